Background: an optimization exercise with open tools, aiming at a short achievable clock period and few clock cycles. Do not read the settings as production practice. The RTL was checked by simulation tests, not by an equivalence proof against the original design. The runs stand in the order in which they began. Some may have run side by side, so a run need not build on the results above it, and the first need not be the original design. Not every run is shown, and edits may drop behaviour that the tests do not exercise. Power figures rest on the tool's default switching activity, not on a simulated workload.

File: design.v
module ALU(
    input  logic [7:0] reg_1,
    input  logic [7:0] reg_2,
    input  logic [2:0] op,
    output logic [7:0] out
);
    always_comb begin
        case (op)
            3'd0: out = reg_1 + reg_2;
            3'd1: out = reg_1 - reg_2;
            3'd2: out = reg_1 & reg_2;
            3'd3: out = reg_1 | reg_2;
            3'd4: out = {7'd0, reg_1 < reg_2};
            3'd5: out = reg_1 ^ reg_2;
            3'd6: out = reg_1 << reg_2[2:0];
            default: out = reg_1 >> reg_2[2:0];
        endcase
    end
endmodule
module reg_file (
    input  logic       clk,
    input  logic       reset,
    input  logic       we,
    input  logic [2:0] RS, RT, RD,
    input  logic [7:0] RD_data,
    output logic [7:0] RS_data, RT_data
);
    logic [7:0] file [1:7];
    always_ff @(posedge clk) begin
        for (int i = 1; i < 8; i++) begin
            if (reset) file[i] <= 8'd0;
            else if (we && RD == i[2:0]) file[i] <= RD_data;
        end
    end
    assign RS_data = (RS == 3'd0) ? 8'd0 : file[RS];
    assign RT_data = (RT == 3'd0) ? 8'd0 : file[RT];
endmodule
module core #(
    parameter logic [7:0] pc_start = 8'd0,
    parameter int WBD = 8,            
    parameter int WBW = 3,            
    parameter int NDC = 8,            
    parameter int DPW = 3             
) (
    input  logic        clk,
    input  logic        reset,
    input  logic [63:0][31:0] cw,
    input  logic [63:0][3:0]  cv,
    input  logic [63:0][3:0]  mn,
    input  logic [63:0]       comp,
    input  logic [63:0]       jmpw,
    input  logic [63:0]       comp_n, jmpw_n,
    output logic [5:0]  lwa,
    input  logic [31:0] lw,
    input  logic [3:0]  lwv,
    input  logic        port_rd,
    input  logic [8:0]  port_addr,
    input  logic [7:0]  port_data,
    input  logic        nx_rd,
    input  logic [8:0]  nx_a,
    output logic [5:0]  fa,
    output logic        wq_v,
    output logic [8:0]  wq_a,
    output logic        hd_v,
    output logic [8:0]  hd_a,
    output logic [7:0]  hd_d,
    output logic        dr_urg,       
    input  logic        pop
);
    localparam logic [5:0] O_ALU = 6'd0, O_JMP = 6'd2, O_JEQ = 6'd4, O_ALUI = 6'd8,
                           O_LOAD = 6'd32, O_STORE = 6'd40;
    logic [7:0]  fpc;          
    logic [5:0]  fa_r;         
    logic [63:0] fsel;         
    logic [1:0]  uph;          
    logic [31:0] tmp, tmp2;
    logic        fq_v;
    logic [31:0] fq;
    logic [7:0]  fq_pc;
    logic        fq_rd;        
    logic        e_v, e_alu, e_jeq, e_pt, e_ld, e_st, e_we;
    logic [2:0]  e_cur, e_wa;
    logic [7:0]  e_a, e_b, e_tgt;
    logic [8:0]  e_ad;
    logic [31:0] e_ldw;
    logic [3:0]  e_ldv;
    logic [NDC-1:0] e_dhv;     
    logic        fe_r, fd_r, tk_r;
    logic [2:0]  aop;
    function automatic logic [63:0] onehot(input logic [5:0] w);
        onehot = 64'd1 << w;
    endfunction
    logic [7:0] y;
    ALU alu(.reg_1(e_a), .reg_2(e_b), .op(e_cur), .out(y));
    logic [WBD-1:0][16:0] wb;
    logic [WBD-1:0]       wbv;
    logic [WBW-1:0]       wh, wt;
    logic [WBW:0]         wn;
    wire wb_full = (wn == WBD);
    assign hd_v = (wn != 0);
    assign hd_a = wb[wh][16:8];
    assign hd_d = wb[wh][7:0];
    logic [WBD-1:0] wbm;
    always_comb for (int i = 0; i < WBD; i++) wbm[i] = wbv[i] && (wb[i][16:8] == e_ad);
    wire wb_hit = |wbm;
    logic [NDC-1:0]       dv;
    logic [NDC-1:0][8:0]  dt;
    logic [NDC-1:0][7:0]  dd;
    logic [DPW-1:0]       dptr;
    wire dhit = |e_dhv;
    logic [7:0] dhd;
    always_comb begin
        dhd = 8'd0;
        for (int i = 0; i < NDC; i++) dhd = dhd | (dd[i] & {8{e_dhv[i]}});
    end
    wire       fwd = tk_r ? fd_r : fe_r;      
    wire       ld_code = !e_ad[8];
    wire [7:0] lcb = e_ldw[31 - 8 * e_ad[1:0] -: 8];
    wire       lcv = e_ldv[e_ad[1:0]];
    wire       ld_ready = (ld_code ? lcv : dhit) || fwd;
    wire [7:0] ldd = ld_code ? (lcv ? lcb : port_data) : (dhit ? dhd : port_data);
    wire st_ok  = !wb_full;
    wire stall  = e_v && ((e_ld && !ld_ready) || (e_st && !st_ok));
    wire e_done = e_v && !stall;
    wire taken  = e_v && e_jeq && !e_pt && (e_a == e_b);
    wire [7:0] e_res = e_ld ? ldd : y;
    wire st_en  = e_v && e_st && st_ok;
    wire ld_fill = e_v && e_ld && !ld_code && !dhit && fwd;
    wire d_alloc = (st_en && !dhit) || ld_fill;
    wire [5:0] op  = fq[31:26];
    wire [2:0] rs  = fq[23:21];
    wire [2:0] rt  = fq[18:16];
    wire [2:0] rd  = fq[13:11];
    wire [5:0] fn  = fq[5:0];
    wire [7:0] imm = fq[7:0];
    wire [8:0] ad  = fq[8:0];
    logic [7:0] A0, B0;
    reg_file register_file(
        .clk(clk), .reset(reset), .we(e_v && e_we),
        .RS(rs), .RT(rt), .RD(e_wa),
        .RD_data(e_res), .RS_data(A0), .RT_data(B0)
    );
    wire [7:0] A = (e_v && e_we && e_wa == rs) ? e_res : A0;
    wire [7:0] B = (e_v && e_we && e_wa == rt) ? e_res : B0;
    logic       fk;
    logic [2:0] fcode;
    always_comb begin
        fk = 1'b1;
        case (fn)
            6'd32: fcode = 3'd0;
            6'd34: fcode = 3'd1;
            6'd36: fcode = 3'd2;
            6'd37: fcode = 3'd3;
            6'd42: fcode = 3'd4;
            6'd38: fcode = 3'd5;
            6'd4:  fcode = 3'd6;
            6'd7:  fcode = 3'd7;
            default: begin fcode = 3'd0; fk = 1'b0; end
        endcase
    end
    wire d_alu  = (op == O_ALU);
    wire [2:0] aop_n = (e_v && e_alu) ? e_cur : (e_v && e_jeq) ? 3'd5 : aop;
    wire d_alui = (op == O_ALUI);
    wire d_ld   = (op == O_LOAD) && (rt != 3'd0);     
    wire [2:0] d_wa = d_alu ? rd : rt;
    wire d_same  = (op == O_JEQ) && (rs == rt);
    wire d_redir = fq_v && d_same && !fq_rd;
    wire [7:0] d_tgt = fq_pc + imm;
    logic [NDC-1:0] d_dhv;
    always_comb for (int i = 0; i < NDC; i++)
        d_dhv[i] = (d_alloc && dptr == i[DPW-1:0]) ? (e_ad == ad) : (dv[i] && dt[i] == ad);
    assign lwa = ad[7:2];
    assign fa = fa_r;
    wire [5:0]  fb = fa_r + 6'd1;
    wire [63:0] fsb = {fsel[62:0], fsel[63]};
    wire [63:0] fsb2 = {fsel[61:0], fsel[63:62]};
    logic        jq_v;
    logic [7:0]  jq_t;
    logic        fd_v;
    logic [7:0]  fd_t;
    logic [63:0] fd_sel;
    logic        fcq, fjq;
    logic [31:0] fw;
    logic [7:0]  nb3, n2b3;
    logic [3:0]  fvv, nvv, fmn, nmn;
    logic        fcomp, fjmp, njmp, n2jmp;
    always_comb begin
        fw = '0; nb3 = '0; n2b3 = '0; fvv = '0; nvv = '0; fmn = '0; nmn = '0;
        fcomp = 1'b0; fjmp = 1'b0; njmp = 1'b0; n2jmp = 1'b0;
        for (int w = 0; w < 64; w++) begin
            fw    = fw    | (cw[w] & {32{fsel[w]}});
            fvv   = fvv   | (cv[w] & {4{fsel[w]}});
            fmn   = fmn   | (mn[w] & {4{fsel[w]}});
            fcomp = fcomp | (comp[w] & fsel[w]);
            fjmp  = fjmp  | (jmpw[w] & fsel[w]);
            nb3   = nb3   | (cw[w][7:0] & {8{fsb[w]}});
            nvv   = nvv   | (cv[w] & {4{fsb[w]}});
            nmn   = nmn   | (mn[w] & {4{fsb[w]}});
            njmp  = njmp  | (jmpw[w] & fsb[w]);
            n2b3  = n2b3  | (cw[w][7:0] & {8{fsb2[w]}});
            n2jmp = n2jmp | (jmpw[w] & fsb2[w]);
        end
    end
    wire [1:0]  o = fpc[1:0];
    wire        aligned = (o == 2'd0);
    wire [63:0] cat = {tmp, tmp2};
    logic [31:0] uword;
    always_comb begin
        case (o)
            2'd1:    uword = cat[55:24];
            2'd2:    uword = cat[47:16];
            default: uword = cat[39:8];
        endcase
    end
    wire [3:0] lo_mask = (o == 2'd1) ? 4'b0001 : (o == 2'd2) ? 4'b0011 : (o == 2'd3) ? 4'b0111 : 4'b0000;
    wire       u_ready = &(fvv | lo_mask) && &(nvv | ~lo_mask);
    wire e_take  = !e_v || e_done;
    wire d_take  = fq_v && e_take;
    wire fq_free = !fq_v || d_take;
    wire a_go   = aligned && (uph == 2'd0) && fcq;        
    wire u_go   = (uph == 2'd2);                          
    wire f_jmp  = !jq_v && ((a_go && fjq) || (u_go && uword[31:26] == O_JMP));
    wire [7:0] f_jt = u_go ? uword[7:0] : fw[7:0];
    wire f_out  = !jq_v && (a_go || u_go) && !f_jmp && fq_free && !d_redir;
    wire [31:0] fword = u_go ? uword : fw;
    wire fold   = aligned && fd_v;
    wire u_adv  = !jq_v && !aligned && uph == 2'd0 && u_ready;
    wire f_jump = taken || d_redir || jq_v || (f_out && !u_go && fold);
    wire f_seq  = !f_jump && ((f_out && !u_go) || (!f_out && !f_jmp && u_adv));
    always_ff @(posedge clk) begin
        if (reset) begin
            fpc   <= pc_start;
            fa_r  <= pc_start[7:2];
            fsel  <= onehot(pc_start[7:2]);
            jq_v  <= 1'b0;
            fd_v  <= 1'b0;
            fcq   <= 1'b0;
            fjq   <= 1'b0;
            uph   <= 2'd0;
            fq_v  <= 1'b0;
            e_v   <= 1'b0;
            tk_r  <= 1'b0;
            fe_r  <= 1'b0;
            fd_r  <= 1'b0;
            aop   <= 3'd0;
            wh    <= '0;
            wt    <= '0;
            wn    <= '0;
            wbv   <= '0;
            dv    <= '0;
            dptr  <= '0;
        end else begin
            if (e_v && e_alu) aop <= e_cur;
            if (e_v && e_jeq) aop <= 3'd5;
            if (st_en) begin
                wb[wt] <= {e_ad, e_b};
                wt <= wt + 1'b1;
            end
            if (pop) wh <= wh + 1'b1;
            for (int i = 0; i < WBD; i++) begin
                if (st_en && wt == i[WBW-1:0]) wbv[i] <= 1'b1;
                else if (pop && wh == i[WBW-1:0]) wbv[i] <= 1'b0;
            end
            wn <= wn + st_en - pop;
            if (st_en && dhit) begin
                for (int i = 0; i < NDC; i++) if (e_dhv[i]) dd[i] <= e_b;
            end
            if (d_alloc) begin
                dv[dptr] <= 1'b1;
                dt[dptr] <= e_ad;
                dd[dptr] <= st_en ? e_b : port_data;
                dptr <= dptr + 1'b1;
            end
            tk_r <= d_take;
            fe_r <= nx_rd && (nx_a == e_ad);
            fd_r <= nx_rd && (nx_a == ad);
            if (d_take) begin
                e_v    <= !taken;
                e_alu  <= d_alu;
                e_jeq  <= (op == O_JEQ);
                e_pt   <= d_same;
                e_ld   <= d_ld;
                e_st   <= (op == O_STORE);
                e_we   <= (d_alu || d_alui || d_ld) && (d_wa != 3'd0);
                e_cur  <= (d_alu && fk) ? fcode : aop_n;
                e_wa   <= d_wa;
                e_a    <= A;
                e_b    <= d_alui ? imm : B;
                e_ad   <= ad;
                e_tgt  <= d_tgt;
                e_ldw  <= lw;
                e_ldv  <= lwv;
                e_dhv  <= d_dhv;
            end else if (e_done || taken) e_v <= 1'b0;
            if (taken) fq_v <= 1'b0;
            else if (f_out) begin
                fq_v  <= 1'b1;
                fq    <= fword;
                fq_pc <= fpc;
                fq_rd <= 1'b0;
            end else begin
                if (d_take) fq_v <= 1'b0;
                if (d_redir) fq_rd <= 1'b1;
            end
            jq_v <= !taken && !d_redir && f_jmp;
            jq_t <= f_jt;
            fd_v <= !f_jump && (f_seq ? n2jmp : njmp);
            if (taken) begin
                fcq <= |(comp_n & onehot(e_tgt[7:2]));
                fjq <= |(jmpw_n & onehot(e_tgt[7:2]));
            end else if (d_redir) begin
                fcq <= |(comp_n & onehot(d_tgt[7:2]));
                fjq <= |(jmpw_n & onehot(d_tgt[7:2]));
            end else if (jq_v) begin
                fcq <= 1'b0;
                fjq <= 1'b0;
            end else if (f_out && !u_go && fold) begin
                fcq <= |(comp_n & fd_sel);
                fjq <= |(jmpw_n & fd_sel);
            end else if (f_seq) begin
                fcq <= |(comp_n & fsb);
                fjq <= |(jmpw_n & fsb);
            end else begin
                fcq <= |(comp_n & fsel);
                fjq <= |(jmpw_n & fsel);
            end
            fd_t <= f_seq ? n2b3 : nb3;
            fd_sel <= onehot(f_seq ? n2b3[7:2] : nb3[7:2]);
            if (taken) begin
                fpc  <= e_tgt;
                fa_r <= e_tgt[7:2];
                fsel <= onehot(e_tgt[7:2]);
                uph  <= 2'd0;
            end else if (d_redir) begin
                fpc  <= d_tgt;
                fa_r <= d_tgt[7:2];
                fsel <= onehot(d_tgt[7:2]);
                uph  <= 2'd0;
            end else if (jq_v) begin
                fpc  <= jq_t;
                fa_r <= jq_t[7:2];
                fsel <= onehot(jq_t[7:2]);
                uph  <= 2'd0;
            end else if (f_jmp) begin
                uph  <= 2'd0;
            end else if (f_out) begin
                uph <= 2'd0;
                if (u_go) begin
                    fpc <= fpc + 8'd4;           
                end else if (fold) begin
                    fpc  <= fd_t;
                    fa_r <= fd_t[7:2];
                    fsel <= fd_sel;
                end else begin
                    fpc  <= fpc + 8'd4;
                    fa_r <= fb;
                    fsel <= fsb;
                end
            end else if (u_adv) begin
                tmp  <= fw;
                uph  <= 2'd1;
                fa_r <= fb;
                fsel <= fsb;
            end else if (uph == 2'd1) begin
                tmp2 <= fw;
                uph  <= 2'd2;
            end
        end
    end
    wire       xa_p = port_rd && !port_addr[8] && (port_addr[7:2] == fa_r);
    wire       xb_p = port_rd && !port_addr[8] && (port_addr[7:2] == fb);
    wire       xa_w = wq_v && !wq_a[8] && (wq_a[7:2] == fa_r);
    wire       xb_w = wq_v && !wq_a[8] && (wq_a[7:2] == fb);
    wire [3:0] ea = (xa_p ? (4'b0001 << port_addr[1:0]) : 4'b0000) | (xa_w ? (4'b0001 << wq_a[1:0]) : 4'b0000);
    wire [3:0] eb = (xb_p ? (4'b0001 << port_addr[1:0]) : 4'b0000) | (xb_w ? (4'b0001 << wq_a[1:0]) : 4'b0000);
    function automatic logic [2:0] pick(input logic [3:0] m);
        if (m[0])      pick = 3'b100;
        else if (m[3]) pick = 3'b111;
        else if (m[1]) pick = 3'b101;
        else if (m[2]) pick = 3'b110;
        else           pick = 3'b000;
    endfunction
    wire [3:0] m0 = (aligned ? fmn : (~lo_mask & ~fvv)) & ~ea;
    wire [3:0] m1 = (aligned ? nmn : (lo_mask & ~nvv)) & ~eb;
    wire [2:0] p0 = pick(m0);
    wire [2:0] p1 = pick(m1);
    wire ld_pend = wq_v && (wq_a == e_ad);
    wire ld_miss = e_v && e_ld && !fwd && !ld_pend &&
                   (ld_code ? !lcv : (!dhit && !wb_hit));
    always_ff @(posedge clk) begin
        if (reset) begin
            wq_v <= 1'b0;
            wq_a <= 9'd0;
            dr_urg <= 1'b0;
        end else begin
            dr_urg <= e_v && ((e_st && wb_full) || (e_ld && !ld_code && !dhit && wb_hit));
            wq_v <= 1'b0;
            if (ld_miss) begin
                wq_v <= 1'b1;
                wq_a <= e_ad;
            end else if (uph == 2'd0 && p0[2]) begin
                wq_v <= 1'b1;
                wq_a <= {1'b0, fa_r, p0[1:0]};
            end else if (uph == 2'd0 && p1[2] && (!aligned || !fjmp)) begin
                wq_v <= 1'b1;
                wq_a <= {1'b0, fb, p1[1:0]};
            end
        end
    end
endmodule
module bus #(
    parameter int SD = 16             
) (
    input  logic        clk,
    input  logic        reset,
    output logic [63:0][31:0] cw,     
    output logic [63:0][3:0]  cv,     
    output logic [63:0][3:0]  mn,     
    output logic [63:0]       comp,   
    output logic [63:0]       jmpw,   
    output logic [63:0]       comp_n, jmpw_n,    
    input  logic [5:0]  lwa0, lwa1,
    output logic [31:0] lw0, lw1,
    output logic [3:0]  lwv0, lwv1,
    input  logic [5:0]  fa0, fa1,
    input  logic        wq_v0, wq_v1,
    input  logic [8:0]  wq_a0, wq_a1,
    input  logic        hd_v0, dr0, hd_v1, dr1,
    input  logic [8:0]  hd_a0, hd_a1,
    input  logic [7:0]  hd_d0, hd_d1,
    output logic        pop0, pop1,
    output logic        nx_rd,
    output logic [8:0]  nx_a,
    output logic        port_rd,
    output logic [8:0]  RAM_address,
    output logic [7:0]  RAM_data_in,
    input  logic [7:0]  RAM_data_out,
    output logic        rw
);
    localparam logic [5:0] O_JMP = 6'd2, O_JEQ = 6'd4, O_ALUI = 6'd8;
    logic [255:0][7:0] cb;
    logic [255:0]      cvb;
    logic [63:0]       isj, no2;      
    logic [15:0] fh, fl;
    always_ff @(posedge clk) begin
        for (int i = 0; i < 256; i++) begin
            if (reset) cvb[i] <= 1'b0;
            else if (fh[i / 16] && fl[i % 16]) cvb[i] <= 1'b1;
            if (fh[i / 16] && fl[i % 16]) cb[i] <= RAM_data_out;
        end
        for (int w = 0; w < 64; w++) begin
            if (fh[w / 4] && fl[(w % 4) * 4]) begin
                isj[w] <= (RAM_data_out[7:2] == O_JMP);
                no2[w] <= (RAM_data_out[7:2] == O_JEQ) || (RAM_data_out[7:2] == O_ALUI);
            end
        end
    end
    genvar g;
    generate
        for (g = 0; g < 64; g++) begin : gw
            wire [3:0] nd = !cvb[4*g] ? 4'b1111 : isj[g] ? 4'b1001 : no2[g] ? 4'b1011 : 4'b1111;
            assign cw[g] = {cb[4*g], cb[4*g+1], cb[4*g+2], cb[4*g+3]};
            assign cv[g] = {cvb[4*g+3], cvb[4*g+2], cvb[4*g+1], cvb[4*g]};
            assign mn[g] = nd & ~cv[g];
            wire [3:0] fnow = {fh[g / 4] && fl[(g % 4) * 4 + 3], fh[g / 4] && fl[(g % 4) * 4 + 2],
                               fh[g / 4] && fl[(g % 4) * 4 + 1], fh[g / 4] && fl[(g % 4) * 4]};
            wire [3:0] cvn  = cv[g] | fnow;
            wire       isjn = fnow[0] ? (RAM_data_out[7:2] == O_JMP) : isj[g];
            wire       no2n = fnow[0] ? ((RAM_data_out[7:2] == O_JEQ) || (RAM_data_out[7:2] == O_ALUI)) : no2[g];
            wire [3:0] ndn  = !cvn[0] ? 4'b1111 : isjn ? 4'b1001 : no2n ? 4'b1011 : 4'b1111;
            assign comp_n[g] = ((ndn & ~cvn) == 4'b0000);
            assign jmpw_n[g] = cvn[0] && cvn[3] && isjn;
            always_ff @(posedge clk) begin
                if (reset) begin
                    comp[g] <= 1'b0;
                    jmpw[g] <= 1'b0;
                end else begin
                    comp[g] <= comp_n[g];
                    jmpw[g] <= jmpw_n[g];
                end
            end
        end
    endgenerate
    assign lw0 = cw[lwa0];  assign lwv0 = cv[lwa0];
    assign lw1 = cw[lwa1];  assign lwv1 = cv[lwa1];
    logic       s0v, s1v, bgv;
    logic [7:0] s0a, s1a, bga;
    logic [5:0] s0p, s1p, sp, fa0q, fa1q;
    function automatic logic [3:0] excl(input logic [5:0] w, input logic pv, input logic [8:0] pa,
                                        input logic qv, input logic [7:0] qa);
        excl = ((pv && !pa[8] && pa[7:2] == w) ? (4'b0001 << pa[1:0]) : 4'b0000) |
               ((qv && qa[7:2] == w) ? (4'b0001 << qa[1:0]) : 4'b0000);
    endfunction
    function automatic logic [1:0] first(input logic [3:0] m);
        first = m[0] ? 2'd0 : m[1] ? 2'd1 : m[2] ? 2'd2 : 2'd3;
    endfunction
    wire [5:0] d0s = s0p - fa0;
    wire [5:0] d1s = s1p - fa1;
    wire [5:0] j0  = fa0 - fa0q;
    wire [5:0] j1  = fa1 - fa1q;
    wire s0in = (d0s >= 6'd1) && (d0s <= SD);
    wire s1in = (d1s >= 6'd1) && (d1s <= SD);
    wire s0bh = (d0s < 6'd1) || (d0s > 6'd48) || (j0 > SD && j0 <= 6'd32);
    wire s1bh = (d1s < 6'd1) || (d1s > 6'd48) || (j1 > SD && j1 <= 6'd32);
    wire [3:0] s0m = ~cv[s0p] & ~excl(s0p, port_rd, RAM_address, s0v, s0a);
    wire [3:0] s1m = ~cv[s1p] & ~excl(s1p, port_rd, RAM_address, s1v, s1a);
    wire [3:0] spm = ~cv[sp]  & ~excl(sp,  port_rd, RAM_address, bgv, bga);
    logic s0c, s1c, spc, s0mv, s1mv, spmv;
    always_ff @(posedge clk) begin
        if (reset) begin
            s0p <= 6'd1; s1p <= 6'd2; sp <= 6'd0;
            fa0q <= 6'd0; fa1q <= 6'd1;
            s0v <= 1'b0; s1v <= 1'b0; bgv <= 1'b0;
            s0a <= 8'd0; s1a <= 8'd0; bga <= 8'd0;
            s0c <= 1'b0; s1c <= 1'b0; spc <= 1'b0;
            s0mv <= 1'b0; s1mv <= 1'b0; spmv <= 1'b0;
        end else begin
            fa0q <= fa0;
            fa1q <= fa1;
            s0mv <= 1'b0;
            s1mv <= 1'b0;
            spmv <= 1'b0;
            if (s0bh) begin s0p <= fa0 + 6'd1; s0mv <= 1'b1; end
            else if (s0in && s0c && !s0mv) begin s0p <= s0p + 6'd1; s0mv <= 1'b1; end
            if (s1bh) begin s1p <= fa1 + 6'd1; s1mv <= 1'b1; end
            else if (s1in && s1c && !s1mv) begin s1p <= s1p + 6'd1; s1mv <= 1'b1; end
            if (spc && !spmv) begin sp <= sp + 6'd1; spmv <= 1'b1; end
            s0c <= !(|s0m);
            s1c <= !(|s1m);
            spc <= !(|spm);
            s0v <= !s0bh && s0in && (|s0m);
            s0a <= {s0p, first(s0m)};
            s1v <= !s1bh && s1in && (|s1m);
            s1a <= {s1p, first(s1m)};
            bgv <= |spm;
            bga <= {sp, first(spm)};
        end
    end
    logic [2:0] wt0, wt1;
    logic       rr;
    wire r0 = wq_v0 || dr0;
    wire r1 = wq_v1 || dr1;
    wire pri = (&wt0) ? 1'b0 : 1'b1;
    logic       sel_v, sel_w, sel_c;
    logic [8:0] sel_a;
    logic [7:0] sel_d;
    always_comb begin
        sel_v = 1'b1;
        sel_w = 1'b0;
        sel_c = 1'b0;
        sel_a = {1'b0, bga};
        sel_d = 8'd0;
        if (r0 || r1) begin
            sel_c = (r0 && r1) ? pri : r1;
            sel_w = sel_c ? dr1 : dr0;
            if (sel_w) begin
                sel_a = sel_c ? hd_a1 : hd_a0;
                sel_d = sel_c ? hd_d1 : hd_d0;
            end else begin
                sel_a = sel_c ? wq_a1 : wq_a0;
            end
        end else if (s1v) begin
            sel_a = {1'b0, s1a};
        end else if (hd_v0 || hd_v1) begin
            sel_w = 1'b1;
            sel_c = (hd_v0 && hd_v1) ? rr : hd_v1;
            sel_a = sel_c ? hd_a1 : hd_a0;
            sel_d = sel_c ? hd_d1 : hd_d0;
        end else if (s0v) begin
            sel_a = {1'b0, s0a};
        end else if (!bgv) begin
            sel_v = 1'b0;
        end
    end
    assign pop0  = sel_v && sel_w && !sel_c;
    assign pop1  = sel_v && sel_w && sel_c;
    assign nx_rd = sel_v && !sel_w;
    assign nx_a  = sel_a;
    always_ff @(posedge clk) begin
        if (reset) begin
            rr <= 1'b0;
            wt0 <= 3'd0;
            wt1 <= 3'd0;
            port_rd <= 1'b0;
            rw <= 1'b0;
            RAM_address <= 9'd0;
            RAM_data_in <= 8'd0;
            fh <= 16'd0;
            fl <= 16'd0;
        end else begin
            wt0 <= (r0 && !(sel_v && !sel_c)) ? wt0 + 3'd1 : 3'd0;
            wt1 <= (r1 && !(sel_v && sel_c)) ? wt1 + 3'd1 : 3'd0;
            if (sel_w) rr <= !sel_c;
            rw <= sel_v && sel_w;
            port_rd <= sel_v && !sel_w;
            fh <= (sel_v && !sel_w && !sel_a[8]) ? (16'd1 << sel_a[7:4]) : 16'd0;
            fl <= 16'd1 << sel_a[3:0];
            if (sel_v) begin
                RAM_address <= sel_a;
                RAM_data_in <= sel_d;
            end
        end
    end
endmodule
`timescale 1ns/1ps
module top(
    input clk,
    input rst,
    output [8:0] RAM_address,
    output [7:0] RAM_data_in,
    input  [7:0] RAM_data_out,
    output RAM_rw
);
    wire [63:0][31:0] cw;
    wire [63:0][3:0]  cv, mn;
    wire [63:0]       comp, jmpw, comp_n, jmpw_n;
    wire [5:0]  lwa0, lwa1, fa0, fa1;
    wire [31:0] lw0, lw1;
    wire [3:0]  lwv0, lwv1;
    wire        wq_v0, wq_v1;
    wire [8:0]  wq_a0, wq_a1;
    wire        hd_v0, dr0, hd_v1, dr1, pop0, pop1;
    wire [8:0]  hd_a0, hd_a1;
    wire [7:0]  hd_d0, hd_d1;
    wire        port_rd, nx_rd;
    wire [8:0]  nx_a;
    core #(.pc_start(8'd0)) core0 (
        .clk(clk), .reset(rst),
        .cw(cw), .cv(cv), .mn(mn), .comp(comp), .jmpw(jmpw), .comp_n(comp_n), .jmpw_n(jmpw_n),
        .lwa(lwa0), .lw(lw0), .lwv(lwv0),
        .port_rd(port_rd), .port_addr(RAM_address), .port_data(RAM_data_out),
        .nx_rd(nx_rd), .nx_a(nx_a), .fa(fa0),
        .wq_v(wq_v0), .wq_a(wq_a0),
        .hd_v(hd_v0), .hd_a(hd_a0), .hd_d(hd_d0), .dr_urg(dr0), .pop(pop0)
    );
    core #(.pc_start(8'd4)) core1 (
        .clk(clk), .reset(rst),
        .cw(cw), .cv(cv), .mn(mn), .comp(comp), .jmpw(jmpw), .comp_n(comp_n), .jmpw_n(jmpw_n),
        .lwa(lwa1), .lw(lw1), .lwv(lwv1),
        .port_rd(port_rd), .port_addr(RAM_address), .port_data(RAM_data_out),
        .nx_rd(nx_rd), .nx_a(nx_a), .fa(fa1),
        .wq_v(wq_v1), .wq_a(wq_a1),
        .hd_v(hd_v1), .hd_a(hd_a1), .hd_d(hd_d1), .dr_urg(dr1), .pop(pop1)
    );
    bus system_bus (
        .clk(clk), .reset(rst),
        .cw(cw), .cv(cv), .mn(mn), .comp(comp), .jmpw(jmpw), .comp_n(comp_n), .jmpw_n(jmpw_n),
        .lwa0(lwa0), .lwa1(lwa1), .lw0(lw0), .lw1(lw1), .lwv0(lwv0), .lwv1(lwv1),
        .fa0(fa0), .fa1(fa1),
        .wq_v0(wq_v0), .wq_v1(wq_v1), .wq_a0(wq_a0), .wq_a1(wq_a1),
        .hd_v0(hd_v0), .dr0(dr0), .hd_v1(hd_v1), .dr1(dr1),
        .hd_a0(hd_a0), .hd_a1(hd_a1), .hd_d0(hd_d0), .hd_d1(hd_d1),
        .pop0(pop0), .pop1(pop1),
        .nx_rd(nx_rd), .nx_a(nx_a),
        .port_rd(port_rd),
        .RAM_address(RAM_address), .RAM_data_in(RAM_data_in),
        .RAM_data_out(RAM_data_out), .rw(RAM_rw)
    );
endmodule
File: run.sh
#!/bin/bash
# synth_recipe.tcl (not shown) runs the flow's synth.tcl, then flattens the netlist and writes it again
# the make line also repeats each setting of config.mk as NAME=value (left out here)
make -C /OpenROAD-flow-scripts/flow DESIGN_CONFIG=/design/flow/config.mk WORK_HOME=/design/flow/orfs CLKGATE_MAP_FILE= SYNTH_SCRIPT=/design/flow/synth_recipe.tcl finish
File: config.mk
export PLATFORM = sky130hd
export DESIGN_NAME = top
export DESIGN_NICKNAME = top
export VERILOG_FILES = /design/flow/design.v
export SDC_FILE = /design/flow/constraint.sdc
export NUM_CORES = 4
export LEC_CHECK = 0
export ABC_CLOCK_PERIOD_IN_PS = 2500
export CAP_MARGIN = 20
export CORE_MARGIN = 2
export CORE_UTILIZATION = 50
export SETUP_SLACK_MARGIN = 2.0
export SLEW_MARGIN = 20
export TNS_END_PERCENT = 5
File: constraint.sdc
create_clock -name core_clock -period 5.0 [get_ports {clk}]
set_input_delay 1.0000 -clock core_clock [delete_from_list [all_inputs] [get_ports {clk}]]
set_output_delay 1.0000 -clock core_clock [all_outputs]
set_load 0.01 [all_outputs]
==> results.tsv, run 1 <==
metric	value	unit
post-synthesis cell area	261000	um2
TritonCTS Buffers	432	
Remaining Overflow, GRT	1637	
share of flip-flops with an asynchronous set or reset	0	%
Yosys warnings	22	
first-pass GRT wire length	3250000	um
I/O Buffers	27	
flops & latches, synth	4030	
Die Span X	726	um
Post-DP Area	286000	um2
Final GP Congestion	1.40	
total global-route track usage	89.4	%
hold_buf cts	0	
Synth Flop Type	edfxtp_1	
EDFF count, synth	3088	
Root Driver	clkbuf_16	
largest net degree at the start of global routing	146	
clk sinks	4030	
Post-Syn Nets	22829	
sequential area share after synthesis	42.8	%
die height	726	um
Ports	28	
Max H-tree Level	5	
Synth area leader	edfxtp_1	
count of cell types in the netlist	98	
# rows	265	
top cell type's share of synthesized area	35.5	%
hpwl dp	1510000	um
Avg Inst Size Synth	11.5	um2
failing step	global routing	
most area-consuming cells after synthesis	edfxtp_1, mux4_2, dfxtp_1	
status	aborted with a tool error	
Initial Utilization	50.2	%
vias in the first global route	319418	
Stop Error	[ERROR GRT-0116] Global routing finished with congestion. Check the congestion regions in the DRC Viewer.	
Max clock buf depth	4	
Post-Syn Instances	22641	
## how the worst max path moves through the flow
stage,end,slack [ps],cells past startpoint,from
floorplan,core0.e_cur[0],660,10,core0.e_ad[0]
global placement,core1.fa_r[3],-780,14,core1.fpc[1]
detailed placement,core0.fsel[39],-460,14,core0.fpc[1]
CTS,core0.e_ldw[15],740,6,core0.fq[2]
## metrics by stage
step	hold WS [ps]	setup WS, ps	util [%]	std cells	setup TNS [ps]
detailed placement	433	-459	55.0	29862	-3300
global placement	417	-780	55.0	29859	-60180
floorplan	408	659	-	22641	0
CTS	285	743	58.9	30942	0
## layer usage
| metal | overflow | global-route usage (%) |
|---|---|---|
| met5 | 42 | 71.5 |
| met4 | 630 | 86.0 |
| met3 | 225 | 84.4 |
| met2 | 610 | 95.9 |
| met1 | 130 | 90.1 |
## cell usage after synthesis, drive strengths merged (44+ instances only)
master,instances
edfxtp,3088
a22o,2004
mux4,1884
a221oi,1840
clkbuf,1833
nor2,1549
nand2,1043
dfxtp,942
a22oi,898
a21oi,844
buf,656
nand4,655
o21ai,410
o22ai,399
inv,390
and2,347
xor2,327
mux2i,321
nand3,289
nor3,262
nor4,219
xnor2,211
mux2,194
nand2b,168
ha,166
nor2b,120
a31oi,117
or4,107
a211oi,106
and3,98
o221ai,98
o21a,90
o211ai,81
or2,75
a21boi,63
a32oi,62
o2111ai,50
a21o,47
or3,47
a31o,44
## kinds of logic after synthesis
group	after synthesis	share of synthesized area [%]
fa+ha+maj	178	0.888
xor+xnor	541	1.83
compound gates	7520	22.4
mux	2399	18.4
buf+inv	2890	4.19
simple gates	5083	9.58
flops	4030	42.8
## power by group through the flow
| stage | clock network, mW | registers, mW | logic [mW] |
|---|---|---|---|
| after global placement | 0 | 37.4 | 2.88 |
| after CTS | 34.6 | 36.7 | 2.97 |
| after detailed placement | 0 | 37.4 | 2.92 |
| after floorplan | 0 | 37.1 | 1.45 |
## timing repair
| item | CTS |
|---|---|
| cloned | 18 |
| setup endpoints to repair | 1466 |
| pin swaps | 117 |
| resized for setup | 586 |
| buffers inserted | 245 |
Testbench counts, summed over its fixed seeds: cycles 21,706.
==> run 2: changes to the inputs <==
--- a/design.v
+++ b/design.v
@@ -51,3 +51,2 @@
     input  logic [63:0]       jmpw,
-    input  logic [63:0]       comp_n, jmpw_n,
     output logic [5:0]  lwa,
@@ -175,16 +174,9 @@
     wire [63:0] fsb = {fsel[62:0], fsel[63]};
-    wire [63:0] fsb2 = {fsel[61:0], fsel[63:62]};
-    logic        jq_v;
-    logic [7:0]  jq_t;
-    logic        fd_v;
-    logic [7:0]  fd_t;
-    logic [63:0] fd_sel;
-    logic        fcq, fjq;
     logic [31:0] fw;
-    logic [7:0]  nb3, n2b3;
+    logic [7:0]  nb3;
     logic [3:0]  fvv, nvv, fmn, nmn;
-    logic        fcomp, fjmp, njmp, n2jmp;
+    logic        fcomp, fjmp, njmp;
     always_comb begin
-        fw = '0; nb3 = '0; n2b3 = '0; fvv = '0; nvv = '0; fmn = '0; nmn = '0;
-        fcomp = 1'b0; fjmp = 1'b0; njmp = 1'b0; n2jmp = 1'b0;
+        fw = '0; nb3 = '0; fvv = '0; nvv = '0; fmn = '0; nmn = '0;
+        fcomp = 1'b0; fjmp = 1'b0; njmp = 1'b0;
         for (int w = 0; w < 64; w++) begin
@@ -199,4 +191,2 @@
             njmp  = njmp  | (jmpw[w] & fsb[w]);
-            n2b3  = n2b3  | (cw[w][7:0] & {8{fsb2[w]}});
-            n2jmp = n2jmp | (jmpw[w] & fsb2[w]);
         end
@@ -219,12 +209,8 @@
     wire fq_free = !fq_v || d_take;
-    wire a_go   = aligned && (uph == 2'd0) && fcq;        
+    wire a_go   = aligned && (uph == 2'd0) && fcomp;      
     wire u_go   = (uph == 2'd2);                          
-    wire f_jmp  = !jq_v && ((a_go && fjq) || (u_go && uword[31:26] == O_JMP));
+    wire f_jmp  = (a_go && fjmp) || (u_go && uword[31:26] == O_JMP);
     wire [7:0] f_jt = u_go ? uword[7:0] : fw[7:0];
-    wire f_out  = !jq_v && (a_go || u_go) && !f_jmp && fq_free && !d_redir;
-    wire [31:0] fword = u_go ? uword : fw;
-    wire fold   = aligned && fd_v;
-    wire u_adv  = !jq_v && !aligned && uph == 2'd0 && u_ready;
-    wire f_jump = taken || d_redir || jq_v || (f_out && !u_go && fold);
-    wire f_seq  = !f_jump && ((f_out && !u_go) || (!f_out && !f_jmp && u_adv));
+    wire f_out  = (a_go || u_go) && !f_jmp && fq_free && !d_redir;
+    wire fold   = aligned && njmp;
     always_ff @(posedge clk) begin
@@ -234,6 +220,2 @@
             fsel  <= onehot(pc_start[7:2]);
-            jq_v  <= 1'b0;
-            fd_v  <= 1'b0;
-            fcq   <= 1'b0;
-            fjq   <= 1'b0;
             uph   <= 2'd0;
@@ -297,3 +279,3 @@
                 fq_v  <= 1'b1;
-                fq    <= fword;
+                fq    <= u_go ? uword : fw;
                 fq_pc <= fpc;
@@ -304,26 +286,2 @@
             end
-            jq_v <= !taken && !d_redir && f_jmp;
-            jq_t <= f_jt;
-            fd_v <= !f_jump && (f_seq ? n2jmp : njmp);
-            if (taken) begin
-                fcq <= |(comp_n & onehot(e_tgt[7:2]));
-                fjq <= |(jmpw_n & onehot(e_tgt[7:2]));
-            end else if (d_redir) begin
-                fcq <= |(comp_n & onehot(d_tgt[7:2]));
-                fjq <= |(jmpw_n & onehot(d_tgt[7:2]));
-            end else if (jq_v) begin
-                fcq <= 1'b0;
-                fjq <= 1'b0;
-            end else if (f_out && !u_go && fold) begin
-                fcq <= |(comp_n & fd_sel);
-                fjq <= |(jmpw_n & fd_sel);
-            end else if (f_seq) begin
-                fcq <= |(comp_n & fsb);
-                fjq <= |(jmpw_n & fsb);
-            end else begin
-                fcq <= |(comp_n & fsel);
-                fjq <= |(jmpw_n & fsel);
-            end
-            fd_t <= f_seq ? n2b3 : nb3;
-            fd_sel <= onehot(f_seq ? n2b3[7:2] : nb3[7:2]);
             if (taken) begin
@@ -338,8 +296,6 @@
                 uph  <= 2'd0;
-            end else if (jq_v) begin
-                fpc  <= jq_t;
-                fa_r <= jq_t[7:2];
-                fsel <= onehot(jq_t[7:2]);
-                uph  <= 2'd0;
             end else if (f_jmp) begin
+                fpc  <= f_jt;
+                fa_r <= f_jt[7:2];
+                fsel <= onehot(f_jt[7:2]);
                 uph  <= 2'd0;
@@ -350,5 +306,5 @@
                 end else if (fold) begin
-                    fpc  <= fd_t;
-                    fa_r <= fd_t[7:2];
-                    fsel <= fd_sel;
+                    fpc  <= nb3;
+                    fa_r <= nb3[7:2];
+                    fsel <= onehot(nb3[7:2]);
                 end else begin
@@ -358,3 +314,3 @@
                 end
-            end else if (u_adv) begin
+            end else if (!aligned && uph == 2'd0 && u_ready) begin
                 tmp  <= fw;
@@ -420,3 +376,2 @@
     output logic [63:0]       jmpw,   
-    output logic [63:0]       comp_n, jmpw_n,    
     input  logic [5:0]  lwa0, lwa1,
@@ -470,4 +425,2 @@
             wire [3:0] ndn  = !cvn[0] ? 4'b1111 : isjn ? 4'b1001 : no2n ? 4'b1011 : 4'b1111;
-            assign comp_n[g] = ((ndn & ~cvn) == 4'b0000);
-            assign jmpw_n[g] = cvn[0] && cvn[3] && isjn;
             always_ff @(posedge clk) begin
@@ -477,4 +430,4 @@
                 end else begin
-                    comp[g] <= comp_n[g];
-                    jmpw[g] <= jmpw_n[g];
+                    comp[g] <= ((ndn & ~cvn) == 4'b0000);
+                    jmpw[g] <= cvn[0] && cvn[3] && isjn;
                 end
@@ -615,3 +568,3 @@
     wire [63:0][3:0]  cv, mn;
-    wire [63:0]       comp, jmpw, comp_n, jmpw_n;
+    wire [63:0]       comp, jmpw;
     wire [5:0]  lwa0, lwa1, fa0, fa1;
@@ -628,3 +581,3 @@
         .clk(clk), .reset(rst),
-        .cw(cw), .cv(cv), .mn(mn), .comp(comp), .jmpw(jmpw), .comp_n(comp_n), .jmpw_n(jmpw_n),
+        .cw(cw), .cv(cv), .mn(mn), .comp(comp), .jmpw(jmpw),
         .lwa(lwa0), .lw(lw0), .lwv(lwv0),
@@ -637,3 +590,3 @@
         .clk(clk), .reset(rst),
-        .cw(cw), .cv(cv), .mn(mn), .comp(comp), .jmpw(jmpw), .comp_n(comp_n), .jmpw_n(jmpw_n),
+        .cw(cw), .cv(cv), .mn(mn), .comp(comp), .jmpw(jmpw),
         .lwa(lwa1), .lw(lw1), .lwv(lwv1),
@@ -646,3 +599,3 @@
         .clk(clk), .reset(rst),
-        .cw(cw), .cv(cv), .mn(mn), .comp(comp), .jmpw(jmpw), .comp_n(comp_n), .jmpw_n(jmpw_n),
+        .cw(cw), .cv(cv), .mn(mn), .comp(comp), .jmpw(jmpw),
         .lwa0(lwa0), .lwa1(lwa1), .lw0(lw0), .lw1(lw1), .lwv0(lwv0), .lwv1(lwv1),
==> results.tsv, run 2 <==
metric	value	unit
status	aborted with a tool error	
failing step	global routing	
Stop Error	[ERROR GRT-0116] Global routing finished with congestion. Check the congestion regions in the DRC Viewer.	
Synth area leader	edfxtp_1	
top cell type's share of synthesized area	36.7	%
Final GP Congestion	1.29	
Post-Syn Nets	19660	
pre-CTS WS	73.3	ps
clk sinks	3926	
TritonCTS Buffers	425	
Max clock buf depth	4	
Die Span X	697	um
most area-consuming cells after synthesis	edfxtp_1, mux4_2, dfxtp_1	
Remaining Overflow, GRT	1236	
largest net degree at the start of global routing	173	
flops & latches, synth	3926	
first-pass GRT wire length	2900000	um
vias in the first global route	283054	
share of flip-flops with an asynchronous set or reset	0	%
top-count cell post-synth	edfxtp_1	
Root Driver	clkbuf_16	
Post-Syn Instances	19474	
die height	697	um
# rows	254	
total global-route track usage	87.8	%
EDFF count, synth	2928	
hpwl dp	1320000	um
sequential area share after synthesis	45.0	%
I/O Buffers	27	
placed insts	25821	
Synth Flop Type	edfxtp_1	
Yosys warnings	22	
Post-DP Area	258000	um2
Synth top cells by count	edfxtp_1, mux4_2, a22o_1	
count of cell types in the netlist	115	
Initial Utilization	50.1	%
post-synthesis cell area	240000	um2
Ports	28	
Max H-tree Level	5	
Avg Inst Size Synth	12.3	um2
## run 2: worst min path at each step
stage / to / depth (start not counted)
floorplan: system_bus.wt0[0] / 1
global placement: system_bus.wt0[0] / 1
detailed placement: system_bus.wt0[0] / 1
CTS: system_bus.cb[949] / 1
## run 2: power groups by stage
stage	logic, mW	clock network (mW)	registers (mW)
floorplan	2.05	0	36.1
global placement	4.15	0	36.4
detailed placement	4.24	0	36.5
CTS	4.69	34.2	35.7
## run 2: routing by layer
metal  GRT usage [%]  overflow
met4            83.0       396
met3            82.4       169
met1            88.8       127
met5            64.9        23
met2            95.2       521
## run 2: cells by family after synthesis
family	share of synthesized area (%)
compound gates	20.1
buf+inv	4.15
mux	19.7
xor+xnor	2.03
flops	45.0
fa+ha+maj	0.956
simple gates	8.05
## run 2: metrics by stage
| stage | hold WS, ps | power (mW) | TNS (ps) | utilization (%) |
|---|---|---|---|---|
| after global placement | 417 | 40.6 | -17680 | 53.9 |
| after CTS | 212 | 74.7 | 0 | 59.4 |
| after detailed placement | 438 | 40.7 | 0 | 53.9 |
| after floorplan | 407 | 38.1 | 0 | - |
## run 2: repair_timing
| item | CTS |
|---|---|
| endpoints found under the setup margin | 1567 |
| hold buffers | 0 |
| gates cloned | 13 |
| setup buffers | 650 |
| resized for setup | 886 |
| pin swaps | 179 |
Testbench counts for the RTL of run 2, summed over its fixed seeds: cycles 21,463.
==> run 3: changes to the inputs <==
--- a/design.v
+++ b/design.v
@@ -72,3 +72,2 @@
     logic [5:0]  fa_r;         
-    logic [63:0] fsel;         
     logic [1:0]  uph;          
@@ -88,5 +87,2 @@
     logic [2:0]  aop;
-    function automatic logic [63:0] onehot(input logic [5:0] w);
-        onehot = 64'd1 << w;
-    endfunction
     logic [7:0] y;
@@ -173,3 +169,2 @@
     wire [5:0]  fb = fa_r + 6'd1;
-    wire [63:0] fsb = {fsel[62:0], fsel[63]};
     logic [31:0] fw;
@@ -178,17 +173,11 @@
     logic        fcomp, fjmp, njmp;
-    always_comb begin
-        fw = '0; nb3 = '0; fvv = '0; nvv = '0; fmn = '0; nmn = '0;
-        fcomp = 1'b0; fjmp = 1'b0; njmp = 1'b0;
-        for (int w = 0; w < 64; w++) begin
-            fw    = fw    | (cw[w] & {32{fsel[w]}});
-            fvv   = fvv   | (cv[w] & {4{fsel[w]}});
-            fmn   = fmn   | (mn[w] & {4{fsel[w]}});
-            fcomp = fcomp | (comp[w] & fsel[w]);
-            fjmp  = fjmp  | (jmpw[w] & fsel[w]);
-            nb3   = nb3   | (cw[w][7:0] & {8{fsb[w]}});
-            nvv   = nvv   | (cv[w] & {4{fsb[w]}});
-            nmn   = nmn   | (mn[w] & {4{fsb[w]}});
-            njmp  = njmp  | (jmpw[w] & fsb[w]);
-        end
-    end
+    assign fw    = cw[fa_r];
+    assign fvv   = cv[fa_r];
+    assign fmn   = mn[fa_r];
+    assign fcomp = comp[fa_r];
+    assign fjmp  = jmpw[fa_r];
+    assign nb3   = cw[fb][7:0];
+    assign nvv   = cv[fb];
+    assign nmn   = mn[fb];
+    assign njmp  = jmpw[fb];
     wire [1:0]  o = fpc[1:0];
@@ -219,3 +208,2 @@
             fa_r  <= pc_start[7:2];
-            fsel  <= onehot(pc_start[7:2]);
             uph   <= 2'd0;
@@ -289,3 +277,2 @@
                 fa_r <= e_tgt[7:2];
-                fsel <= onehot(e_tgt[7:2]);
                 uph  <= 2'd0;
@@ -294,3 +281,2 @@
                 fa_r <= d_tgt[7:2];
-                fsel <= onehot(d_tgt[7:2]);
                 uph  <= 2'd0;
@@ -299,3 +285,2 @@
                 fa_r <= f_jt[7:2];
-                fsel <= onehot(f_jt[7:2]);
                 uph  <= 2'd0;
@@ -308,3 +293,2 @@
                     fa_r <= nb3[7:2];
-                    fsel <= onehot(nb3[7:2]);
                 end else begin
@@ -312,3 +296,2 @@
                     fa_r <= fb;
-                    fsel <= fsb;
                 end
@@ -318,3 +301,2 @@
                 fa_r <= fb;
-                fsel <= fsb;
             end else if (uph == 2'd1) begin
==> results.tsv, run 3 <==
metric	value	unit
Max H-tree Level	5	
count of cell types in the netlist	109	
top-count cell post-synth	mux4_2	
setup violators final	0	
P&R area growth vs syn	14.6	%
Yosys warnings	22	
Leak	94.6	nW
final core utilization	57.5	%
Non-Filler Cell Area, Final	283000	um2
GRT busiest layer	met2	
Max Cap Viol	0	
largest family of logic cells by synthesized area	multiplexers	
most area-consuming cells after synthesis	edfxtp_1, mux4_2, dfxtp_1	
Initial Utilization	50.1	%
Max FO, Critical Path	7	
Hold Path Class	in2reg	
number of flip-flops in the largest register	2048	
Synth Area in XOR/XNOR	1.93	%
hold_buf cts	0	
clock period minus worst slack	4270	ps
Post-Syn Nets	16943	
clock-pin slew on the worst setup and hold paths	70	ps
vias in the first global route	175825	
TritonCTS Buffers	430	
Synth area leader	edfxtp_1	
crit path DAT	5010	ps
Worst Tran Pin Value	1380	ps
Root Driver	clkbuf_16	
VDD IR-drop max	372	uV
layout cell share with drive strength beyond 1	39.4	%
Worst-Skew Late Latency	1130	ps
Post-DP Area	260000	um2
CORE AREA	493000	um2
DIE AREA	500000	um2
clk sinks	3798	
Synth top cells by count	mux4_2, edfxtp_1, nand2_1	
GRT met1 Usage	60.5	%
initial antenna violation count	167	
biggest regs	system_bus.cb x2048, system_bus.cvb x256	
most frequent cells in the layout	mux4_2, edfxtp_1, buf_4, nand2_1, nor2_1	
multiplexer area fraction after synthesis	37.8	%
Compound-Gate Fraction of Synth Area	6.99	%
share of flip-flops with an asynchronous set or reset	0	%
drt drc	0	
post-synthesis cell area	247000	um2
Post-DRT Antenna Nets	0	
Final Hold Vio Count	0	
Detailed Routing Iterations Pass 1	9	
Reg with most FFs	system_bus.cb	
Final period util	85.3	%
Remaining Overflow, GRT	0	
wire per inst	50.7	um
I/O Buffers	27	
sequential area share after synthesis	42.6	%
NumNets Final	17252	
RSZ-0062 raised after global routing	yes	
Final GP Congestion	1.12	
Final Routed Wirelength	1230000	um
Crit Path Class	reg2reg	
Post-Syn Instances	16757	
via-per-instance ratio	7.90	
Slew headroom	7.48	%
total global-route track usage	48.0	%
status	no timing/DRC/antenna violations	
met3 usage	23.5	%
TritonCTS clock tree	built	
Ports	28	
die height	707	um
Synth Area in Simple Gates	6.22	%
Avg Inst Size Synth	14.7	um2
largest net degree at the start of global routing	138	
routing usage on met2	63.8	%
Fillers	38640	
initial DRC count	34841	
EDFF count, synth	2928	
pre-CTS WS	-10.3	ps
Worst Path Required	5750	ps
hpwl dp	835000	um
f_max	234	MHz
Startpoint Class	register	
vias after detailed routing	190929	
Max clock buf depth	4	
Clock Skews	106	ps
CP endpoint kind	register	
# rows	258	
Die Span X	707	um
adder-cell area share of the yosys netlist	0.928	%
power density over the cells	256	nW/um2
Pins Over Slew Limit	0	
most common cell after layout, fill and taps aside	mux4_2	
top cell type's share of synthesized area	35.6	%
Synth Flop Type	edfxtp_1	
flops & latches, synth	3798	
Setup WS post-layout	734	ps
first-pass GRT wire length	1610000	um
[run 3: cell count changes after synthesis, sizes merged, moves of 99 or more]
cell    delta
buf       -99
dfxtp    -128
nor2     -133
a221oi  -1571
nand4    -422
nand2    +327
a22oi    -336
inv      -158
o22ai    -198
clkbuf   -266
mux4    +2005
a22o    -1487
[run 3: critical path, cell delays in order, from the launching register on]
cell	delay (ps)
dfxtp_4	420
buf_12	170
buf_16	190
buf_16	210
mux4_2	620
mux4_2	510
o22ai_4	210
o32ai_2	150
buf_6	190
o21a_1	190
or4_4	550
nor3b_4	240
buf_12	150
buf_6	130
[run 3: layout make-up]
class,instances,area [um2],area share [%]
Multi-Input combinational cell,10956,135000,47.8
Sequential cell,3798,105000,37.2
Timing Repair Buffer,1617,17900,6.33
Clock buffer,552,11700,4.14
Tap cell,6500,8130,2.87
Clock inverter,260,2930,1.04
Inverter,263,1050,0.370
Antenna cell,227,568,0.201
[run 3: routing by layer]
layer  routed length [um]  share of wire (%)
met3               204000                 17
met4               114000                9.3
met5                 1740               0.14
met1               415000                 34
met2               491000                 40
[run 3: cell families (layout without fill, tap and decap cells)]
| group | after synthesis | in the layout |
|---|---|---|
| AO/OA/AOI/OAI | 2464 | 2464 |
| flip-flops | 3798 | 3798 |
| adder cells (fa/ha/maj) | 176 | 176 |
| multiplexers | 4450 | 4450 |
| AND/OR/NAND/NOR | 3324 | 3324 |
| buffers and inverters | 2003 | 2692 |
| other | 0 | 227 |
| XOR/XNOR | 542 | 542 |
[run 3: worst paths after layout]
kind	start	to	slack, ps	cells past startpoint
min	rst	core1.wt[1]	330	2
max reg2reg	core1.fa_r[0]	core1.tmp2[27]	730	13
max	core1.fa_r[0]	core1.tmp2[27]	730	13
min reg2reg	system_bus.wt0[0]	system_bus.wt0[0]	430	1
[run 3: repair_timing]
action | CTS | global route
cloned | 44 | 41
buffers inserted | 97 | 188
resized for setup | 271 | 360
endpoints found under the setup margin | 1323 | 1706
pin swaps | 36 | 84
[run 3: through the flow]
step	hold slack [ps]	std cells	total power [mW]	setup TNS [ps]
6_report	330	24173	72.4	0
5_1_grt	327	24041	73.6	0
4_1_cts	296	23717	72.0	0
3_5_place_dp	418	22764	39.2	-10.3
3_3_place_gp	409	22763	39.2	-296
2_1_floorplan	398	16757	37.1	0
[run 3: where the power goes]
group          internal [mW]  switching [mW]
sequential              34.2           0.506
clock                   18.8            14.6
combinational           1.38            2.94
total                   54.4            18.0
Testbench counts for the RTL of run 3, summed over its fixed seeds: cycles 21,463.
==> run 4: changes to the inputs <==
--- a/design.v
+++ b/design.v
@@ -46,7 +46,8 @@
     input  logic        reset,
-    input  logic [63:0][31:0] cw,
-    input  logic [63:0][3:0]  cv,
-    input  logic [63:0][3:0]  mn,
-    input  logic [63:0]       comp,
-    input  logic [63:0]       jmpw,
+    input  logic [31:0] fw,
+    input  logic [3:0]  fvv, fmn,
+    input  logic        fcomp, fjmp,
+    input  logic [7:0]  nb3,
+    input  logic [3:0]  nvv, nmn,
+    input  logic        njmp,
     output logic [5:0]  lwa,
@@ -169,15 +170,2 @@
     wire [5:0]  fb = fa_r + 6'd1;
-    logic [31:0] fw;
-    logic [7:0]  nb3;
-    logic [3:0]  fvv, nvv, fmn, nmn;
-    logic        fcomp, fjmp, njmp;
-    assign fw    = cw[fa_r];
-    assign fvv   = cv[fa_r];
-    assign fmn   = mn[fa_r];
-    assign fcomp = comp[fa_r];
-    assign fjmp  = jmpw[fa_r];
-    assign nb3   = cw[fb][7:0];
-    assign nvv   = cv[fb];
-    assign nmn   = mn[fb];
-    assign njmp  = jmpw[fb];
     wire [1:0]  o = fpc[1:0];
@@ -353,7 +341,6 @@
     input  logic        reset,
-    output logic [63:0][31:0] cw,     
-    output logic [63:0][3:0]  cv,     
-    output logic [63:0][3:0]  mn,     
-    output logic [63:0]       comp,   
-    output logic [63:0]       jmpw,   
+    output logic [1:0][31:0] fw,
+    output logic [1:0][3:0]  fvv, fmn, nvv, nmn,
+    output logic [1:0]       fcomp, fjmp, njmp,
+    output logic [1:0][7:0]  nb3,
     input  logic [5:0]  lwa0, lwa1,
@@ -377,16 +364,28 @@
     localparam logic [5:0] O_JMP = 6'd2, O_JEQ = 6'd4, O_ALUI = 6'd8;
-    logic [255:0][7:0] cb;
-    logic [255:0]      cvb;
-    logic [63:0]       isj, no2;      
-    logic [15:0] fh, fl;
+    logic [3:0][5:0]  bt;          
+    logic [3:0][31:0] bd;
+    logic [3:0][3:0]  bv;
+    logic [15:0] fh, fl;           
+    wire       fill = port_rd && !RAM_address[8];
+    wire [5:0] fwd_w = RAM_address[7:2];
+    wire [1:0] fk = RAM_address[1:0];
+    wire [5:0] tg [0:3];
+    assign tg[0] = fa0;
+    assign tg[1] = fa0 + 6'd1;
+    assign tg[2] = fa1;
+    assign tg[3] = fa1 + 6'd1;
     always_ff @(posedge clk) begin
-        for (int i = 0; i < 256; i++) begin
-            if (reset) cvb[i] <= 1'b0;
-            else if (fh[i / 16] && fl[i % 16]) cvb[i] <= 1'b1;
-            if (fh[i / 16] && fl[i % 16]) cb[i] <= RAM_data_out;
-        end
-        for (int w = 0; w < 64; w++) begin
-            if (fh[w / 4] && fl[(w % 4) * 4]) begin
-                isj[w] <= (RAM_data_out[7:2] == O_JMP);
-                no2[w] <= (RAM_data_out[7:2] == O_JEQ) || (RAM_data_out[7:2] == O_ALUI);
+        for (int k = 0; k < 4; k++) begin
+            if (reset) begin
+                bt[k] <= 6'd0;
+                bv[k] <= 4'b0000;
+            end else if (bt[k] != tg[k]) begin
+                bt[k] <= tg[k];
+                if (bt[k ^ 1] == tg[k]) begin
+                    bv[k] <= bv[k ^ 1];
+                    bd[k] <= bd[k ^ 1];
+                end else bv[k] <= 4'b0000;
+            end else if (fill && fwd_w == bt[k]) begin
+                bv[k][fk] <= 1'b1;
+                bd[k][31 - 8 * fk -: 8] <= RAM_data_out;
             end
@@ -394,28 +393,37 @@
     end
-    genvar g;
-    generate
-        for (g = 0; g < 64; g++) begin : gw
-            wire [3:0] nd = !cvb[4*g] ? 4'b1111 : isj[g] ? 4'b1001 : no2[g] ? 4'b1011 : 4'b1111;
-            assign cw[g] = {cb[4*g], cb[4*g+1], cb[4*g+2], cb[4*g+3]};
-            assign cv[g] = {cvb[4*g+3], cvb[4*g+2], cvb[4*g+1], cvb[4*g]};
-            assign mn[g] = nd & ~cv[g];
-            wire [3:0] fnow = {fh[g / 4] && fl[(g % 4) * 4 + 3], fh[g / 4] && fl[(g % 4) * 4 + 2],
-                               fh[g / 4] && fl[(g % 4) * 4 + 1], fh[g / 4] && fl[(g % 4) * 4]};
-            wire [3:0] cvn  = cv[g] | fnow;
-            wire       isjn = fnow[0] ? (RAM_data_out[7:2] == O_JMP) : isj[g];
-            wire       no2n = fnow[0] ? ((RAM_data_out[7:2] == O_JEQ) || (RAM_data_out[7:2] == O_ALUI)) : no2[g];
-            wire [3:0] ndn  = !cvn[0] ? 4'b1111 : isjn ? 4'b1001 : no2n ? 4'b1011 : 4'b1111;
-            always_ff @(posedge clk) begin
-                if (reset) begin
-                    comp[g] <= 1'b0;
-                    jmpw[g] <= 1'b0;
-                end else begin
-                    comp[g] <= ((ndn & ~cvn) == 4'b0000);
-                    jmpw[g] <= cvn[0] && cvn[3] && isjn;
-                end
-            end
+    logic [3:0][31:0] sd;
+    logic [3:0][3:0]  sv, smn;
+    logic [3:0]       scomp, sjmp;
+    always_comb begin
+        for (int k = 0; k < 4; k++) begin
+            logic ha, hb, isj, no2;
+            logic [3:0] nd;
+            ha = (bt[k & 2] == tg[k]);
+            hb = (bt[k | 1] == tg[k]);
+            sd[k] = ha ? bd[k & 2] : bd[k | 1];
+            sv[k] = ha ? bv[k & 2] : hb ? bv[k | 1] : 4'b0000;
+            isj = sv[k][0] && (sd[k][31:26] == O_JMP);
+            no2 = sv[k][0] && (sd[k][31:26] == O_JEQ || sd[k][31:26] == O_ALUI);
+            nd = !sv[k][0] ? 4'b1111 : isj ? 4'b1001 : no2 ? 4'b1011 : 4'b1111;
+            smn[k] = (ha || hb) ? (nd & ~sv[k]) : 4'b0000;
+            scomp[k] = (ha || hb) && ((nd & ~sv[k]) == 4'b0000);
+            sjmp[k] = isj && sv[k][3];
         end
-    endgenerate
-    assign lw0 = cw[lwa0];  assign lwv0 = cv[lwa0];
-    assign lw1 = cw[lwa1];  assign lwv1 = cv[lwa1];
+    end
+    always_comb begin
+        for (int c = 0; c < 2; c++) begin
+            fw[c]    = sd[2 * c];
+            fvv[c]   = sv[2 * c];
+            fmn[c]   = smn[2 * c];
+            fcomp[c] = scomp[2 * c];
+            fjmp[c]  = sjmp[2 * c];
+            nb3[c]   = sd[2 * c + 1][7:0];
+            nvv[c]   = sv[2 * c + 1];
+            nmn[c]   = smn[2 * c + 1];
+            njmp[c]  = sjmp[2 * c + 1];
+        end
+    end
+    wire [63:0][3:0] cv = '0;
+    assign lw0 = 32'd0;  assign lwv0 = 4'b0000;
+    assign lw1 = 32'd0;  assign lwv1 = 4'b0000;
     logic       s0v, s1v, bgv;
@@ -465,7 +473,7 @@
             spc <= !(|spm);
-            s0v <= !s0bh && s0in && (|s0m);
+            s0v <= 1'b0;
             s0a <= {s0p, first(s0m)};
-            s1v <= !s1bh && s1in && (|s1m);
+            s1v <= 1'b0;
             s1a <= {s1p, first(s1m)};
-            bgv <= |spm;
+            bgv <= 1'b0;
             bga <= {sp, first(spm)};
@@ -548,5 +556,6 @@
 );
-    wire [63:0][31:0] cw;
-    wire [63:0][3:0]  cv, mn;
-    wire [63:0]       comp, jmpw;
+    wire [1:0][31:0] fw;
+    wire [1:0][3:0]  fvv, fmn, nvv, nmn;
+    wire [1:0]       fcomp, fjmp, njmp;
+    wire [1:0][7:0]  nb3;
     wire [5:0]  lwa0, lwa1, fa0, fa1;
@@ -563,3 +572,4 @@
         .clk(clk), .reset(rst),
-        .cw(cw), .cv(cv), .mn(mn), .comp(comp), .jmpw(jmpw),
+        .fw(fw[0]), .fvv(fvv[0]), .fmn(fmn[0]), .fcomp(fcomp[0]), .fjmp(fjmp[0]),
+        .nb3(nb3[0]), .nvv(nvv[0]), .nmn(nmn[0]), .njmp(njmp[0]),
         .lwa(lwa0), .lw(lw0), .lwv(lwv0),
@@ -572,3 +582,4 @@
         .clk(clk), .reset(rst),
-        .cw(cw), .cv(cv), .mn(mn), .comp(comp), .jmpw(jmpw),
+        .fw(fw[1]), .fvv(fvv[1]), .fmn(fmn[1]), .fcomp(fcomp[1]), .fjmp(fjmp[1]),
+        .nb3(nb3[1]), .nvv(nvv[1]), .nmn(nmn[1]), .njmp(njmp[1]),
         .lwa(lwa1), .lw(lw1), .lwv(lwv1),
@@ -581,3 +592,4 @@
         .clk(clk), .reset(rst),
-        .cw(cw), .cv(cv), .mn(mn), .comp(comp), .jmpw(jmpw),
+        .fw(fw), .fvv(fvv), .fmn(fmn), .nvv(nvv), .nmn(nmn),
+        .fcomp(fcomp), .fjmp(fjmp), .njmp(njmp), .nb3(nb3),
         .lwa0(lwa0), .lwa1(lwa1), .lw0(lw0), .lw1(lw1), .lwv0(lwv0), .lwv1(lwv1),
--- a/config.mk
+++ b/config.mk
@@ -11,3 +11,3 @@
 export CORE_UTILIZATION = 50
-export SETUP_SLACK_MARGIN = 2.0
+export SETUP_SLACK_MARGIN = 1.5
 export SLEW_MARGIN = 20
==> results.tsv, run 4 <==
metric	value	unit
Pins Over Slew Limit	0	
hold_buf cts	0	
TritonCTS Buffers	143	
EDFF count, synth	816	
Post-DRT Antenna Nets	0	
CORE AREA	146000	um2
share of flip-flops with an asynchronous set or reset	0	%
Post-Syn Instances	7330	
sum of negative setup slack	0	ps
Max Cap Viol	0	
f_max	282	MHz
pre-CTS WS	724	ps
most frequent cells in the layout	edfxtp_1, nand2_1, nor2_1, dfxtp_1, a21oi_1	
initial antenna violation count	9	
P_int	18.8	mW
first-pass GRT wire length	366000	um
Min-Delay Endpoint	system_bus.wt0[0]	
Die Span X	388	um
Max H-tree Level	4	
RSZ-0062 raised after global routing	yes	
Post-Syn Nets	7499	
Worst-Skew Late Latency	790	ps
Startpoint Class	register	
Synth top cells by count	edfxtp_1, nand2_1, nor2_1	
Synth Flop Type	edfxtp_1	
Yosys warnings	22	
Worst Path Required	5660	ps
Critical R2R Launch	core1.fa_r[0]	
Setup WS post-layout	1450	ps
biggest regs	core0.wb x136, core1.wb x136, system_bus.bd x120	
initial DRC count	6961	
hpwl dp	166000	um
vias in the first global route	56512	
clock period minus worst slack	3550	ps
Hold Path Class	reg2reg	
Final period util	70.9	%
top cell type's share of synthesized area	33.2	%
I/O Buffers	27	
TritonCTS clock tree	built	
min-delay src	system_bus.wt0[0]	
Worst Tran Pin Value	1190	ps
flops & latches, synth	1255	
via-per-instance ratio	6.48	
status	no timing/DRC/antenna violations	
VDD IR-drop max	311	uV
RR Endpoint	core1.wq_a[2]	
clock-pin slew on the worst setup and hold paths	60	ps
Detailed Routing Iterations Pass 1	9	
most area-consuming cells after synthesis	edfxtp_1, dfxtp_1, mux2i_1	
switching power	7.40	mW
crit path DAT	4210	ps
power density over the cells	317	nW/um2
Remaining Overflow, GRT	0	
die height	388	um
Root Driver	clkbuf_16	
FF-to-FF path depth	14	
layout cell share with drive strength beyond 1	15.2	%
Clock Skews	30.3	ps
Clock power frac	40.4	%
Initial Utilization	50.5	%
count of cell types in the netlist	116	
Critical path origin	core1.fa_r[0]	
largest net degree at the start of global routing	137	
drt drc	0	
Avg Inst Size Synth	10.1	um2
NumNets Final	7439	
vias after detailed routing	60384	
Gate power share	13.3	%
WHS Path Cells	1	
most common cell after layout, fill and taps aside	edfxtp_1	
sequential area share after synthesis	45.1	%
CP endpoint kind	register	
Final GP Congestion	0.920	
Max FO, Critical Path	16	
# rows	140	
DIE AREA	151000	um2
clk sinks	1255	
total global-route track usage	31.5	%
Final Hold Vio Count	0	
wire per inst	26.3	um
top-count cell post-synth	edfxtp_1	
Ports	28	
Fillers	12665	
Crit Path Class	reg2reg	
setup violators final	0	
sw frac	28.2	%
flop-to-flop setup slack	1450	ps
post-synthesis cell area	73800	um2
Final Routed Wirelength	245000	um
Leak	30.1	nW
Flop pwr share	46.3	%
P&R area growth vs syn	12.1	%
Max clock buf depth	3	
Slew headroom	20.5	%
Synth area leader	edfxtp_1	
[run 4: cell type report]
cell class | count | area (um2) | share of cell area (%)
diodes | 8 | 20.0 | 0.0242
multi-input cells | 5297 | 38400 | 46.4
flip-flops and latches | 1255 | 33300 | 40.3
well taps | 1917 | 2400 | 2.90
clock inverters | 60 | 559 | 0.676
inverters | 194 | 743 | 0.899
clock buffers | 203 | 4080 | 4.94
repair buffers | 379 | 3200 | 3.87
[run 4: metal layers]
| metal | vias up | part of all wire, % | track usage (%) |
|---|---|---|---|
| met4 | 4 | 3.3 | 10.1 |
| met5 | - | 0.011 | 0 |
| li1 | 27242 | - | - |
| met1 | 29748 | 43 | 45.9 |
| met3 | 460 | 9.1 | 5.39 |
| met2 | 2930 | 45 | 47.6 |
[run 4: cell families (layout without fill, tap and decap cells)]
family | after synthesis | after routing | synth area share, %
mux | 606 | 606 | 10.2
simple gates | 1994 | 1994 | 12.4
buf+inv | 778 | 836 | 4.16
other cells | 0 | 8 | 0
flops | 1255 | 1255 | 45.1
compound gates | 1982 | 1982 | 18.4
fa+ha+maj | 159 | 159 | 2.78
xor+xnor | 556 | 556 | 6.93
[run 4: per-stage QoR]
step / std cells / total power [mW] / area (um2) / hold slack, ps / utilization [%]
after global routing: 9306 / 27.1 / 82700 / 456 / 56.6
after detailed placement: 8936 / 15.7 / 76200 / 427 / 52.2
final: 9313 / 26.2 / 82700 / 432 / 56.6
after CTS: 9263 / 26.3 / 81900 / 435 / 56.1
after global placement: 8936 / 15.6 / 76200 / 421 / 52.2
after floorplan: 7330 / 14.3 / 73900 / 408 / -
[run 4: timing repair]
item / 4_1_cts / 5_1_grt
pin swaps: 11 / 22
gates resized for setup: 94 / 103
gates cloned: 0 / 3
setup buffers: 64 / 39
setup endpoints to repair: 438 / 416
[run 4: how the worst max path moves through the flow]
stage	to	slack (ps)
3_3_place_gp	system_bus.bd[64]	810
5_1_grt	core1.fa_r[0]	1320
6_report	core1.wq_a[2]	1450
3_5_place_dp	core1.wq_a[5]	720
2_1_floorplan	core1.wb[0]	1020
4_1_cts	core0.tmp2[10]	1350
[run 4: critical path: stages, from the launching register on]
cell and delay [ps]:
dfxtp_4 410, buf_4 180, and3_4 260, and3_4 250, xnor3_1 280, and2_4 180
buf_8 150, a221oi_4 330, o32ai_2 150, or3b_4 420, a311oi_4 320, buf_4 200
clkbuf_16 140, nand2b_1 50, o311a_1 110
[run 4: power by group through the flow]
stage                     clock [mW]  sequential (mW)  combinational [mW]
after floorplan                    0             12.0                2.23
after global routing            11.1             12.2                3.76
after detailed placement           0             12.3                3.35
after CTS                       10.7             12.1                3.40
after global placement             0             12.3                3.31
final                           10.6             12.2                3.49
Testbench counts for the RTL of run 4, summed over its fixed seeds: cycles 105,701.
==> run 5: changes to the inputs <==
--- a/config.mk
+++ b/config.mk
@@ -7,8 +7,9 @@
 export LEC_CHECK = 0
-export ABC_CLOCK_PERIOD_IN_PS = 2500
+export ABC_CLOCK_PERIOD_IN_PS = 2000
 export CAP_MARGIN = 20
 export CORE_MARGIN = 2
-export CORE_UTILIZATION = 50
-export SETUP_SLACK_MARGIN = 1.5
+export CORE_UTILIZATION = 60
+export PLACE_DENSITY = 0.7
+export SETUP_SLACK_MARGIN = 2.5
 export SLEW_MARGIN = 20
-export TNS_END_PERCENT = 5
+export TNS_END_PERCENT = 10
==> results.tsv, run 5 <==
metric	value	unit
Final Routed Wirelength	252000	um
pre-CTS WS	777	ps
Synth area leader	edfxtp_1	
DIE AREA	126000	um2
first-pass GRT wire length	373000	um
worst path cell trace	buf_12 > buf_6 > buf_6 > xor2_2 > nand4b_1 > buf_4 > nor2_4 > a32o_2 > a211oi_4 > o41ai_4 > buf_6 > nand3b_1 > o31ai_2 > buf_6 > mux2_4 > and2_4	
die height	355	um
most frequent CP cell	buf_6	
total global-route track usage	38.4	%
Multi-input gate area	40100	um2
vias in the first global route	59364	
# rows	128	
Pins Over Slew Limit	0	
Remaining Overflow, GRT	0	
RSZ-0062 raised after global routing	yes	
share of flip-flops with an asynchronous set or reset	0	%
most frequent cells in the layout	edfxtp_1, nand2_1, nor2_1, buf_4, dfxtp_1	
initial DRC count	9634	
Crit Path Class	reg2reg	
layout cell share with drive strength beyond 1	22.0	%
count of cell types in the netlist	116	
Clock Skews	24.7	ps
GRT busiest layer	met2	
status	no timing/DRC/antenna violations	
Avg Inst Size Synth	10.1	um2
Synth Flop Type	edfxtp_1	
largest net degree at the start of global routing	160	
Slew headroom	17.2	%
hold_buf cts	0	
post-synthesis cell area	73800	um2
TritonCTS clock tree	built	
slowest stage delay, CP	440	ps
Max Cap Viol	0	
Leak	32.2	nW
Max H-tree Level	4	
Seq. cell area	33400	um2
P&R area growth vs syn	18.4	%
routing usage on met2	55.8	%
top cell type's share of synthesized area	33.2	%
top-count cell post-synth	edfxtp_1	
biggest regs	core0.wb x136, core1.wb x136, system_bus.bd x120	
EDFF count, synth	816	
initial antenna violation count	5	
Post-DRT Antenna Nets	0	
sequential area share after synthesis	45.1	%
Final Hold Vio Count	0	
Worst Tran Pin Value	1240	ps
drt drc	0	
flops & latches, synth	1255	
sum of negative setup slack	0	ps
met3 usage	8.59	%
Worst Path Required	5690	ps
Fillers	8802	
Slowest-stage cell, CP	o41ai_4	
Hold Path Class	reg2reg	
most common cell after layout, fill and taps aside	edfxtp_1	
Max FO, Critical Path	8	
Post-DP Area	76000	um2
Setup WS post-layout	1480	ps
TritonCTS Buffers	137	
I/O Buffers	27	
Final period util	70.5	%
GRT met1 Usage	55.3	%
flop-to-flop setup slack	1480	ps
Yosys warnings	22	
Ports	28	
CORE AREA	122000	um2
clock period minus worst slack	3520	ps
Post-Syn Instances	7330	
wire per inst	27.0	um
most area-consuming cells after synthesis	edfxtp_1, dfxtp_1, mux2i_1	
Die Span X	355	um
Max clock buf depth	3	
Post-Syn Nets	7499	
Non-Filler Cell Area, Final	87400	um2
power density over the cells	301	nW/um2
total power draw	26.3	mW
vias after detailed routing	63749	
Initial Utilization	60.5	%
f_max	284	MHz
Detailed Routing Iterations Pass 1	7	
via-per-instance ratio	6.84	
CP endpoint kind	register	
CP bufs+invs	6	
clk sinks	1255	
Final GP Congestion	0.990	
crit path DAT	4210	ps
NumNets Final	7750	
Worst-Skew Late Latency	790	ps
Startpoint Class	register	
Root Driver	clkbuf_16	
Crit path max-delay family	compound AO/OA/AOI/OAI gates	
VDD IR-drop max	403	uV
Synth top cells by count	edfxtp_1, nand2_1, nor2_1	
clock-pin slew on the worst setup and hold paths	60	ps
setup violators final	0	
hpwl dp	166000	um
[run 5: cell counts after synthesis]
Identical to the previous run, type by type.
[run 5: layer usage]
metal	vias up	wire length, um
li1	27831	-
met5	-	25
met1	30988	100000
met4	4	12300
met3	714	30900
met2	4212	108000
[run 5: final timing paths]
check / startpoint / to / cells past startpoint
worst max-delay path: core0.fa_r[0] / core0.wq_a[5] / 16
worst min-delay path: system_bus.wt0[0] / system_bus.wt0[0] / 1
worst max register to register: core0.fa_r[0] / core0.wq_a[5] / 16
worst min register to register: system_bus.wt0[0] / system_bus.wt0[0] / 1
[run 5: timing repair]
action,in CTS,in global routing
buffers inserted,232,146
gates cloned,21,3
endpoints found under the setup margin,1689,1639
gates resized for setup,364,392
pin swaps,86,122
[run 5: layout make-up]
| type | count | share of cell area [%] |
|---|---|---|
| inverters | 194 | 0.908 |
| repair buffers | 690 | 7.53 |
| well taps | 1625 | 2.33 |
| flip-flops and latches | 1255 | 38.2 |
| clock inverters | 70 | 0.812 |
| clock buffers | 182 | 4.29 |
| diodes | 2 | 0.00573 |
| multi-input cells | 5303 | 46.0 |
[run 5: worst reg2reg max path, delay by kind of cell (launching register included)]
kind                      cells  cell delay (ps)
AOI/OAI and AO/OA             4              970
buffers and inverters         6              920
and+or+nand+nor               4              670
xor gates and xnor gates      1              180
muxes                         1              310
DFF                           1              360
[run 5: logic make-up (layout without fill, tap and decap cells)]
logic type                 after synthesis  in the layout  share of synthesized area, %
and+or+nand+nor                       1994           2000                          12.4
AOI/OAI and AO/OA                     1982           1982                          18.4
DFF                                   1255           1255                          45.1
buffers and inverters                  778           1136                          4.16
muxes                                  606            606                          10.2
xor gates and xnor gates               556            556                          6.93
adders and majority gates              159            159                          2.78
other                                    0              2                             0
[run 5: through the flow]
stage          utilization (%)  hold WS (ps)  cells
6_report                  71.7           436   9321
5_1_grt                   71.7           447   9319
4_1_cts                   69.3           436   9170
3_5_place_dp              62.4           428   8665
3_3_place_gp              62.4           425   8663
2_1_floorplan                -           408   7330
[run 5: report_power, final]
group	switching, mW	internal [mW]
registers	0.583	11.5
clock network	4.45	5.79
logic	2.48	1.47

re-timing with driven ports:
How much do the figures lean on ideal ports? The routed layouts below were timed once more, with nothing changed but the port constraints. Step 1 (the two cells are an assumption about what drives the block):
set clk [get_ports {clk}]
set_driving_cell -lib_cell sky130_fd_sc_hd__clkbuf_16 $clk
set_driving_cell -lib_cell sky130_fd_sc_hd__buf_2 [delete_from_list [all_inputs] $clk]
Step 2, shift: input delay + t, output delay - t, t = (earliest + latest rising clock arrival at the registers) / 2. This alone moves slack from input paths to output paths. a / b / c = ideal / step 1 / step 2; a / b = the first two.
run	shift t [ns]	setup WS [ns]	worst setup path after step 2	worst data-port slew with drivers (ns)
run 3	1.215	0.734 / 0.734 / 0.734	register to register	0.05
run 4	0.849	1.453 / 1.453 / 1.208	input to register	0.05
run 5	0.861	1.476 / 1.476 / 1.295	input to register	0.09
After both steps every run listed still meets setup and hold. For run 4, which loses most, drivers alone change the setup slack by 0.000 ns; drivers and shift together by -0.245 ns.
